What follows belongs to an exercise in optimizing a design on an open flow for small area; a production flow would make more cautious choices. Where RTL was checked, it was by simulation tests only, not by an equivalence proof against the original. The runs stand in the order in which they began. Some may have run side by side, so a run need not build on the results above it, and the first need not be the original design. The series may have gaps, and a smaller design here may also do less where the tests do not look. No functional check of the RTL was part of runs 8 and 12. Power is estimated from default activity; no workload was simulated.

**flow/design.v**
```verilog
module apbslave(pclk,presetn,paddr,pwrite,psel,penable,pwdata,ss,misodata,receivedata,
tip,prdata,mstr,cpol,cpha,lsbfe,spiswai,sppr,spr,spiintr_req,pready,pslverr,senddata,mosidata,spimode,state,spe);
reg [7:0]spicr1;
reg [7:0]spicr2;
reg [7:0]spisr;
reg [7:0]spibr;
reg [7:0]spidr;
input pclk,presetn,pwrite,psel,penable,ss,receivedata,tip;
input [2:0]paddr;
input [7:0]pwdata;
input [7:0]misodata;
output [7:0]prdata;
output spiintr_req;
output cpol,cpha,mstr,lsbfe,spiswai;
output pready,pslverr;
output reg senddata;
output reg[7:0]mosidata;
output reg [1:0]spimode;
wire temp=senddata;
wire [7:0]dcr1;
wire [7:0]dcr2;
wire [7:0]dbr;
wire [7:0]ddr;
wire dsend;
wire wrenb;
wire rdenb;
wire sptef;
wire spif;
output [2:0]sppr;
output [2:0]spr;
output spe;
wire modfen;
wire modf;
wire spie;
wire sptie;
wire ssoe;
parameter cr2mask=8'b00011011;
parameter brmask=8'b01110111;
wire spc0,bidiroe;
wire modef;
assign lsbfe=spicr1[0];
assign ssoe=spicr1[1];
assign cpha=spicr1[2];
assign cpol=spicr1[3];
assign mstr=spicr1[4];
assign sptie=spicr1[5];
assign spe=spicr1[6];
assign spie=spicr1[7];
assign spc0=spicr2[0];
assign spiswai=spicr2[1];
assign bidiroe=spicr2[3];
assign modfen=spicr2[4];
assign sppr=spibr[6:4];
assign spr=spibr[2:0];
parameter idle=2'b00,
	  setup=2'b01,
          enable=2'b10;
parameter spirun=2'b00,
          spiwait=2'b01,
          spistop=2'b10;
output reg [1:0]state;
reg [1:0]nextstate;
reg [1:0]nextmode;
assign prdata=(rdenb==0)?8'b0:((paddr==3'b000)?spicr1:((paddr==3'b001)?spicr2:((paddr==3'b010)?spibr:((paddr==3'b011)?spisr:spidr))));
assign pready=(state==enable)?1:0;
assign wrenb=((state==enable)&&(pwrite==1'b1))?1:0;
assign rdenb=((state==enable)&&(pwrite==1'b0))?1:0;
assign pslverr=(state==enable)?1:0;
assign sptef=(spidr==8'h00)?1:0;
assign spif=(spidr!=8'h00)?1:0;
assign modef=(~ss)&&mstr&&modfen&&(~ssoe);
assign spiintr_req=(~spie&&(~sptie))?1'b0:(spie&&(~sptie))?(spif||modf):((~spie&&sptie)?sptef:(spif||sptef||modf));
assign dcr2=(wrenb==1'b1)?((paddr==3'b001)?(pwdata&cr2mask):spicr2):spicr2;
assign dcr1=(wrenb==1'b1)?((paddr==3'b000)?pwdata:spicr1):spicr1;
assign dbr=(wrenb==1'b1)?((paddr==3'b010)?(pwdata&brmask):spibr):spibr;
assign ddr=(wrenb==1'b1)?((paddr==3'b101)?(pwdata):spidr):((spidr==pwdata)&(spidr!=misodata)&((spimode==spiwait)|(spimode==spirun)))?8'b0:((receivedata&((spimode==spiwait)|(spimode==spirun)))?misodata:spidr);
assign dsend=(wrenb==1'b1)?(senddata):((spidr==pwdata)&(spidr!=misodata)&((spimode==spiwait)|(spimode==spirun)))?(1'b1):((((spimode==spiwait)|(spimode==spirun))&receivedata)?1'b0:1'b0); 
assign modf=mstr&modfen&(~ss)&(~ssoe);
always@(posedge pclk)
begin
   spisr<=(presetn==0)?8'b00000000:{spif,1'b0,sptef,modf,4'b0};
end
always@(posedge pclk)
begin
  if(~presetn)
        mosidata<=8'b0; 
  else if(((spidr==pwdata)&&(spidr!=misodata))&&((spimode==spirun)||(spimode==spiwait))&&(~wrenb))
        mosidata<=spidr; 
end
always@(posedge pclk)
begin
	if(~presetn) state<=idle; 
	else state<=nextstate; 
end
always@(psel,penable,state)
begin
   nextstate=idle;
   case(state)
       idle:
        begin 
            if(psel&(~penable))
                 nextstate=setup;
        end
       setup:
         begin
             if(psel&penable)
                  nextstate=enable;
             else if((psel)&(~penable))
                   nextstate=setup;
         end
       enable:
          begin
             if(psel&(~penable))
                  nextstate=setup;
             else if((psel)&(penable))
                   nextstate=enable;
          end
    endcase
end
always@(posedge pclk)
begin
	if(~presetn) 
          spimode<=spirun; 
	else 
          spimode<=nextmode;
end
always@(spimode,spe,spiswai)
begin
  nextmode=spirun;
  case(spimode)
   spirun:
   begin 
        if(spe==1'b0) 
           nextmode=spiwait;
   end
   spiwait:
      begin
        if(spiswai==1'b1)
           nextmode=spistop; 
        else if((spe==1'b0)&(spiswai==1'b0))
           nextmode=spiwait;
      end
   spistop:
    begin
     if(spiswai==1'b0) 
         nextmode=spiwait; 
     else if(spiswai)
           nextmode=spistop;
    end
  endcase 
end  
always@(posedge pclk)
begin
  if(~presetn) begin spicr1<=8'h04; end
  else begin spicr1<=dcr1; end
end
always@(posedge pclk)
begin
  if(~presetn) begin spicr2<=8'h00; end
  else begin spicr2<=dcr2; end
end
always@(posedge pclk)
begin
  if(~presetn) begin spibr<=8'h00; end
  else begin spibr<=dbr; end
end
always@(posedge pclk)
begin 
  if(~presetn) begin spidr<=8'b0; end
  else begin spidr<=ddr; end
end
always@(posedge pclk)
begin
  if(~presetn) begin senddata<=1'b0; end
  else begin senddata<=dsend; end
end 
endmodule
module baudgenerator(pclk,presetn,spimode,spiswai,sppr,spr,cpol,cpha,ss,sclk,flaglow,flaghigh,flagslow,flagshigh,baudratedivisor);
input pclk,presetn,spiswai,cpol,cpha,ss;
input [1:0]spimode;
input [2:0]sppr;
input [2:0]spr;
output reg sclk,flaglow,flaghigh,flagslow,flagshigh;
output [11:0]baudratedivisor;
wire temp;
wire temp1;
wire presclk,dflaglow,dflaghigh,dflagslow,dflagshigh;
reg [11:0]count;
wire [11:0]dcount;
wire dsclk;
assign baudratedivisor=(sppr+1)*2**(spr+1);
assign temp=(((spimode==2'b00)|(spimode==2'b01))&(~ss)&(~spiswai));
assign temp1=((~cpha)&(cpol))|((cpha)&(~cpol));
assign presclk=1'b0;
assign dcount=(temp)?((count==(baudratedivisor-2'b01))?12'b0:(count+1'b1)):12'b0;
assign dsclk=(temp)?((count==(baudratedivisor-2'b01))?(~sclk):sclk):presclk;
assign dflaglow=(temp1)?flaglow:(sclk?(1'b0):((count==(baudratedivisor-2'b01))?1'b1:1'b0));
assign dflagslow=(temp1)?flagslow:(~sclk?(1'b0):((count==(baudratedivisor-2'b10))?1'b1:1'b0));
assign dflaghigh=(temp1)?(sclk?((count==(baudratedivisor-2'b01))?1'b1:1'b0):(1'b0)):flaghigh;
assign dflagshigh=(temp1)?(~sclk?((count==(baudratedivisor-2'b10))?1'b1:1'b0):(1'b0)):flagshigh;
always@(posedge pclk)
begin
 if(~presetn) begin count<=12'b0; end
 else begin count<=dcount; end
end
always@(posedge pclk)
begin
 if(~presetn) begin sclk<=presclk; end
 else begin sclk<=dsclk; end
end
always@(posedge pclk)
begin
 if(~presetn) begin flaglow<=1'b0; end
 else begin flaglow<=dflaglow; end
end
always@(posedge pclk)
begin
 if(~presetn) begin flagslow<=1'b0; end
 else begin flagslow<=dflagslow; end
end
always@(posedge pclk)
begin
 if(~presetn) begin flaghigh<=1'b0; end
 else begin flaghigh<=dflaghigh; end
end
always@(posedge pclk)
begin
 if(~presetn) begin flagshigh<=1'b0; end
 else begin flagshigh<=dflagshigh; end
end
endmodule
module shiftregister(pclk,presetn,ss,senddata,lsbfe,cpha,cpol,flaglow,flaghigh,flagslow,flagshigh,mosidata,miso,receivedata,mosi,misodata,count,count1,count2,count3);
input pclk,presetn,ss,senddata,lsbfe,cpha,cpol,flaglow,flaghigh,flagslow,flagshigh;
input [7:0]mosidata;
input miso,receivedata;
output reg mosi;
output [7:0]misodata;
output reg [2:0]count;
output reg [2:0]count1;
output reg [2:0]count2;
output reg [2:0]count3;
reg [7:0]tempreg;
reg [7:0]shift_register;
wire temp,dtemp,tempout;
wire [2:0]tempcount;
wire [2:0]tempcount2;
wire [7:0]dtempshift;
wire dtempmosi;
assign temp=((~cpol)&cpha)|((~cpha)&cpol); 
assign tempout=(tempreg[count2])|(tempreg[count3]);
assign tempcount=({3{~ss}})&(temp?(lsbfe?(flagshigh?((count<=3'd7)?((count+1'b1)&({3{flagshigh}})):(3'd0)):(count)):(flagshigh?((count1>=3'd0)?((count1-1'b1)&({3{flagshigh}})):(3'd7)):(count1))):(lsbfe?(flagslow?((count<=3'd7)?((count+1'b1)&({3{flagslow}})):(3'd0)):(count)):(flagslow?((count1>=3'd0)?((count1-1'b1)&({3{flagslow}})):(3'd7)):(count1))));
assign tempcount2=({3{~ss}})&(temp?(lsbfe?(flaghigh?((count2<=3'd7)?((count2+1'b1)&({3{flaghigh}})):(3'd0)):(count2)):(flaghigh?((count3>=3'd0)?((count3-1'b1)&({3{flaghigh}})):(3'd7)):(count3))):(lsbfe?(flaglow?((count2<=3'd7)?((count2+1'b1)&({3{flaglow}})):(3'd0)):(count2)):(flaglow?((count3>=3'd0)?((count3-1'b1)&({3{flaglow}})):(3'd7)):(count3))));
assign dtemp=(~ss)&(temp?(lsbfe?((count2<=3'd7)?((miso)&(flaghigh)):(tempout)):((count3>=3'd0)?((miso)&(flaghigh)):(tempout))):(lsbfe?((count2<=3'd7)?((miso)&(flaglow)):(tempout)):((count3>=3'd0)?((miso)&(flaglow)):(tempout))));
assign misodata=(receivedata==1'b1)?tempreg:8'h00;
assign dtempshift=(senddata==1'b1)?mosidata:shift_register;
assign dtempmosi=(~ss)?((temp==1'b1)?((lsbfe==1)?((count<=3'd7)?((flagshigh==1)?(shift_register[count]):(mosi)):(mosi)):(mosi)):((count>=3'd0)?((flagshigh==1'b1)?(shift_register[count1]):(mosi)):(mosi))):mosi;
always@(posedge pclk)
begin
  if(~presetn) begin mosi<=1'b0; end
  else begin mosi<=dtempmosi; end
end
always@(posedge pclk)
begin
   if(~presetn)begin shift_register<=8'b0; end
   else begin shift_register<=dtempshift; end
end
always@(posedge pclk)
begin
 if(~presetn)
   begin
     count<=3'b0;
     count1<=3'b0;
   end
  else
    begin
       if(lsbfe) begin count<=tempcount; end
       else begin count1<=tempcount; end
    end
end
always@(posedge pclk)
begin
 if(~presetn)
   begin
     count2<=3'b0;
     count3<=3'b0;
   end
  else
    begin
       if(lsbfe) begin count2<=tempcount2; end
       else begin count3<=tempcount2; end
    end
end
always@(posedge pclk)
begin
 if(~presetn)
   begin
     tempreg<=8'b0;
   end
  else
    begin
       if(lsbfe) begin tempreg[count2]<=dtemp; end
       else begin tempreg[count3]<=dtemp; end
    end
end
endmodule
module sscontrol(pclk,presetn,mstr,spiswai,spimode,senddata,baudratedivisor,target,receivedata,ss,tip,count);
input pclk,presetn,mstr,spiswai,senddata;
input [1:0]spimode;
input [11:0]baudratedivisor;
output reg receivedata;
output reg ss;
output tip;
wire drcv;
wire dss;
output [15:0]target;
wire [15:0]dcnt;
output reg [15:0]count;
assign tip=(~ss);
assign drcv=(mstr&(~spiswai)&((spimode==2'b01)|(spimode==2'b00)))?((senddata==1'b1)?(1'b0):(((count<(target-1'b1))|(count==(target-1'b1)))?((count==(target-1'b1))?(1'b1):(receivedata)):(1'b0))):(1'b0);
assign dss=(mstr&(~spiswai)&((spimode==2'b01)|(spimode==2'b00)))?((senddata==1'b1)?(1'b0):(((count<(target-1'b1))|(count==(target-1'b1)))?(1'b0):(1'b1))):(1'b1);
assign dcnt=(mstr&(~spiswai)&((spimode==2'b01)|(spimode==2'b00)))?((senddata==1'b1)?(16'b0):((count<(target-1'b1))?(count+1'b1):(16'h0000))):(16'h0000);
assign target=baudratedivisor*16;
always@(posedge pclk)
begin
 if(~presetn)
     receivedata<=1'b0;
 else
     receivedata<=drcv;
end
always@(posedge pclk)
begin
 if(~presetn)
     ss<=1'b1;
 else
     ss<=dss;
end
always@(posedge pclk)
begin
 if(~presetn)
     count<=16'hffff;
 else
     count<=dcnt;
end
endmodule
module spi(pclk,presetn,paddr,pwrite,psel,penable,pwdata,miso,sclk,ss,spiintr_req,mosi,prdata,pready,pslverr);
input pclk,presetn,pwrite,psel,penable,miso;
input[2:0]paddr;
input[7:0]pwdata;
output ss,sclk,spiintr_req,mosi,pready,pslverr;
output [7:0]prdata;
wire [1:0]spimode;
wire [1:0]state;
wire spe;
wire [7:0]misodata;
wire [7:0]mosidata;
wire senddata,receivedata;
wire tip;
wire mstr,cpol,cpha,lsbfe,spiswai;
wire [2:0]sppr;
wire [2:0]spr;
wire flaglow,flaghigh,flagslow,flagshigh;
wire [11:0]baudratedivisor;
wire [2:0]count;
wire [2:0]count1;
wire [2:0]count2;
wire [2:0]count3;
wire [15:0]target;
wire [15:0]cnt;
apbslave dut(pclk,presetn,paddr,pwrite,psel,penable,pwdata,ss,misodata,receivedata,tip,prdata,mstr,cpol,cpha,lsbfe,spiswai,sppr,spr,spiintr_req,pready,pslverr,senddata,mosidata,spimode,state,spe);
baudgenerator dut1(pclk,presetn,spimode,spiswai,sppr,spr,cpol,cpha,ss,sclk,flaglow,flaghigh,flagslow,flagshigh,baudratedivisor);
shiftregister dut2(pclk,presetn,ss,senddata,lsbfe,cpha,cpol,flaglow,flaghigh,flagslow,flagshigh,mosidata,miso,receivedata,mosi,misodata,count,count1,count2,count3);
sscontrol dut3(pclk,presetn,mstr,spiswai,spimode,senddata,baudratedivisor,target,receivedata,ss,tip,cnt);
endmodule
```
**flow/run.sh**
```bash
#!/bin/bash
# synth_recipe.tcl (not shown) runs the flow's synth.tcl, then flattens the netlist and writes it again
# the make line also repeats each setting of config.mk as NAME=value (left out here)
make -C /OpenROAD-flow-scripts/flow DESIGN_CONFIG=/design/flow/config.mk WORK_HOME=/design/flow/orfs CLKGATE_MAP_FILE= SYNTH_SCRIPT=/design/flow/synth_recipe.tcl finish
```
**flow/config.mk**
```make
export PLATFORM = sky130hd
export DESIGN_NAME = spi
export DESIGN_NICKNAME = spi
export VERILOG_FILES = /design/flow/design.v
export SDC_FILE = /design/flow/constraint.sdc
export NUM_CORES = 4
export LEC_CHECK = 0
export CAP_MARGIN = 20
export CORE_MARGIN = 2
export CORE_UTILIZATION = 40
export PLACE_DENSITY = 0.6
export SLEW_MARGIN = 20
```
**flow/constraint.sdc**
```tcl
create_clock -name core_clock -period 8.0 [get_ports {pclk}]
set_input_delay 1.6000 -clock core_clock [delete_from_list [all_inputs] [get_ports {pclk}]]
set_output_delay 1.6000 -clock core_clock [all_outputs]
set_load 0.01 [all_outputs]
```
==> results of run 1 <==
-- cell usage after synthesis, types with 7 or more instances --
library cell | n | share of area (%)
dfxtp_1 | 106 | 27
nand2_1 | 85 | 4.0
nor2_1 | 62 | 3.0
inv_1 | 47 | 2.2
clkbuf_1 | 46 | 2.2
mux2i_1 | 44 | 5.6
nor2b_1 | 43 | 3.4
ha_1 | 41 | 6.5
xnor2_1 | 38 | 4.2
o21ai_0 | 34 | 2.2
xor2_1 | 33 | 3.7
nand3_1 | 32 | 2.0
a21oi_1 | 31 | 2.0
and3_1 | 26 | 2.1
nand2b_1 | 24 | 1.9
nor3_1 | 22 | 1.4
fa_1 | 17 | 4.3
a21boi_0 | 12 | 1.1
nor3b_1 | 9 | 0.86
a211oi_1 | 8 | 0.76
a21o_1 | 8 | 0.76
a221o_1 | 8 | 1.0
o31ai_1 | 8 | 0.76
a22oi_1 | 7 | 0.67
and2_1 | 7 | 0.56
nand4_1 | 7 | 0.56
o22ai_1 | 7 | 0.56
-- cells in the final DEF (no fill, tap or decap), types with 7 or more instances in the layout --
cell type        instances
and2_1                   7
a21o_1                   8
nor3_1                  22
o22ai_1                  7
o31ai_1                  8
a211oi_1                 8
clkdlybuf4s50_1         29
ha_1                    41
nor2_1                  62
nor3b_1                  9
nand2_1                 85
o21ai_0                 34
xor2_1                  33
nor2b_1                 43
a21boi_0                12
fa_1                    17
nand2b_1                24
inv_1                   47
a22oi_1                  7
nand3_1                 32
a221o_1                  8
dfxtp_1                106
a21oi_1                 31
nand4_1                  7
and3_1                  26
xnor2_1                 38
clkbuf_16                9
conb_1                   8
mux2i_1                 44
-- stage by stage --
stage / cell area (sq um) / utilization, % / hold WS (ns) / std cells / worst slack, ns
detailed placement: 8340 / 43.0 / 0.469 / 1183 / 1.90
floorplan: 7910 / - / 0.445 / 939 / 2.62
global route: 8650 / 44.6 / 0.505 / 1198 / 1.41
finish: 8650 / 44.6 / 0.477 / 1198 / 1.93
global placement: 8340 / 43.0 / 0.459 / 1183 / 2.06
CTS: 8640 / 44.6 / 0.480 / 1198 / 1.88
-- power by group --
| part | switching (uW) | internal (uW) | total [uW] | leakage, uW |
|---|---|---|---|---|
| combinational | 62.4 | 51.1 | 114 | 0.00231 |
| clock | 204 | 252 | 456 | 0.000145 |
| sequential | 7.22 | 533 | 541 | 0.000861 |
-- path summary, 6_finish.rpt --
kind              slack (ns)  cells after the start                   endpoint
setup / recovery        1.93                     21  dut3.count[15]$_SDFF_PN1_
hold / removal          0.48                      1    dut.state[0]$_SDFF_PN0_
setup reg to reg        1.93                     21  dut3.count[15]$_SDFF_PN1_
hold reg to reg         0.48                      1    dut.state[0]$_SDFF_PN0_
-- area by class of cell --
type | instances | area [sq um] | area share (%)
Clock buffer | 10 | 239 | 2.76
Timing Repair Buffer | 34 | 325 | 3.76
Inverter | 47 | 176 | 2.04
Clock inverter | 5 | 63.8 | 0.738
Multi-Input combinational cell | 731 | 5390 | 62.3
Sequential cell | 106 | 2120 | 24.5
Tap cell | 265 | 332 | 3.83
-- flip-flops by register name, indices dropped and copies added (netlist names), 2 cells and up --
signal               cells
dut2.count1              3
dut.spicr1               8
dut3.count              16
dut.state                2
dut.mosidata             8
dut.spisr                3
dut2.shift_register      8
dut1.count              12
dut2.tempreg             8
dut2.count3              3
dut.spibr                6
dut.spicr2               4
dut2.count               3
dut.spidr                8
dut.spimode              2
dut2.count2              3
-- metal layers --
metal / GRT usage, % / up-vias / wire length, um
met5: 0 / - / 0
met4: 3.53 / 0 / 166
met3: 3.21 / 10 / 431
met2: 30.6 / 57 / 8930
met1: 25.1 / 3000 / 8990
li1: - / 3255 / -
-- logic make-up (layout without fill, tap and decap cells) --
logic type,Yosys count,after routing
mux,53,53
buf+inv,102,96
other cells,2,8
compound gates,171,171
flops,106,106
xor+xnor,75,75
simple gates,366,366
fa+ha+maj,58,58
==> flow_metrics.tcl, run 1 <==
set metrics [dict create \
    outcome "no timing/DRC/antenna violations" \
    grt_pass1_wl_mm 30.5 \
    nNetsFinal 1004 \
    total_power_uw 1110 \
    hpwl_mm 13.8 \
    grt_overflow 0 \
    r2r-start "dut.spibr[4]$_SDFFE_PN0P_" \
    finalHoldViolCount 0 \
    syn_area_per_cell_sq_um 8.45 \
    crit_slowest_cell "fa_1" \
    nFillCells 2000 \
    fin_setup_tns_ns 0 \
    cts_tree "built" \
    cp-startpoint "dut.spibr[4]$_SDFFE_PN0P_" \
    vias 6322 \
    ctsResizeCount 0 \
    worstSetupStartpointType "flip-flop" \
    routed_via_density 5.28 \
    grt_util_all_layers_pct 18.4 \
    synth-adder-area-share_pct 10.8 \
    path_buf_inv 2 \
    worstPathMaxFanout 16 \
    synth-xor-area-share_pct 8.93 \
    max_freq_ghz 0.165 \
    clock_latency_ns 0.35 \
    yosysSeqAreaShare_pct 26.9 \
    synth_compound_area_share_pct 15.7 \
    drive_gt1_share_pct 6.43 \
    row_count 51 \
    layout_worst_path_cycle_share_pct 75.8 \
    async_flop_share_pct 0 \
    cap_violations 0 \
    skew_ns 0.00860 \
    total_leakage_power_uw 0.00332 \
    synth_edf_count 0 \
    die_y_um 144 \
    critical_path_class "reg -> reg" \
    clk_pin_slew_worst_paths_ns 0.07 \
    rsz0062_at_grt "no" \
    cellPowerDensity_nw_per_um2 128 \
    cts_max_path_buffers 2 \
    htreeDepth 3 \
    antenna_found_initial 0 \
    synthFlopType "dfxtp_1" \
    port_buffers 30 \
    syn_to_final_growth_pct 9.69 \
    syn_area_sq_um 7890 \
    die_w_um 144 \
    first_pass_iters 4 \
    peakVddDrop_mv 0.112 \
    crit_top_cell "fa_1" \
    yosys.area_share.simple_pct 24.8 \
    drt_iter0_drc 284 \
    final-setup-viol-count 0 \
    io_pins 31 \
    postRouteAntennaNets 0 \
    slew_viol_final 0 \
    holdCritStartpoint "dut.state[1]$_SDFF_PN0_" \
    wl_mm 18.5 \
    synth_top_family_by_area "simple AND/OR/NAND/NOR gates" \
    cts-root-buf "clkbuf_16" \
    muxShareOfSynthArea_pct 7.73 \
    cp_top_family "adder cells" \
    ys_seq_elements 106 \
    layout_min_cycle_time_ns 6.07 \
    syn_inst 933 \
    arrival_ns 6.33 \
    synthDistinctLibCells 85 \
    hold_path_class "reg -> reg" \
    maxSlewHeadroom_pct 41.0 \
    antennaDiodeCount 0 \
    grt_pass1_vias 5907 \
    hold_buffers 0 \
    required_ns 8.27 \
    gp_congestion 0.845 \
    cp-end-kind "flip-flop" \
    cts_num_sinks 106 \
    coreArea_sq_um 19400 \
    drc 0 \
    start_util_pct 40.7 \
    die_area_sq_um 20900 \
    numCtsBuffers 9 \
    worst_pin_slew_ns 0.881 \
    grt_max_degree 96 \
    post-cts-setup-buffers 0 \
    path_cells "ha_1 > xor2_1 > nand2b_1 > or2_2 > fa_1 > inv_1 > fa_1 > inv_1 > fa_1 > nand2b_1 > a21oi_2 > xnor2_4 > a311o_2 > and2_2 > ha_1 > and4_1 > nand3_1 > o221ai_1 > a21oi_1 > nand3b_1 > o21ai_0" \
    critPathMaxStageDelay_ns 0.56 \
    wl_per_cell_um 15.5 \
    ys_warn_count 4 \
]
==> inputs of run 2 (changes only) <==
==> flow/design.v (replaced) <==
module spi(pclk,presetn,paddr,pwrite,psel,penable,pwdata,miso,sclk,ss,spiintr_req,mosi,prdata,pready,pslverr);
input pclk,presetn,pwrite,psel,penable,miso;
input [2:0]paddr;
input [7:0]pwdata;
output reg ss,sclk,mosi;
output spiintr_req,pready,pslverr;
output [7:0]prdata;
reg st_act;             
reg st_en;              
reg md_wait, md_stop;   
reg [7:0] spicr1;
reg [4:0] spicr2;       
reg [6:0] spibr;        
reg [7:0] spidr;
reg [7:0] mosidata;
reg senddata;
reg jr;                 
reg spif_q, modf_q;     
reg receivedata;
wire lsbfe  = spicr1[0];
wire ssoe   = spicr1[1];
wire cpha   = spicr1[2];
wire cpol   = spicr1[3];
wire mstr   = spicr1[4];
wire sptie  = spicr1[5];
wire spe    = spicr1[6];
wire spie   = spicr1[7];
wire spiswai = spicr2[1];
wire modfen  = spicr2[4];
wire [2:0] sppr = spibr[6:4];
wire [2:0] spr  = spibr[2:0];
wire mode_ok = ~md_stop;
wire wrenb = st_en & pwrite;
wire rdenb = st_en & ~pwrite;
reg  [7:0] tempreg;
wire [7:0] misodata = receivedata ? tempreg : 8'h00;
wire cond = (spidr == pwdata) & (spidr != misodata) & mode_ok;
wire spif = |spidr;
wire modf = mstr & modfen & ~ss & ~ssoe;
reg [7:0] rd;
always @* begin
  case (paddr)
    3'd0: rd = spicr1;
    3'd1: rd = {3'b000, spicr2[4:3], 1'b0, spicr2[1:0]};
    3'd2: rd = {1'b0, spibr[6:4], 1'b0, spibr[2:0]};
    3'd3: rd = {spif_q, 1'b0, ~jr & ~spif_q, modf_q, 4'b0000};
    default: rd = spidr;
  endcase
end
assign prdata = rdenb ? rd : 8'h00;
assign pready = st_en;
assign pslverr = st_en;
assign spiintr_req = (spie & (spif | modf)) | (sptie & ~spif);
always @(posedge pclk) begin
  if (~presetn) begin
    st_act <= 1'b0; st_en <= 1'b0;
    md_wait <= 1'b0; md_stop <= 1'b0;
    spicr1 <= 8'h04; spicr2 <= 5'h00; spibr <= 7'h00; spidr <= 8'h00;
    senddata <= 1'b0; jr <= 1'b1; spif_q <= 1'b0; modf_q <= 1'b0;
  end else begin
    st_act <= psel & (~penable | st_act);
    st_en  <= psel & penable & st_act;
    md_stop <= spiswai & (md_wait | md_stop);
    md_wait <= md_stop ? ~spiswai : (~spe & ~(md_wait & spiswai));
    if (wrenb & paddr == 3'd0) spicr1 <= pwdata;
    if (wrenb & paddr == 3'd1) spicr2 <= {pwdata[4:3], 1'b0, pwdata[1:0]};
    if (wrenb & paddr == 3'd2) spibr <= {pwdata[6:4], 1'b0, pwdata[2:0]};
    if (wrenb) begin
      if (paddr == 3'd5) spidr <= pwdata;
    end else if (cond) spidr <= 8'h00;
    else if (receivedata & mode_ok) spidr <= tempreg;
    if (~wrenb) senddata <= cond;
    jr <= 1'b0;
    spif_q <= spif;
    modf_q <= modf;
  end
end
always @(posedge pclk)
  if (~wrenb & cond) mosidata <= spidr;
wire [9:0] K = ({7'b0, sppr} << spr) | ((10'd1 << spr) - 10'd1);
reg [11:0] bcnt;
reg flaglow, flaghigh, flagslow, flagshigh;
wire beq  = (bcnt[11:1] == {1'b0, K});
wire hit1 = beq & bcnt[0];
wire hit2 = beq & ~bcnt[0];
wire brun = mode_ok & ~ss & ~spiswai;
wire tpol = cpol ^ cpha;
always @(posedge pclk) begin
  if (~presetn) begin
    bcnt <= 12'd0; sclk <= 1'b0;
    flaglow <= 1'b0; flaghigh <= 1'b0; flagslow <= 1'b0; flagshigh <= 1'b0;
  end else begin
    bcnt <= (brun & ~hit1) ? bcnt + 12'd1 : 12'd0;
    sclk <= brun & (sclk ^ hit1);
    if (~tpol) begin
      flaglow  <= ~sclk & hit1;
      flagslow <= sclk & hit2;
    end else begin
      flaghigh  <= sclk & hit1;
      flagshigh <= ~sclk & hit2;
    end
  end
end
reg [14:0] scnt;
wire sen = mstr & ~spiswai & mode_ok;
wire sle = ~jr & (scnt[14:5] <= K);
wire seq = ~jr & (scnt[14:5] == K) & (&scnt[4:0]);
wire slt = sle & ~seq;
always @(posedge pclk) begin
  if (~presetn) begin
    receivedata <= 1'b0; ss <= 1'b1; scnt <= 15'd0;
  end else begin
    receivedata <= sen & ~senddata & (seq | (slt & receivedata));
    ss <= ~sen | (~senddata & ~sle);
    scnt <= (sen & ~senddata & slt) ? scnt + 15'd1 : 15'd0;
  end
end
reg [7:0] shreg;
reg [2:0] c0, c1, c2, c3;
wire fA = tpol ? flagshigh : flagslow;
wire fB = tpol ? flaghigh : flaglow;
wire [2:0] ridx = lsbfe ? c2 : c3;
always @(posedge pclk) begin
  if (~presetn) begin
    mosi <= 1'b0; shreg <= 8'h00; tempreg <= 8'h00;
    c0 <= 3'd0; c1 <= 3'd0; c2 <= 3'd0; c3 <= 3'd0;
  end else begin
    if (senddata) shreg <= mosidata;
    if (lsbfe) begin
      c0 <= ss ? 3'd0 : c0 + {2'b0, fA};
      c2 <= ss ? 3'd0 : c2 + {2'b0, fB};
    end else begin
      c1 <= ss ? 3'd0 : c1 - {2'b0, fA};
      c3 <= ss ? 3'd0 : c3 - {2'b0, fB};
    end
    tempreg[ridx] <= ~ss & miso & fB;
    if (~ss & flagshigh & (~tpol | lsbfe)) mosi <= shreg[tpol ? c0 : c1];
  end
end
endmodule
--- a/flow/config.mk
+++ b/flow/config.mk
@@ -7,2 +7,3 @@
 export LEC_CHECK = 0
+export ABC_AREA = 1
 export CAP_MARGIN = 20
==> flow_metrics.tcl, run 2 <==
set metrics [dict create \
    outcome "no timing/DRC/antenna violations" \
    layout_min_cycle_time_ns 5.42 \
    finalHoldViolCount 0 \
    cp-end-kind "output pin" \
    switchingPower_uw 217 \
    path_cells "clkdlybuf4s50_1 > nor2_1 > nand2_1 > o22ai_1 > a211oi_1 > a211oi_1 > clkdlybuf4s50_1" \
    required_ns 6.40 \
    setup_slack_ns 2.58 \
    worstHoldEndpoint "st_en$_SDFF_PN0_" \
    yosysTopAreaCell "dfxtp_1" \
    htreeDepth 3 \
    wl_per_cell_um 14.6 \
    syn_to_final_growth_pct 12.5 \
    syn_area_sq_um 5580 \
    largest-register "scnt" \
    cts_max_path_buffers 2 \
    vias 4984 \
    postRouteAntennaNets 0 \
    worstSetupStartpointType "input pin" \
    cap_violations 0 \
    syn_area_per_cell_sq_um 7.12 \
    grt_overflow 0 \
    wl_mm 14.5 \
    sw_frac_of_total_pct 21.6 \
    synth_most_common_cell "nand2_1" \
    antennaDiodeCount 0 \
    hpwl_mm 11.0 \
    hold_depth 2 \
    r2r-start "spibr[1]$_SDFFE_PN0P_" \
    crit_slowest_cell "clkdlybuf4s50_1" \
    p_int_uw 787 \
    synthFlopType "dfxtp_1" \
    synthDistinctLibCells 40 \
    maxSlewHeadroom_pct 45.7 \
    grt_pass1_vias 4599 \
    instances_no_fill 987 \
    routed_via_density 5.05 \
    rsz0062_at_grt "no" \
    multi_input_area_sq_um 2870 \
    total_leakage_power_uw 0.00261 \
    ys_seq_elements 105 \
    p_seq_share_pct 53.0 \
    arrival_ns 3.82 \
    cts-root-buf "clkbuf_16" \
    worstPathMaxFanout 11 \
    clk_pin_slew_worst_paths_ns 0.07 \
    whs_ns 0.440 \
    worst_pin_slew_ns 0.814 \
    layout_commonest_cell "nand2_1" \
    critical_path_class "in -> out" \
    top_regs "scnt x15, bcnt x12" \
    port_buffers 30 \
    clkPwrFrac_pct 43.5 \
    ff_latch_area_sq_um 2180 \
    placedCellCount 971 \
    post-cts-setup-buffers 0 \
    holdCritStartpoint "st_act$_SDFF_PN0_" \
    drive_gt1_share_pct 4.96 \
    grt_max_degree 41 \
    drt_iter0_drc 315 \
    critPathMaxStageDelay_ns 0.60 \
    dpl_worst_slack_ns 2.59 \
    row_count 43 \
    io_pins 31 \
    syn_inst 783 \
    coreArea_sq_um 13800 \
    antenna_found_initial 0 \
    grt_util_all_layers_pct 20.4 \
    synth_common_cells "161 x nand2_1, 105 x nor2_1, 100 x inv_1" \
    die_y_um 122 \
    reg2reg_slack_ns 5.23 \
    ys_warn_count 1 \
    start_util_pct 40.5 \
    peakVddDrop_mv 0.106 \
    yosysSeqAreaShare_pct 39.1 \
    largest_register_ffs 15 \
    die_w_um 122 \
    fin_setup_tns_ns 0 \
    die_area_sq_um 14900 \
    numCtsBuffers 9 \
    final-setup-viol-count 0 \
    worstReg2RegEnd "scnt[14]$_SDFF_PN0_" \
    first_pass_iters 5 \
    cellPowerDensity_nw_per_um2 160 \
    ctsResizeCount 0 \
    synth_top_area_share_pct 34.8 \
    r2r_cells 15 \
    synth_area_leaders "dfxtp_1 35%, nand2_1 11%, nor2_1 7.1%, inv_1 6.7%, ha_1 5.8%" \
    cts_num_sinks 105 \
    hold_buffers 0 \
    comb_power_share_pct 3.6 \
    hold_path_class "reg -> reg" \
    gp_congestion 0.854 \
    clock_latency_ns 0.35 \
    final_cell_mix "161 x nand2_1, 105 x nor2_1, 100 x inv_1" \
    layout_worst_path_cycle_share_pct 67.8 \
    skew_ns 0.00859 \
    slew_viol_final 0 \
    cts_tree "built" \
    drc 0 \
    nFillCells 1444 \
    synth_edf_count 8 \
    max_freq_ghz 0.184 \
    grt_pass1_wl_mm 23.5 \
    async_flop_share_pct 0 \
    nNetsFinal 845 \
]
run 2: cell types whose count changed after synthesis, moves of 18 or more:
cell      delta
nand2_1     +76
inv_1       +53
mux2i_1     -44
nor2_1      +43
nor2b_1     -43
clkbuf_1    -34
xnor2_1     -32
and3_1      -24
nand2b_1    -24
a21oi_1     +19
nand3_1     +19
xor2_1      -18
run 2: metal layers:
layer  vias to the layer above  wire length, um  GRT usage [%]
met5                         -                0              0
met4                         0              236           6.82
met3                        17              689           3.23
met2                       122             6210           31.4
met1                      2247             7320           29.0
li1                       2598                -              -
run 2: worst max path at each step:
stage,from,end,slack [ns],depth (start not counted)
6_report,paddr[2],prdata[0],2.58,7
5_1_grt,paddr[2],prdata[0],2.38,7
4_1_cts,paddr[2],prdata[4],2.58,7
3_5_place_dp,paddr[2],prdata[4],2.59,7
3_3_place_gp,paddr[2],prdata[4],2.60,7
2_1_floorplan,paddr[0],prdata[0],3.97,5
run 2: critical path, delay by kind of cell:
kind	cells	cell delay (ns)
AOI/OAI and AO/OA	3	0.55
and+or+nand+nor	2	0.47
buffers and inverters	2	1.19
run 2: power groups by stage:
stage / clock, uW / combinational (uW) / sequential (uW)
2_1_floorplan: 0 / 18.2 / 543
3_5_place_dp: 0 / 35.9 / 544
3_3_place_gp: 0 / 35.9 / 544
6_report: 437 / 35.7 / 532
5_1_grt: 466 / 39.8 / 532
4_1_cts: 447 / 36.1 / 532
run 2: per-stage QoR:
stage | util [%] | area (sq um) | total power, uW
2_1_floorplan | - | 5580 | 561
3_3_place_gp | 43.4 | 5980 | 580
3_5_place_dp | 43.4 | 5980 | 580
4_1_cts | 45.5 | 6270 | 1020
5_1_grt | 45.5 | 6270 | 1040
6_report | 45.5 | 6270 | 1000
run 2: cell families after synthesis:
group	after synthesis	synth area share, %
adders and majority gates	26	5.83
xor gates and xnor gates	22	3.59
buffers and inverters	129	9.45
DFF	105	39.1
and+or+nand+nor	372	28.9
AOI/OAI and AO/OA	129	13.1
run 2: cell type report:
class	count	share of cell area [%]
multi-input combinational	549	45.7
sequential	105	34.8
inverter	106	6.34
timing repair buffer	31	4.91
clock buffer	11	3.71
tap	180	3.59
clock inverter	5	0.918
==> inputs of run 3 (changes only) <==
--- a/flow/design.v
+++ b/flow/design.v
@@ -16,3 +16,2 @@
 reg senddata;
-reg jr;                 
 reg spif_q, modf_q;     
@@ -45,3 +44,3 @@
     3'd2: rd = {1'b0, spibr[6:4], 1'b0, spibr[2:0]};
-    3'd3: rd = {spif_q, 1'b0, ~jr & ~spif_q, modf_q, 4'b0000};
+    3'd3: rd = {spif_q, 1'b0, ~spif_q, modf_q, 4'b0000};
     default: rd = spidr;
@@ -58,3 +57,3 @@
     spicr1 <= 8'h04; spicr2 <= 5'h00; spibr <= 7'h00; spidr <= 8'h00;
-    senddata <= 1'b0; jr <= 1'b1; spif_q <= 1'b0; modf_q <= 1'b0;
+    senddata <= 1'b0;
   end else begin
@@ -72,6 +71,7 @@
     if (~wrenb) senddata <= cond;
-    jr <= 1'b0;
-    spif_q <= spif;
-    modf_q <= modf;
   end
+end
+always @(posedge pclk) begin
+  spif_q <= spif;
+  modf_q <= modf;
 end
@@ -79,3 +79,15 @@
   if (~wrenb & cond) mosidata <= spidr;
-wire [9:0] K = ({7'b0, sppr} << spr) | ((10'd1 << spr) - 10'd1);
+reg [9:0] K;
+always @* begin
+  case (spr)
+    3'd0: K = {7'b0, sppr};
+    3'd1: K = {6'b0, sppr, 1'b1};
+    3'd2: K = {5'b0, sppr, 2'b11};
+    3'd3: K = {4'b0, sppr, 3'b111};
+    3'd4: K = {3'b0, sppr, 4'b1111};
+    3'd5: K = {2'b0, sppr, 5'b11111};
+    3'd6: K = {1'b0, sppr, 6'b111111};
+    default: K = {sppr, 7'b1111111};
+  endcase
+end
 reg [11:0] bcnt;
@@ -105,4 +117,4 @@
 wire sen = mstr & ~spiswai & mode_ok;
-wire sle = ~jr & (scnt[14:5] <= K);
-wire seq = ~jr & (scnt[14:5] == K) & (&scnt[4:0]);
+wire sle = (scnt[14:5] <= K);
+wire seq = (scnt[14:5] == K) & (&scnt[4:0]);
 wire slt = sle & ~seq;
@@ -110,3 +122,3 @@
   if (~presetn) begin
-    receivedata <= 1'b0; ss <= 1'b1; scnt <= 15'd0;
+    receivedata <= 1'b0; ss <= 1'b1;
   end else begin
@@ -114,5 +126,6 @@
     ss <= ~sen | (~senddata & ~sle);
-    scnt <= (sen & ~senddata & slt) ? scnt + 15'd1 : 15'd0;
   end
 end
+always @(posedge pclk)
+  scnt <= (sen & ~senddata & slt) ? scnt + 15'd1 : 15'd0;
 reg [7:0] shreg;
==> flow/flow/run.sh (new file) <==
#!/bin/bash
set -o pipefail
bash standard.sh > standard.log 2>&1
==> flow/standard.sh (new file) <==
#!/bin/bash
# synth_recipe.tcl (not shown) runs the flow's synth.tcl, then flattens the netlist and writes it again
# the make line also repeats each setting of config.mk as NAME=value (left out here)
make -C /OpenROAD-flow-scripts/flow DESIGN_CONFIG=/design/flow/config.mk WORK_HOME=/design/flow/orfs CLKGATE_MAP_FILE= SYNTH_SCRIPT=/design/flow/synth_recipe.tcl "${@:-finish}"
removed: flow/run.sh
==> flow_metrics.tcl, run 3 <==
set metrics [dict create \
    port_buffers 30 \
    layout_commonest_cell "nand2_1" \
    row_count 43 \
    whs_ns 0.441 \
    vias 4999 \
    syn_inst 804 \
    drc 0 \
    clock_latency_ns 0.36 \
    outcome "no timing/DRC/antenna violations" \
    ctsResizeCount 0 \
    synth_edf_count 8 \
    start_util_pct 40.9 \
    drive_gt1_share_pct 4.48 \
    utilization_pct 45.8 \
    synth_top_area_share_pct 33.8 \
    syn_area_sq_um 5680 \
    slew_viol_final 0 \
    hold_path_class "reg -> reg" \
    peakVddDrop_mv 0.103 \
    r2r_cells 13 \
    hold_depth 1 \
    syn_area_per_cell_sq_um 7.07 \
    cts-root-buf "clkbuf_16" \
    grt_util_all_layers_pct 19.3 \
    arrival_ns 3.78 \
    coreArea_sq_um 13900 \
    synthFlopType "dfxtp_1" \
    grt_max_degree 43 \
    place_area_sq_um 6040 \
    die_y_um 123 \
    io_pins 31 \
    synth_common_cells "145 x nand2_1, 115 x nor2_1, 113 x inv_1" \
    hpwl_mm 10.1 \
    postRouteAntennaNets 0 \
    cap_violations 0 \
    final_cell_mix "145 x nand2_1, 115 x nor2_1, 113 x inv_1" \
    synth_area_leaders "dfxtp_1 34%, nand2_1 9.6%, nor2_1 7.6%, inv_1 7.5%, ha_1 5.7%" \
    placedCellCount 990 \
    instances_no_fill 1006 \
    clk_pin_slew_worst_paths_ns 0.07 \
    die_area_sq_um 15200 \
    hold_buffers 0 \
    worst_pin_slew_ns 0.665 \
    ys_warn_count 1 \
    antenna_found_initial 0 \
    layout_min_cycle_time_ns 5.38 \
    total_leakage_power_uw 0.00261 \
    largest_register_ffs 15 \
    fin_setup_tns_ns 0 \
    cts_max_path_buffers 2 \
    stdcell_area_sq_um 6360 \
    cellPowerDensity_nw_per_um2 165 \
    yosysTopAreaCell "dfxtp_1" \
    final-setup-viol-count 0 \
    largest-register "scnt" \
    grt_overflow 0 \
    layout_worst_path_cycle_share_pct 67.2 \
    max_freq_ghz 0.186 \
    yosysSeqAreaShare_pct 38.1 \
    grt_pass1_vias 4617 \
    post-cts-setup-buffers 0 \
    numCtsBuffers 9 \
    synthDistinctLibCells 41 \
    die_w_um 123 \
    maxSlewHeadroom_pct 55.3 \
    async_flop_share_pct 0 \
    cts_tree "built" \
    gp_congestion 0.831 \
    worstSetupStartpointType "input pin" \
    synth_most_common_cell "nand2_1" \
    first_pass_iters 5 \
    ys_seq_elements 104 \
    top_regs "scnt x15, bcnt x12" \
    wl_mm 13.7 \
    rsz0062_at_grt "no" \
    worstPathMaxFanout 11 \
    cp-end-kind "output pin" \
    critical_path_class "in -> out" \
    drt_iter0_drc 342 \
    grt_pass1_wl_mm 22.9 \
    required_ns 6.40 \
    wl_per_cell_um 13.6 \
    skew_ns 0.00609 \
    syn_to_final_growth_pct 12.0 \
    nNetsFinal 864 \
    htreeDepth 3 \
    finalHoldViolCount 0 \
    routed_via_density 4.97 \
    cts_num_sinks 104 \
    antennaDiodeCount 0 \
]
==> run 3: area by class of cell <==
cell class | count | area (sq um)
clock inverter | 7 | 98.8
timing repair buffer | 31 | 308
multi-input combinational | 558 | 2910
tap | 180 | 225
clock buffer | 9 | 225
sequential | 104 | 2160
inverter | 117 | 439
fill | 1436 | 7520
==> run 3: power breakdown <==
| part | switching [uW] | internal (uW) |
|---|---|---|
| Combinational | 21.2 | 13.7 |
| Sequential | 1.89 | 525 |
| Clock | 209 | 277 |
==> run 3: layer usage <==
| layer | GRT usage, % | wire length (um) |
|---|---|---|
| met1 | 26.6 | 6830 |
| met2 | 31.0 | 6120 |
| met3 | 3.87 | 508 |
| met4 | 4.90 | 197 |
| met5 | 0 | 0 |
==> run 3: final timing paths <==
kind                         endpoint  slack [ns]                   start
setup / recovery            prdata[0]        2.62                paddr[2]
hold / removal         modf_q$_DFF_P_        0.44  spicr1[1]$_SDFFE_PN0P_
hold reg to reg        modf_q$_DFF_P_        0.44  spicr1[1]$_SDFFE_PN0P_
setup reg to reg  scnt[11]$_SDFF_PN0_        5.19   spibr[1]$_SDFFE_PN0P_
==> run 3: through the flow <==
step / power [uW] / setup WS, ns
floorplan: 556 / 3.93
global placement: 574 / 2.67
detailed placement: 574 / 2.67
CTS: 1060 / 2.65
global route: 1080 / 2.47
finish: 1050 / 2.62
==> run 3: cells by family (layout without fill, tap and decap cells) <==
logic type,count (synthesis),after routing,synth area share (%)
buffers and inverters,142,164,10.8
xor gates and xnor gates,27,27,4.16
and+or+nand+nor,365,365,27.6
AOI/OAI and AO/OA,140,140,13.7
adders and majority gates,26,26,5.73
DFF,104,104,38.1
==> run 3: worst max-delay path: stages <==
cell and delay [ns]:
clkdlybuf4s50_1 0.61, nor2_1 0.26, nand2_1 0.22, o22ai_1 0.23, a211oi_1 0.07, a211oi_1 0.20
clkdlybuf4s50_1 0.58
==> inputs of run 4 (changes only) <==
==> flow/flow/run.sh (replaced) <==
#!/bin/bash
# Standard synthesis, then a stronger area re-mapping of the combinational logic
# (flip-flops kept as the standard synthesis made them), then the standard layout.
set -euo pipefail
HERE=$(pwd)
R=$HERE/orfs/results/sky130hd/spi/base
LIB=$FLOW_HOME/platforms/sky130hd/lib/sky130_fd_sc_hd__tt_025C_1v80.lib
YOSYS=$(command -v yosys || echo /OpenROAD-flow-scripts/tools/install/yosys/bin/yosys)

bash standard.sh synth > synth.log 2>&1
cp $R/1_2_yosys.v $HERE/std_synth.v

cat > $HERE/reopt.ys <<EOS
read_liberty -ignore_miss_func $LIB
read_verilog $HERE/std_synth.v
hierarchy -top $FLOW_TOP
blackbox sky130_fd_sc_hd__df* sky130_fd_sc_hd__edf* sky130_fd_sc_hd__sdf* sky130_fd_sc_hd__dl*
flatten
opt -purge
abc -liberty $LIB -dont_use sky130_fd_sc_hd__probe_p_8 -dont_use sky130_fd_sc_hd__probec_p_8 -dont_use sky130_fd_sc_hd__lpflow_* -script $HERE/flow/strong.abc
setundef -zero
splitnets
opt_clean -purge
hilomap -singleton -hicell sky130_fd_sc_hd__conb_1 HI -locell sky130_fd_sc_hd__conb_1 LO
insbuf -buf sky130_fd_sc_hd__buf_4 A X
write_verilog -noattr -nohex -nodec $HERE/reopt.v
EOS
cat > $HERE/reopt_check.ys <<EOS
read_liberty -lib $LIB
read_verilog $HERE/reopt.v
hierarchy -top $FLOW_TOP
check -assert
stat -liberty $LIB
EOS
if $YOSYS -l $HERE/reopt.log -q $HERE/reopt.ys > /dev/null 2>&1 && \
   $YOSYS -l $HERE/reopt_check.log -q $HERE/reopt_check.ys > /dev/null 2>&1; then
  cp $HERE/reopt.v $R/1_2_yosys.v
  rm -f $R/1_synth.odb
fi
bash standard.sh > standard.log 2>&1
==> flow/flow/strong.abc (new file) <==
strash
dch
map -a
strash
dch -f
map -a
mfs2
strash
&get -n
&st
&dch
&nf -R 1000
&put
topo
dnsize -c
==> flow_metrics.tcl, run 4 <==
set metrics [dict create \
    outcome "no timing/DRC/antenna violations" \
    dpl_worst_slack_ns 2.29 \
    row_count 39 \
    worstPathMaxFanout 15 \
    grt_pass1_vias 4003 \
    antennaDiodeCount 0 \
    skew_ns 0.00809 \
    arrival_ns 4.16 \
    port_buffers 30 \
    postRouteAntennaNets 0 \
    largest-register "scnt" \
    die_w_um 113 \
    final_cell_mix "96 x dfxtp_1, 67 x nor2_1, 53 x nand2_1" \
    max_freq_ghz 0.174 \
    grt_util_all_layers_pct 19.1 \
    worst_pin_slew_ns 0.908 \
    rsz0062_at_grt "no" \
    layout_worst_path_cycle_share_pct 72.0 \
    setup_slack_ns 2.24 \
    vias 4307 \
    wl_mm 12.0 \
    grt_overflow 0 \
    syn_area_sq_um 4720 \
    layout_min_cycle_time_ns 5.76 \
    path_buf_inv 2 \
    numCtsBuffers 9 \
    cap_violations 0 \
    io_pins 31 \
    ys_warn_count 1 \
    multi_input_area_sq_um 2440 \
    critical_path_class "in -> out" \
    gp_congestion 0.929 \
    start_util_pct 41.1 \
    nNetsFinal 614 \
    path_cells "clkdlybuf4s50_1 > nor3b_1 > a22o_1 > a211oi_1 > a211oi_1 > clkdlybuf4s50_1" \
    cts_tree "built" \
    syn_to_final_growth_pct 16.4 \
    clk_pin_slew_worst_paths_ns 0.07 \
    final-setup-viol-count 0 \
    top_regs "scnt x15, bcnt x12" \
    syn_area_per_cell_sq_um 8.51 \
    cp-end-kind "output pin" \
    total_leakage_power_uw 0.00193 \
    hold_buffers 0 \
    fin_setup_tns_ns 0 \
    reg2reg_slack_ns 4.79 \
    drive_gt1_share_pct 3.16 \
    grt_pass1_wl_mm 19.6 \
    worstReg2RegEnd "scnt[13]$_SDFF_PN0_" \
    cts-root-buf "clkbuf_16" \
    worstHoldEndpoint "st_en$_SDFF_PN0_" \
    hold_depth 2 \
    cellPowerDensity_nw_per_um2 181 \
    wl_per_cell_um 16.1 \
    cts_max_path_buffers 2 \
    syn_inst 554 \
    ctsResizeCount 0 \
    first_pass_iters 5 \
    finalHoldViolCount 0 \
    holdCritStartpoint "st_act$_SDFF_PN0_" \
    layout_commonest_cell "dfxtp_1" \
    die_y_um 113 \
    worstSetupStartpointType "input pin" \
    nFillCells 1123 \
    htreeDepth 3 \
    ff_latch_area_sq_um 2160 \
    required_ns 6.40 \
    coreArea_sq_um 11500 \
    largest_register_ffs 15 \
    slew_viol_final 0 \
    post-cts-setup-buffers 0 \
    grt_max_degree 42 \
    maxSlewHeadroom_pct 39.3 \
    peakVddDrop_mv 0.156 \
    r2r_cells 12 \
    cts_num_sinks 104 \
    hold_path_class "reg -> reg" \
    clock_latency_ns 0.35 \
    crit_slowest_cell "nor3b_1" \
    routed_via_density 5.78 \
    r2r-start "spibr[0]$_SDFFE_PN0P_" \
    drc 0 \
    critPathMaxStageDelay_ns 0.85 \
    hpwl_mm 8.67 \
    die_area_sq_um 12700 \
    drt_iter0_drc 266 \
    antenna_found_initial 0 \
    cp_top_family "buffers and inverters" \
]
==> run 4: per-layer routing <==
layer  up-vias  GRT usage (%)  wire, um
met4         0           8.13       301
met3        25           4.75       695
met2        91           30.1      5610
met5         -              0         0
met1      2047           24.9      5390
li1       2144              -         -
==> run 4: stage by stage <==
step	std cells	utilization, %	hold WS [ns]	instance area, sq um	total power (uW)
final	745	47.9	0.433	5490	991
after global routing	745	47.9	0.455	5490	1030
after detailed placement	729	45.4	0.423	5210	587
after global placement	729	45.4	0.413	5210	586
after floorplan	554	-	0.409	4720	564
after CTS	745	47.9	0.436	5490	1000
==> run 4: power by group <==
part	switching, uW	leakage (uW)	internal [uW]	total, uW
registers	5.49	0.000835	527	533
clock network	200	0.000138	216	416
logic	25.7	0.000961	17.3	43.0
==> run 4: worst max path at each step <==
stage / startpoint / to / slack (ns) / cells past startpoint
after CTS: paddr[2] / prdata[0] / 2.29 / 6
after global routing: paddr[2] / prdata[0] / 2.08 / 6
after detailed placement: paddr[2] / prdata[0] / 2.29 / 6
after floorplan: paddr[2] / prdata[0] / 3.66 / 4
after global placement: paddr[2] / prdata[0] / 2.41 / 6
final: paddr[2] / prdata[0] / 2.24 / 6
==> run 4: worst min-delay path, cell delays in order, from the launching register on <==
cell and delay [ns]:
dfxtp_1 0.30, clkinv_1 0.05, nor3_1 0.04
==> run 4: final cells by class <==
cell class / instances / area share (%)
Multi-Input combinational cell: 421 / 44.5
Sequential cell: 104 / 39.4
Timing Repair Buffer: 33 / 5.88
Clock buffer: 10 / 4.17
Tap cell: 143 / 3.26
Inverter: 28 / 1.91
Clock inverter: 6 / 0.889
==> inputs of run 5 (changes only) <==
--- a/flow/flow/run.sh
+++ b/flow/flow/run.sh
@@ -9,2 +9,3 @@
 
+export BUFFER_PORTS_ARGS="-buffer_cell sky130_fd_sc_hd__buf_1"
 bash standard.sh synth > synth.log 2>&1
==> flow/flow/strong.abc (replaced) <==
strash
&get -n
&deepsyn -T 60
&put
dch -f
map -a
mfs2
strash
dch -f
map -a
mfs2
strash
&get -n
&st
&dch
&nf -p -R 1000
&put
topo
dnsize -c
--- a/flow/config.mk
+++ b/flow/config.mk
@@ -10,4 +10,5 @@
 export CORE_MARGIN = 2
-export CORE_UTILIZATION = 40
-export PLACE_DENSITY = 0.6
+export CORE_UTILIZATION = 60
+export CTS_BUF_LIST = sky130_fd_sc_hd__clkbuf_2 sky130_fd_sc_hd__clkbuf_4 sky130_fd_sc_hd__clkbuf_8
+export PLACE_DENSITY = 0.7
 export SLEW_MARGIN = 20
==> flow_metrics.tcl, run 5 <==
set metrics [dict create \
    layout_min_cycle_time_ns 4.34 \
    critical_path_class "in -> out" \
    grt_max_degree 37 \
    cts_num_sinks 104 \
    drc 0 \
    grt_pass1_vias 3615 \
    fin_setup_tns_ns 0 \
    nFillCells 609 \
    syn_area_per_cell_sq_um 9.06 \
    htreeDepth 3 \
    reg2reg_slack_ns 4.89 \
    critPathMaxStageDelay_ns 0.43 \
    final_cell_mix "96 x dfxtp_1, 53 x nand2_1, 46 x nor2_1" \
    start_util_pct 61.9 \
    rsz0062_at_grt "no" \
    top_regs "scnt x15, bcnt x12" \
    r2r_cells 9 \
    maxSlewHeadroom_pct 28.4 \
    die_y_um 90.5 \
    coreArea_sq_um 7250 \
    syn_area_sq_um 4490 \
    drt_iter0_drc 305 \
    stdcell_area_sq_um 4930 \
    hold_buffers 0 \
    antenna_found_initial 0 \
    layout_commonest_cell "dfxtp_1" \
    syn_to_final_growth_pct 9.80 \
    crit_top_cell "buf_1" \
    ys_warn_count 1 \
    die_area_sq_um 8200 \
    path_buf_inv 2 \
    max_freq_ghz 0.231 \
    required_ns 6.40 \
    skew_ns 0.00814 \
    place_area_sq_um 4740 \
    cp_top_family "simple AND/OR/NAND/NOR gates" \
    row_count 31 \
    crit_slowest_cell "nor4_1" \
    antennaDiodeCount 0 \
    nNetsFinal 555 \
    hold_path_class "reg -> reg" \
    gp_congestion 0.920 \
    syn_inst 496 \
    hpwl_mm 7.70 \
    peakVddDrop_mv 0.134 \
    cp-end-kind "output pin" \
    largest_register_ffs 15 \
    largest-register "scnt" \
    worstReg2RegEnd "bcnt[6]$_SDFF_PN0_" \
    holdCritStartpoint "st_act$_SDFF_PN0_" \
    cts_max_path_buffers 2 \
    r2r-start "spibr[0]$_SDFFE_PN0P_" \
    routed_via_density 6.22 \
    io_pins 31 \
    worstSetupStartpointType "input pin" \
    post-cts-setup-buffers 0 \
    wl_per_cell_um 16.6 \
    worstHoldEndpoint "st_en$_SDFF_PN0_" \
    vias 3982 \
    numCtsBuffers 9 \
    finalHoldViolCount 0 \
    cts_tree "built" \
    cap_violations 0 \
    worst_pin_slew_ns 1.07 \
    outcome "no timing/DRC/antenna violations" \
    final-setup-viol-count 0 \
    grt_util_all_layers_pct 27.0 \
    first_pass_iters 6 \
    postRouteAntennaNets 0 \
    layout_worst_path_cycle_share_pct 54.2 \
    port_buffers 30 \
    clk_pin_slew_worst_paths_ns 0.09 \
    total_leakage_power_uw 0.00166 \
    drive_gt1_share_pct 3.14 \
    ff_latch_area_sq_um 2160 \
    cts-root-buf "clkbuf_8" \
    grt_pass1_wl_mm 17.8 \
    clock_latency_ns 0.36 \
    cellPowerDensity_nw_per_um2 177 \
    wl_mm 10.6 \
    worstPathMaxFanout 8 \
    ctsResizeCount 0 \
    slew_viol_final 0 \
    multi_input_area_sq_um 2230 \
    arrival_ns 2.74 \
    path_cells "buf_1 > nor2_1 > nand2_1 > nor4_1 > a21o_1 > buf_1" \
    hold_depth 2 \
    die_w_um 90.5 \
    grt_overflow 0 \
]
==> run 5: how the worst max path moves through the flow <==
stage	startpoint	slack, ns	cells after the start	endpoint
after floorplan	paddr[0]	4.02	4	prdata[0]
after global routing	paddr[0]	3.56	6	prdata[1]
after CTS	paddr[2]	3.68	6	prdata[4]
after global placement	paddr[0]	3.73	6	prdata[1]
final	paddr[2]	3.66	6	prdata[4]
after detailed placement	paddr[2]	3.68	6	prdata[4]
==> run 5: per-stage QoR <==
stage	util (%)	worst slack (ns)	instances	hold slack (ns)	power (uW)
after global placement	65.3	3.73	626	0.414	560
after global routing	68.0	3.56	640	0.466	901
after detailed placement	65.4	3.68	626	0.430	561
after CTS	68.0	3.68	640	0.444	877
final	68.0	3.66	640	0.443	872
after floorplan	-	4.02	496	0.407	548
==> run 5: power by group <==
part / internal (uW) / switching (uW) / leakage (uW)
logic: 7.45 / 17.5 / 0.000732
registers: 524 / 0.850 / 0.000829
clock network: 161 / 162 / 0.0000998
total: 692 / 180 / 0.00166
==> run 5: routing by layer <==
metal	vias to the layer above	share of wire [%]	track usage, %
li1	1930	-	-
met3	23	6.6	4.92
met1	1876	45	37.7
met4	0	1.8	10.5
met5	-	0	0
met2	153	46	41.6
==> run 5: worst reg2reg max path, delay by kind of cell, from the launching register on <==
kind | cells | cell delay, ns
and+or+nand+nor | 5 | 1.18
DFF | 1 | 0.53
muxes | 1 | 0.40
AOI/OAI and AO/OA | 3 | 0.90
==> run 5: area by class of cell <==
| cell class | count | area share (%) |
|---|---|---|
| clock buffer | 13 | 3.25 |
| clock inverter | 1 | 0.609 |
| inverter | 26 | 1.98 |
| multi-input combinational | 365 | 45.2 |
| sequential | 104 | 43.8 |
| tap | 99 | 2.51 |
| timing repair buffer | 32 | 2.59 |
==> inputs of run 6 (changes only) <==
--- a/flow/flow/run.sh
+++ b/flow/flow/run.sh
@@ -9,2 +9,3 @@
 
+if [[ -f $HERE/flow/cts_args ]]; then export CTS_ARGS="$(cat $HERE/flow/cts_args)"; fi
 export BUFFER_PORTS_ARGS="-buffer_cell sky130_fd_sc_hd__buf_1"
==> flow/flow/cts_args (new file) <==
-sink_clustering_enable -repair_clock_nets -dont_use_dummy_load -buf_list {sky130_fd_sc_hd__clkbuf_8} -root_buf sky130_fd_sc_hd__clkbuf_8 -sink_clustering_size 26
--- a/flow/config.mk
+++ b/flow/config.mk
@@ -11,3 +11,2 @@
 export CORE_UTILIZATION = 60
-export CTS_BUF_LIST = sky130_fd_sc_hd__clkbuf_2 sky130_fd_sc_hd__clkbuf_4 sky130_fd_sc_hd__clkbuf_8
 export PLACE_DENSITY = 0.7
==> flow_metrics.tcl, run 6 <==
set metrics [dict create \
    outcome "no timing/DRC/antenna violations" \
    clk_pin_slew_worst_paths_ns 0.08 \
    hold_depth 2 \
    total_leakage_power_uw 0.00163 \
    drive_gt1_share_pct 2.24 \
    gp_congestion 0.920 \
    final_cell_mix "96 x dfxtp_1, 53 x nand2_1, 46 x nor2_1" \
    worstSetupStartpointType "input pin" \
    hold_path_class "reg -> reg" \
    worstHoldEndpoint "st_en$_SDFF_PN0_" \
    clock_latency_ns 0.36 \
    ys_warn_count 1 \
    cellPowerDensity_nw_per_um2 165 \
    fin_setup_tns_ns 0 \
    arrival_ns 2.75 \
    grt_overflow 0 \
    syn_inst 496 \
    numCtsBuffers 9 \
    routed_via_density 6.20 \
    worst_pin_slew_ns 1.07 \
    hold_buffers 0 \
    vias 3934 \
    die_w_um 90.5 \
    ff_latch_area_sq_um 2160 \
    syn_to_final_growth_pct 8.33 \
    layout_commonest_cell "dfxtp_1" \
    hpwl_mm 7.70 \
    coreArea_sq_um 7250 \
    cts-root-buf "clkbuf_8" \
    port_buffers 30 \
    crit_slowest_cell "nor2_1" \
    critPathMaxStageDelay_ns 0.37 \
    instances_no_fill 635 \
    nFillCells 614 \
    nNetsFinal 555 \
    slew_viol_final 0 \
    cts_tree "built" \
    antenna_found_initial 0 \
    die_area_sq_um 8200 \
    postRouteAntennaNets 0 \
    grt_pass1_vias 3578 \
    peakVddDrop_mv 0.127 \
    placedCellCount 626 \
    holdCritStartpoint "st_act$_SDFF_PN0_" \
    cap_violations 0 \
    max_freq_ghz 0.230 \
    wl_mm 10.5 \
    ctsResizeCount 0 \
    cp-end-kind "output pin" \
    finalHoldViolCount 0 \
    required_ns 6.40 \
    largest-register "scnt" \
    path_buf_inv 2 \
    drt_iter0_drc 295 \
    critical_path_class "in -> out" \
    layout_worst_path_cycle_share_pct 54.4 \
    syn_area_sq_um 4490 \
    largest_register_ffs 15 \
    row_count 31 \
    worstReg2RegEnd "bcnt[10]$_SDFF_PN0_" \
    rsz0062_at_grt "no" \
    reg2reg_slack_ns 4.87 \
    crit_top_cell "buf_1" \
    final-setup-viol-count 0 \
    htreeDepth 3 \
    drc 0 \
    start_util_pct 61.9 \
    r2r_cells 9 \
    skew_ns 0.0139 \
    grt_pass1_wl_mm 17.7 \
    cp_top_family "compound AO/OA/AOI/OAI gates" \
    maxSlewHeadroom_pct 28.2 \
    antennaDiodeCount 0 \
    r2r-start "spibr[0]$_SDFFE_PN0P_" \
    cts_num_sinks 104 \
    layout_min_cycle_time_ns 4.35 \
    die_y_um 90.5 \
    grt_max_degree 37 \
    syn_area_per_cell_sq_um 9.06 \
    first_pass_iters 6 \
    grt_util_all_layers_pct 26.7 \
    wl_per_cell_um 16.5 \
    multi_input_area_sq_um 2230 \
    cts_max_path_buffers 2 \
    io_pins 31 \
    post-cts-setup-buffers 0 \
    top_regs "scnt x15, bcnt x12" \
    path_cells "buf_1 > nor2_1 > a22o_1 > a21oi_1 > o21ai_0 > buf_1" \
    worstPathMaxFanout 9 \
]
==> run 6: routing by layer <==
metal  part of all wire, %  track usage, %  vias up
li1                      -               -     1926
met1                    45            37.5     1830
met2                    46            41.2      159
met3                   7.2            4.76       19
met4                   1.7            10.3        0
met5                     0               0        -
==> run 6: cell type report <==
class                      instances  area share [%]
clock buffer                       9            2.54
inverter                          26            2.01
multi-input combinational        365            45.9
sequential                       104            44.4
tap                               99            2.54
timing repair buffer              32            2.62
==> run 6: where the power goes <==
part | total, uW | switching, uW | leakage [uW] | internal [uW]
clock | 254 | 152 | 0.0000647 | 101
combinational | 25.0 | 17.5 | 0.000732 | 7.45
sequential | 525 | 0.849 | 0.000829 | 524
total | 803 | 171 | 0.00163 | 632
==> run 6: worst max-delay path by stage <==
stage                            to  slack (ns)  cells after the start  startpoint
after floorplan           prdata[0]        4.02                      4    paddr[0]
after global placement    prdata[1]        3.73                      6    paddr[0]
after detailed placement  prdata[4]        3.68                      6    paddr[2]
after CTS                 prdata[4]        3.68                      6    paddr[2]
after global routing      prdata[1]        3.56                      6    paddr[0]
final                     prdata[1]        3.65                      6    paddr[0]
==> run 6: worst min-delay path: stages, from the launching register on <==
cell and delay, ns:
dfxtp_1 0.31, clkinv_1 0.05, nor3b_1 0.04
==> run 6: stage by stage <==
stage	setup WS (ns)	hold slack (ns)	utilization [%]	power, uW	instance area [sq um]
after floorplan	4.02	0.407	-	548	4490
final	3.65	0.441	67.1	803	4870
after detailed placement	3.68	0.430	65.4	561	4740
after global placement	3.73	0.414	65.3	560	4740
after CTS	3.68	0.443	67.1	808	4870
after global routing	3.56	0.465	67.1	832	4870
==> inputs of run 7 (changes only) <==
--- a/flow/design.v
+++ b/flow/design.v
@@ -134,3 +134,7 @@
 wire fB = tpol ? flaghigh : flaglow;
-wire [2:0] ridx = lsbfe ? c2 : c3;
+wire [2:0] cA = lsbfe ? c0 : ~c1;
+wire [2:0] cB = lsbfe ? c2 : ~c3;
+wire [2:0] sumA = cA + {2'b0, fA};
+wire [2:0] sumB = cB + {2'b0, fB};
+wire [2:0] ridx = cB ^ {3{~lsbfe}};
 always @(posedge pclk) begin
@@ -142,7 +146,7 @@
     if (lsbfe) begin
-      c0 <= ss ? 3'd0 : c0 + {2'b0, fA};
-      c2 <= ss ? 3'd0 : c2 + {2'b0, fB};
+      c0 <= ss ? 3'd0 : sumA;
+      c2 <= ss ? 3'd0 : sumB;
     end else begin
-      c1 <= ss ? 3'd0 : c1 - {2'b0, fA};
-      c3 <= ss ? 3'd0 : c3 - {2'b0, fB};
+      c1 <= ss ? 3'd0 : ~sumA;
+      c3 <= ss ? 3'd0 : ~sumB;
     end
==> flow/flow/run.sh (replaced) <==
#!/bin/bash
# Standard synthesis; then the combinational logic is re-mapped for area with a few
# ABC scripts (flip-flops kept exactly as the standard synthesis made them) and the
# smallest result is kept; then the standard layout from that netlist.
set -euo pipefail
HERE=$(pwd)
R=$HERE/orfs/results/sky130hd/spi/base
LIB=$FLOW_HOME/platforms/sky130hd/lib/sky130_fd_sc_hd__tt_025C_1v80.lib
YOSYS=$(command -v yosys || echo /OpenROAD-flow-scripts/tools/install/yosys/bin/yosys)

# clock tree: no dummy loads, clkbuf_8 only; port buffers: smallest buffer
if [[ -f $HERE/flow/cts_args ]]; then export CTS_ARGS="$(cat $HERE/flow/cts_args)"; fi
export BUFFER_PORTS_ARGS="-buffer_cell sky130_fd_sc_hd__buf_1"

bash standard.sh synth > synth.log 2>&1
cp $R/1_2_yosys.v $HERE/std_synth.v

reopt() {
  local n=$1
  cat > $HERE/reopt_$n.ys <<EOS
read_liberty -ignore_miss_func $LIB
read_verilog $HERE/std_synth.v
hierarchy -top $FLOW_TOP
blackbox sky130_fd_sc_hd__df* sky130_fd_sc_hd__edf* sky130_fd_sc_hd__sdf* sky130_fd_sc_hd__dl*
flatten
opt -purge
abc -liberty $LIB -dont_use sky130_fd_sc_hd__probe_p_8 -dont_use sky130_fd_sc_hd__probec_p_8 -dont_use sky130_fd_sc_hd__lpflow_* -script $HERE/flow/abc$n.script
setundef -zero
splitnets
opt_clean -purge
hilomap -singleton -hicell sky130_fd_sc_hd__conb_1 HI -locell sky130_fd_sc_hd__conb_1 LO
insbuf -buf sky130_fd_sc_hd__buf_1 A X
write_verilog -noattr -nohex -nodec $HERE/reopt_$n.v
EOS
  cat > $HERE/reopt_check_$n.ys <<EOS
read_liberty -lib $LIB
read_verilog $HERE/reopt_$n.v
hierarchy -top $FLOW_TOP
check -assert
stat -liberty $LIB
EOS
  $YOSYS -l $HERE/reopt_$n.log -q $HERE/reopt_$n.ys > /dev/null 2>&1 && \
  $YOSYS -l $HERE/reopt_check_$n.log -q $HERE/reopt_check_$n.ys > /dev/null 2>&1
}
for n in 1 2 3 4; do reopt $n & done
wait || true
best=""; besta=""
for n in 1 2 3 4; do
  a=$(grep -s "Chip area" $HERE/reopt_check_$n.log | tail -1 | awk '{print $NF}') || true
  if grep -qs "Found and reported 0 problems" $HERE/reopt_check_$n.log && [[ -n "$a" ]]; then
    if [[ -z "$best" ]] || awk "BEGIN{exit !($a < $besta)}"; then best=$n; besta=$a; fi
  fi
done
echo "reopt areas:" > $HERE/reopt_choice.log
grep -s "Chip area" $HERE/reopt_check_*.log >> $HERE/reopt_choice.log || true
echo "chosen: ${best:-standard}" >> $HERE/reopt_choice.log
if [[ -n "$best" ]]; then
  cp $HERE/reopt_$best.v $R/1_2_yosys.v
  rm -f $R/1_synth.odb
fi
bash standard.sh > standard.log 2>&1
==> flow/flow/abc1.script (new file) <==
strash
&get -n
&deepsyn -J 100 -S 1
&put
dch -f
map -a
mfs2
strash
dch -f
map -a
mfs2
strash
&get -n
&st
&dch
&nf -p -R 1000
&put
topo
dnsize -c
==> flow/flow/abc2.script (new file) <==
strash
&get -n
&deepsyn -J 100 -S 2
&put
dch -f
map -a
mfs2
strash
dch -f
map -a
mfs2
strash
&get -n
&st
&dch
&nf -p -R 1000
&put
topo
dnsize -c
==> flow/flow/abc3.script (new file) <==
strash
&get -n
&deepsyn -J 100 -S 3
&put
dch -f
map -a
mfs2
strash
dch -f
map -a
mfs2
strash
&get -n
&st
&dch
&nf -p -R 1000
&put
topo
dnsize -c
==> flow/flow/abc4.script (new file) <==
strash
dch
map -a
strash
dch -f
map -a
mfs2
strash
&get -n
&st
&dch
&nf -R 1000
&put
topo
dnsize -c
removed: flow/flow/strong.abc
==> flow_metrics.tcl, run 7 <==
set metrics [dict create \
    outcome "no timing/DRC/antenna violations" \
    clk_pin_slew_worst_paths_ns 0.09 \
    finalHoldViolCount 0 \
    r2r_cells 10 \
    crit_end "prdata[1]" \
    antenna_found_initial 0 \
    postRouteAntennaNets 0 \
    fin_setup_tns_ns 0 \
    cts_max_path_buffers 2 \
    grt_util_all_layers_pct 28.6 \
    post-cts-setup-buffers 0 \
    grt_pass1_wl_mm 18.5 \
    drc 0 \
    htreeDepth 3 \
    hpwl_mm 8.30 \
    layout_min_cycle_time_ns 4.37 \
    wl_mm 11.3 \
    cellPowerDensity_nw_per_um2 166 \
    instances_no_fill 639 \
    top_regs "scnt x15, bcnt x12" \
    hold_buffers 0 \
    crit_slowest_cell "nor2b_1" \
    start_util_pct 61.9 \
    vias 3961 \
    layout_worst_path_cycle_share_pct 54.6 \
    die_w_um 90.3 \
    coreArea_sq_um 7210 \
    gp_congestion 1.00 \
    syn_to_final_growth_pct 8.62 \
    final_cell_mix "96 x dfxtp_1, 56 x nor2_1, 38 x nand2_1" \
    reg2reg_slack_ns 4.86 \
    syn_area_sq_um 4470 \
    cts_tree "built" \
    crit_top_cell "buf_1" \
    cp_top_family "buffers and inverters" \
    worstPathMaxFanout 9 \
    path_buf_inv 2 \
    arrival_ns 2.77 \
    placedCellCount 630 \
    layout_commonest_cell "dfxtp_1" \
    routed_via_density 6.20 \
    largest_register_ffs 15 \
    grt_pass1_vias 3670 \
    ctsResizeCount 0 \
    total_leakage_power_uw 0.00161 \
    cts-root-buf "clkbuf_8" \
    maxSlewHeadroom_pct 40.2 \
    slew_viol_final 0 \
    cts_num_sinks 104 \
    syn_area_per_cell_sq_um 8.96 \
    port_buffers 30 \
    whs_ns 0.435 \
    cap_violations 0 \
    antennaDiodeCount 0 \
    wl_per_cell_um 17.6 \
    drive_gt1_share_pct 2.41 \
    worstReg2RegEnd "spidr[5]$_SDFFE_PN0P_" \
    grt_max_degree 23 \
    peakVddDrop_mv 0.122 \
    max_freq_ghz 0.229 \
    r2r-start "spidr[4]$_SDFFE_PN0P_" \
    first_pass_iters 5 \
    io_pins 31 \
    final-setup-viol-count 0 \
    cp.depth 6 \
    largest-register "scnt" \
    syn_inst 499 \
    ys_warn_count 1 \
    skew_ns 0.0211 \
    hold_path_class "reg -> reg" \
    numCtsBuffers 9 \
    grt_overflow 0 \
    cp-startpoint "paddr[1]" \
    rsz0062_at_grt "no" \
    die_y_um 90.3 \
    cp-end-kind "output pin" \
    path_cells "buf_1 > nor2b_1 > a22o_1 > a21oi_1 > o21ai_0 > buf_1" \
    drt_iter0_drc 340 \
    nNetsFinal 559 \
    hold_depth 2 \
    die_area_sq_um 8150 \
    clock_latency_ns 0.36 \
    critPathMaxStageDelay_ns 0.35 \
    row_count 31 \
    worst_pin_slew_ns 0.890 \
    required_ns 6.40 \
    worstSetupStartpointType "input pin" \
    critical_path_class "in -> out" \
]
run 7: cell types whose count changed in the layout (fill, tap and decap cells not counted), sizes merged, moves of 4 or more:
cell | before | now
a2111oi | 4 | 0
o21ai | 37 | 30
xnor2 | 18 | 13
nor2 | 46 | 56
nand3 | 13 | 17
o22ai | 7 | 14
nand2 | 53 | 38
o221ai | 4 | 0
a21oi | 22 | 35
o211ai | 10 | 3
nor3 | 18 | 24
run 7: where the power goes:
group	internal (uW)	leakage [uW]	switching (uW)
clock network	101	0.0000647	156
registers	524	0.000829	0.937
logic	6.98	0.000718	18.4
total	632	0.00161	175
run 7: worst min-delay path by stage:
stage	start	to
final	st_act$_SDFF_PN0_	st_en$_SDFF_PN0_
after floorplan	st_act$_SDFF_PN0_	st_en$_SDFF_PN0_
after global placement	st_act$_SDFF_PN0_	st_en$_SDFF_PN0_
after CTS	st_act$_SDFF_PN0_	st_en$_SDFF_PN0_
after global routing	spicr1[1]$_SDFFE_PN0P_	modf_q$_DFF_P_
after detailed placement	st_act$_SDFF_PN0_	st_en$_SDFF_PN0_
run 7: metal layers:
metal	global-route usage, %	wire length (um)	vias to the layer above
met3	8.43	817	16
met2	44.7	5340	129
li1	-	-	1942
met4	6.92	148	0
met5	0	0	-
met1	39.4	4950	1874
run 7: layout make-up:
| cell class | instances | area, sq um |
|---|---|---|
| fillers | 579 | 2360 |
| multi-input cells | 366 | 2200 |
| flip-flops and latches | 104 | 2160 |
| repair buffers | 33 | 135 |
| clock buffers | 9 | 124 |
| well taps | 99 | 124 |
| inverters | 28 | 105 |
run 7: through the flow:
stage | utilization (%) | power (uW) | area [sq um] | setup slack [ns]
after floorplan | - | 547 | 4470 | 4.03
after global routing | 67.3 | 836 | 4850 | 3.49
final | 67.3 | 808 | 4850 | 3.63
after detailed placement | 65.5 | 561 | 4720 | 3.66
after CTS | 67.2 | 808 | 4850 | 3.66
after global placement | 65.4 | 561 | 4720 | 3.70
run 7: worst reg2reg max path: cells and delay by family, from the launching register on:
kind                   cells  cell delay [ns]
AND/OR/NAND/NOR            5             1.51
buffers and inverters      2             0.31
AO/OA/AOI/OAI              3             0.76
flip-flops                 1             0.50
==> inputs of run 8 (changes only) <==
--- a/flow/design.v
+++ b/flow/design.v
@@ -77,4 +77,12 @@
 end
-always @(posedge pclk)
-  if (~wrenb & cond) mosidata <= spidr;
+wire load = ~wrenb & cond;
+reg loadq, oldbit;
+always @(posedge pclk) begin
+  if (~presetn) begin
+    mosidata <= 8'h00; loadq <= 1'b0;
+  end else begin
+    if (load) mosidata <= spidr;
+    loadq <= load;
+  end
+end
 reg [9:0] K;
@@ -130,3 +138,2 @@
   scnt <= (sen & ~senddata & slt) ? scnt + 15'd1 : 15'd0;
-reg [7:0] shreg;
 reg [2:0] c0, c1, c2, c3;
@@ -141,6 +148,5 @@
   if (~presetn) begin
-    mosi <= 1'b0; shreg <= 8'h00; tempreg <= 8'h00;
+    mosi <= 1'b0; tempreg <= 8'h00;
     c0 <= 3'd0; c1 <= 3'd0; c2 <= 3'd0; c3 <= 3'd0;
   end else begin
-    if (senddata) shreg <= mosidata;
     if (lsbfe) begin
@@ -153,5 +159,8 @@
     tempreg[ridx] <= ~ss & miso & fB;
-    if (~ss & flagshigh & (~tpol | lsbfe)) mosi <= shreg[tpol ? c0 : c1];
+    if (~ss & flagshigh & (~tpol | lsbfe)) mosi <= loadq ? oldbit : mosidata[tpol ? c0 : c1];
   end
 end
+wire [2:0] c0n = lsbfe ? (ss ? 3'd0 : sumA) : c0;
+wire [2:0] c1n = lsbfe ? c1 : (ss ? 3'd0 : ~sumA);
+always @(posedge pclk) oldbit <= mosidata[tpol ? c0n : c1n];
 endmodule
--- a/flow/flow/run.sh
+++ b/flow/flow/run.sh
@@ -46,4 +46,6 @@
 wait || true
+for n in 5 6 7 8; do reopt $n & done
+wait || true
 best=""; besta=""
-for n in 1 2 3 4; do
+for n in 1 2 3 4 5 6 7 8; do
   a=$(grep -s "Chip area" $HERE/reopt_check_$n.log | tail -1 | awk '{print $NF}') || true
==> flow/flow/abc4.script (replaced) <==
strash
&get -n
&deepsyn -J 100 -S 4
&put
dch -f
map -a
mfs2
strash
dch -f
map -a
mfs2
strash
&get -n
&st
&dch
&nf -p -R 1000
&put
topo
dnsize -c
==> flow/flow/abc5.script (new file) <==
strash
&get -n
&deepsyn -J 100 -S 5
&put
dch -f
map -a
mfs2
strash
dch -f
map -a
mfs2
strash
&get -n
&st
&dch
&nf -p -R 1000
&put
topo
dnsize -c
==> flow/flow/abc6.script (new file) <==
strash
&get -n
&deepsyn -J 100 -S 6
&put
dch -f
map -a
mfs2
strash
dch -f
map -a
mfs2
strash
&get -n
&st
&dch
&nf -p -R 1000
&put
topo
dnsize -c
==> flow/flow/abc7.script (new file) <==
strash
dch
map -a
strash
dch -f
map -a
mfs2
strash
&get -n
&st
&dch
&nf -R 1000
&put
topo
dnsize -c
==> flow/flow/abc8.script (new file) <==
strash
&get -n
&deepsyn -J 100 -S 9 -t
&put
dch -f
map -a
mfs2
strash
dch -f
map -a
mfs2
strash
&get -n
&st
&dch
&nf -p -R 1000
&put
topo
dnsize -c
==> flow_metrics.tcl, run 8 <==
set metrics [dict create \
    outcome "no timing/DRC/antenna violations" \
    drc 0 \
    nNetsFinal 573 \
    grt_util_all_layers_pct 28.5 \
    slew_viol_final 0 \
    port_buffers 30 \
    antennaDiodeCount 0 \
    largest-register "scnt" \
    layout_worst_path_cycle_share_pct 55.8 \
    coreArea_sq_um 7210 \
    crit_top_cell "buf_1" \
    nFillCells 643 \
    final-setup-viol-count 0 \
    skew_ns 0.0246 \
    die_area_sq_um 8090 \
    drt_iter0_drc 283 \
    grt_max_degree 35 \
    die_w_um 90.0 \
    path_cells "buf_1 > nor2_1 > a22o_1 > a21oi_1 > o21ai_0 > buf_1" \
    wl_mm 11.2 \
    numCtsBuffers 9 \
    die_y_um 90.0 \
    utilization_pct 66.7 \
    row_count 31 \
    critPathMaxStageDelay_ns 0.38 \
    critical_path_class "in -> out" \
    vias 4053 \
    hold_path_class "reg -> reg" \
    maxSlewHeadroom_pct 44.5 \
    total_leakage_power_uw 0.00165 \
    path_buf_inv 2 \
    layout_min_cycle_time_ns 4.46 \
    cp-end-kind "output pin" \
    syn_area_per_cell_sq_um 8.64 \
    gp_congestion 0.897 \
    top_regs "scnt x15, bcnt x12" \
    grt_overflow 0 \
    grt_pass1_vias 3858 \
    cellPowerDensity_nw_per_um2 159 \
    max_freq_ghz 0.224 \
    ctsResizeCount 0 \
    layout_commonest_cell "dfxtp_1" \
    io_pins 31 \
    worstPathMaxFanout 9 \
    fin_setup_tns_ns 0 \
    drive_gt1_share_pct 2.17 \
    postRouteAntennaNets 0 \
    post-cts-setup-buffers 0 \
    final_cell_mix "98 x dfxtp_1, 54 x nand2_1, 43 x o21ai_0" \
    start_util_pct 61.4 \
    worst_pin_slew_ns 0.809 \
    crit_slowest_cell "nor2_1" \
    required_ns 6.40 \
    htreeDepth 3 \
    grt_pass1_wl_mm 18.8 \
    cts_tree "built" \
    arrival_ns 2.86 \
    clk_pin_slew_worst_paths_ns 0.09 \
    wl_per_cell_um 17.2 \
    syn_to_final_growth_pct 8.55 \
    cts_num_sinks 98 \
    hpwl_mm 8.16 \
    finalHoldViolCount 0 \
    worstSetupStartpointType "input pin" \
    cp_top_family "compound AO/OA/AOI/OAI gates" \
    syn_inst 513 \
    cts-root-buf "clkbuf_8" \
    rsz0062_at_grt "no" \
    ys_warn_count 1 \
    routed_via_density 6.21 \
    first_pass_iters 5 \
    antenna_found_initial 0 \
    clock_latency_ns 0.36 \
    syn_area_sq_um 4430 \
    cts_max_path_buffers 2 \
    hold_buffers 0 \
    largest_register_ffs 15 \
    peakVddDrop_mv 0.0888 \
    cap_violations 0 \
]
## run 8: cell count changes in the layout (fill, tap and decap cells not counted), sizes merged, moves of 6 or more
cell,delta
nand2,+16
nor2,-15
o21ai,+13
a222oi,-9
a22oi,+9
clkinv,-9
edfxtp,-8
nor2b,+6
nor3,-6
xor2,+6
## run 8: layout make-up
cell class              instances  area, sq um  share of cell area, %
clock buffers                   9          124                   2.57
inverters                      19         71.3                   1.48
multi-input cells             395         2400                   49.8
flip-flops and latches         98         1960                   40.8
well taps                      99          124                   2.57
repair buffers                 33          135                   2.81
## run 8: final timing paths
path | from | slack (ns) | cells past startpoint | end
worst max-delay path | paddr[0] | 3.54 | 6 | prdata[0]
worst min-delay path | loadq$_SDFF_PN0_ | 0.45 | 2 | mosi$_SDFFE_PN0P_
worst max register to register | spibr[0]$_SDFFE_PN0P_ | 5.02 | 10 | scnt[12]$_SDFF_PN0_
worst min register to register | loadq$_SDFF_PN0_ | 0.45 | 2 | mosi$_SDFFE_PN0P_
## run 8: report_power, final
part / switching (uW) / internal (uW) / leakage, uW / total (uW)
clock network: 149 / 101 / 0.0000647 / 250
logic: 17.7 / 7.48 / 0.000796 / 25.2
registers: 0.728 / 488 / 0.000790 / 489
total: 168 / 597 / 0.00165 / 765
## run 8: per-layer routing
layer,wire length (um),global-route usage (%),vias to the layer above
li1,-,-,1993
met1,5370,40.6,1883
met2,4900,44.3,155
met3,710,3.52,22
met4,249,11.7,0
met5,0,0,-
## run 8: worst register-to-register path, delay by kind of cell (launching register included)
family | cells | cell delay, ns
flops | 1 | 0.55
compound gates | 6 | 1.17
mux | 1 | 0.15
simple gates | 3 | 1.02
## run 8: per-stage QoR
stage / instance area, sq um / setup WS, ns / power [uW] / hold slack [ns] / cells
after global routing: 4810 / 3.45 / 788 / 0.477 / 653
after CTS: 4810 / 3.55 / 768 / 0.451 / 653
after floorplan: 4430 / 4.02 / 512 / 0.417 / 513
after detailed placement: 4690 / 3.55 / 525 / 0.442 / 644
after global placement: 4690 / 3.58 / 524 / 0.426 / 644
final: 4810 / 3.54 / 765 / 0.447 / 653
==> inputs of run 9 (changes only) <==
--- a/flow/design.v
+++ b/flow/design.v
@@ -13,4 +13,5 @@
 reg [6:0] spibr;        
-reg [7:0] spidr;
-reg [7:0] mosidata;
+reg [7:0] dr_q;          
+reg dr_zero;             
+wire [7:0] spidr = dr_zero ? 8'h00 : dr_q;
 reg senddata;
@@ -56,3 +57,3 @@
     md_wait <= 1'b0; md_stop <= 1'b0;
-    spicr1 <= 8'h04; spicr2 <= 5'h00; spibr <= 7'h00; spidr <= 8'h00;
+    spicr1 <= 8'h04; spicr2 <= 5'h00; spibr <= 7'h00; dr_q <= 8'h00; dr_zero <= 1'b0;
     senddata <= 1'b0;
@@ -67,5 +68,5 @@
     if (wrenb) begin
-      if (paddr == 3'd5) spidr <= pwdata;
-    end else if (cond) spidr <= 8'h00;
-    else if (receivedata & mode_ok) spidr <= tempreg;
+      if (paddr == 3'd5) begin dr_q <= pwdata; dr_zero <= 1'b0; end
+    end else if (cond) begin dr_q <= spidr; dr_zero <= 1'b1; end
+    else if (receivedata & mode_ok) begin dr_q <= tempreg; dr_zero <= 1'b0; end
     if (~wrenb) senddata <= cond;
@@ -77,12 +78,5 @@
 end
-wire load = ~wrenb & cond;
-reg loadq, oldbit;
-always @(posedge pclk) begin
-  if (~presetn) begin
-    mosidata <= 8'h00; loadq <= 1'b0;
-  end else begin
-    if (load) mosidata <= spidr;
-    loadq <= load;
-  end
-end
+reg loadq;    
+always @(posedge pclk)
+  loadq <= presetn & ~wrenb & cond;
 reg [9:0] K;
@@ -138,2 +132,3 @@
   scnt <= (sen & ~senddata & slt) ? scnt + 15'd1 : 15'd0;
+reg [7:0] shreg;
 reg [2:0] c0, c1, c2, c3;
@@ -148,5 +143,6 @@
   if (~presetn) begin
-    mosi <= 1'b0; tempreg <= 8'h00;
+    mosi <= 1'b0; shreg <= 8'h00; tempreg <= 8'h00;
     c0 <= 3'd0; c1 <= 3'd0; c2 <= 3'd0; c3 <= 3'd0;
   end else begin
+    if (loadq) shreg <= dr_q;
     if (lsbfe) begin
@@ -159,8 +155,5 @@
     tempreg[ridx] <= ~ss & miso & fB;
-    if (~ss & flagshigh & (~tpol | lsbfe)) mosi <= loadq ? oldbit : mosidata[tpol ? c0 : c1];
+    if (~ss & flagshigh & (~tpol | lsbfe)) mosi <= shreg[tpol ? c0 : c1];
   end
 end
-wire [2:0] c0n = lsbfe ? (ss ? 3'd0 : sumA) : c0;
-wire [2:0] c1n = lsbfe ? c1 : (ss ? 3'd0 : ~sumA);
-always @(posedge pclk) oldbit <= mosidata[tpol ? c0n : c1n];
 endmodule
==> flow_metrics.tcl, run 9 <==
set metrics [dict create \
    cts-root-buf "clkbuf_8" \
    grt_use_met2_pct 44.0 \
    holdCritStartpoint "st_act$_SDFF_PN0_" \
    numCtsBuffers 9 \
    grt_overflow 0 \
    syn_inst 488 \
    worstSetupStartpointType "input pin" \
    slew_viol_final 0 \
    syn_area_sq_um 4330 \
    cp-startpoint "pwrite" \
    final-setup-viol-count 0 \
    grt_max_degree 31 \
    nFillCells 593 \
    path_cells "buf_1 > nor2b_1 > nand2_1 > nor3_1 > a222oi_1 > nand2_1 > buf_1" \
    cap_violations 0 \
    whs_ns 0.431 \
    p_seq_share_pct 64.7 \
    hpwl_mm 7.67 \
    ctsResizeCount 0 \
    drt_iter0_drc 277 \
    row_count 30 \
    top_regs "scnt x15, bcnt x12" \
    largest-register "scnt" \
    p_int_uw 596 \
    finalHoldViolCount 0 \
    layout_commonest_cell "dfxtp_1" \
    worstPathMaxFanout 6 \
    worst_pin_slew_ns 0.765 \
    antennaDiodeCount 0 \
    clkPwrFrac_pct 32.4 \
    coreArea_sq_um 6870 \
    comb_power_share_pct 2.9 \
    htreeDepth 3 \
    globalRouteMet3Util_pct 7.11 \
    critical_path_class "in -> out" \
    ys_warn_count 1 \
    sw_frac_of_total_pct 21.2 \
    drc 0 \
    cellPowerDensity_nw_per_um2 160 \
    layout_min_cycle_time_ns 4.56 \
    switchingPower_uw 161 \
    routed_via_density 6.38 \
    multi_input_area_sq_um 2300 \
    die_y_um 88.9 \
    total_leakage_power_uw 0.00161 \
    nNetsFinal 549 \
    postRouteAntennaNets 0 \
    wl_mm 10.5 \
    fin_setup_tns_ns 0 \
    ff_latch_area_sq_um 1960 \
    port_buffers 30 \
    final_cell_mix "98 x dfxtp_1, 45 x nor2_1, 34 x nand2_1, 34 x a21oi_1, 32 x o21ai_0" \
    clk_pin_slew_worst_paths_ns 0.07 \
    post-cts-setup-buffers 0 \
    io_pins 31 \
    required_ns 6.40 \
    grt_busiest_layer "met2" \
    cp-end-kind "output pin" \
    wl_per_cell_um 16.8 \
    crit_slowest_cell "nor3_1" \
    clock_latency_ns 0.36 \
    arrival_ns 2.96 \
    cts_num_sinks 98 \
    gp_congestion 0.910 \
    grt_pass1_wl_mm 17.1 \
    hold_path_class "reg -> reg" \
    layout_worst_path_cycle_share_pct 57.0 \
    largest_register_ffs 15 \
    first_pass_iters 5 \
    skew_ns 0.0250 \
    die_w_um 88.9 \
    cts_tree "built" \
    die_area_sq_um 7900 \
    antenna_found_initial 0 \
    outcome "no timing/DRC/antenna violations" \
    syn_to_final_growth_pct 9.00 \
    maxSlewHeadroom_pct 47.5 \
    critPathMaxStageDelay_ns 0.52 \
    drive_gt1_share_pct 2.64 \
    cts_max_path_buffers 2 \
    start_util_pct 63.0 \
    grt_util_all_layers_pct 27.9 \
    peakVddDrop_mv 0.0836 \
    use_met1_pct 38.1 \
    grt_pass1_vias 3476 \
    rsz0062_at_grt "no" \
    r2r-start "spibr[0]$_SDFFE_PN0P_" \
    max_freq_ghz 0.219 \
    syn_area_per_cell_sq_um 8.86 \
    vias 3996 \
    hold_buffers 0 \
]
run 9: path summary, 6_finish.rpt:
kind                        end  cells after the start  slack, ns
max                   prdata[4]                      7       3.44
min            st_en$_SDFF_PN0_                      2       0.43
min reg2reg    st_en$_SDFF_PN0_                      2       0.43
max reg2reg  bcnt[1]$_SDFF_PN0_                     10       4.76
run 9: layout make-up:
class | instances | share of cell area [%]
multi-input combinational | 371 | 48.8
sequential | 98 | 41.6
timing repair buffer | 34 | 3.03
clock buffer | 9 | 2.63
tap | 96 | 2.55
inverter | 18 | 1.43
run 9: power by group through the flow:
| stage | logic (uW) | clock network [uW] | registers (uW) |
|---|---|---|---|
| after floorplan | 8.97 | 0 | 500 |
| after global placement | 20.5 | 0 | 501 |
| final | 21.8 | 245 | 489 |
| after CTS | 21.1 | 252 | 489 |
| after detailed placement | 20.9 | 0 | 501 |
| after global routing | 23.5 | 271 | 489 |
run 9: routing by layer:
layer	part of all wire [%]	vias up	wire length, um
li1	-	1918	-
met1	45	1887	4760
met2	45	170	4750
met3	7.7	21	809
met4	1.8	0	184
met5	0	-	0
run 9: per-stage QoR:
stage	cells	total power, uW	cell area (sq um)	util (%)	setup WS [ns]
detailed placement	617	522	4580	66.7	3.11
global route	626	784	4710	68.6	3.21
global placement	617	521	4580	66.7	3.19
CTS	626	762	4710	68.5	3.10
floorplan	488	509	4330	-	3.68
finish	626	756	4710	68.6	3.44
run 9: worst max-delay path: cells and delay by family:
family,cells,cell delay [ns]
buf+inv,2,0.26
compound gates,1,0.18
simple gates,4,0.92
==> inputs of run 10 (changes only) <==
--- a/flow/design.v
+++ b/flow/design.v
@@ -117,6 +117,9 @@
 end
-reg [14:0] scnt;
+reg [9:0] shi;
+reg [4:0] slo;
+wire slo_end = (slo == 5'b10000);
+wire slo_fb = slo[4] ^ slo[2] ^ (slo[3:0] == 4'b0000);
 wire sen = mstr & ~spiswai & mode_ok;
-wire sle = (scnt[14:5] <= K);
-wire seq = (scnt[14:5] == K) & (&scnt[4:0]);
+wire sle = (shi <= K);
+wire seq = (shi == K) & slo_end;
 wire slt = sle & ~seq;
@@ -130,4 +133,7 @@
 end
-always @(posedge pclk)
-  scnt <= (sen & ~senddata & slt) ? scnt + 15'd1 : 15'd0;
+wire srun = sen & ~senddata & slt;
+always @(posedge pclk) begin
+  slo <= srun ? {slo[3:0], slo_fb} : 5'd0;
+  shi <= srun ? shi + {9'd0, slo_end} : 10'd0;
+end
 reg [7:0] shreg;
==> flow_metrics.tcl, run 10 <==
set metrics [dict create \
    outcome "no timing/DRC/antenna violations" \
    cts_num_sinks 98 \
    cp-end-kind "output pin" \
    comb_power_share_pct 6.2 \
    syn_inst 493 \
    clk_pin_slew_worst_paths_ns 0.09 \
    row_count 30 \
    sw_frac_of_total_pct 23.7 \
    drive_gt1_share_pct 2.63 \
    postRouteAntennaNets 0 \
    grt_max_degree 23 \
    die_y_um 88.6 \
    ys_warn_count 1 \
    clock_latency_ns 0.37 \
    nNetsFinal 552 \
    layout_commonest_cell "dfxtp_1" \
    finalHoldViolCount 0 \
    reg2reg_slack_ns 4.64 \
    antennaDiodeCount 0 \
    start_util_pct 62.5 \
    rsz0062_at_grt "no" \
    maxSlewHeadroom_pct 51.2 \
    drc 0 \
    grt_pass1_wl_mm 17.1 \
    drt_iter0_drc 313 \
    top_regs "bcnt x12, shi x10" \
    arrival_ns 2.95 \
    p_int_uw 612 \
    hpwl_mm 7.64 \
    vias 3940 \
    cap_violations 0 \
    grt_pass1_vias 3570 \
    layout_min_cycle_time_ns 4.55 \
    peakVddDrop_mv 0.0994 \
    die_w_um 88.6 \
    wl_mm 10.5 \
    skew_ns 0.0364 \
    die_area_sq_um 7850 \
    cts_tree "built" \
    io_pins 31 \
    numCtsBuffers 9 \
    slew_viol_final 0 \
    syn_area_sq_um 4290 \
    post-cts-setup-buffers 0 \
    cellPowerDensity_nw_per_um2 171 \
    r2r-start "spibr[0]$_SDFFE_PN0P_" \
    fin_setup_tns_ns 0 \
    r2r_cells 14 \
    final-setup-viol-count 0 \
    final_cell_mix "98 x dfxtp_1, 58 x nor2_1, 44 x nand2_1" \
    syn_to_final_growth_pct 8.89 \
    wl_per_cell_um 16.8 \
    hold_depth 2 \
    critical_path_class "in -> out" \
    switchingPower_uw 190 \
    worstSetupStartpointType "input pin" \
    worstReg2RegEnd "shi[8]$_SDFF_PN0_" \
    largest_register_ffs 12 \
    htreeDepth 3 \
    grt_overflow 0 \
    gp_congestion 0.902 \
    clkPwrFrac_pct 31.3 \
    holdCritStartpoint "st_act$_SDFF_PN0_" \
    first_pass_iters 7 \
    routed_via_density 6.26 \
    coreArea_sq_um 6870 \
    worst_pin_slew_ns 0.726 \
    worstPathMaxFanout 8 \
    worstHoldEndpoint "st_en$_SDFF_PN0_" \
    total_leakage_power_uw 0.00166 \
    ctsResizeCount 0 \
    required_ns 6.40 \
    hold_path_class "reg -> reg" \
    cts_max_path_buffers 2 \
    cts-root-buf "clkbuf_8" \
    largest-register "bcnt" \
    hold_buffers 0 \
    utilization_pct 68.0 \
    antenna_found_initial 0 \
    max_freq_ghz 0.220 \
    syn_area_per_cell_sq_um 8.71 \
    nFillCells 596 \
    layout_worst_path_cycle_share_pct 56.9 \
    grt_util_all_layers_pct 28.1 \
    port_buffers 30 \
    p_seq_share_pct 62.5 \
]
## run 10: worst max-delay path, cell delays in order
cell	delay, ns
buf_1	0.08
nand2b_1	0.21
nor4_2	0.57
a22oi_1	0.19
o21ai_0	0.13
buf_1	0.17
## run 10: how the worst max path moves through the flow
| stage | slack, ns | startpoint | endpoint |
|---|---|---|---|
| after global placement | 3.17 | pwrite | prdata[7] |
| after floorplan | 3.64 | pwrite | prdata[7] |
| final | 3.45 | pwrite | prdata[7] |
| after detailed placement | 3.07 | pwrite | prdata[7] |
| after global routing | 3.30 | pwrite | prdata[7] |
| after CTS | 3.06 | pwrite | prdata[7] |
## run 10: cell type report
class	count	area, sq um	share of cell area [%]
Timing Repair Buffer	32	128	2.73
Tap cell	96	120	2.57
Multi-Input combinational cell	367	2240	47.9
Inverter	27	101	2.17
Sequential cell	98	1960	42.0
Clock buffer	9	124	2.65
## run 10: power by group through the flow
stage	clock [uW]	combinational (uW)	sequential [uW]
6_report	251	49.3	501
3_3_place_gp	0	45.6	512
4_1_cts	253	47.6	501
5_1_grt	271	54.0	502
3_5_place_dp	0	47.2	512
2_1_floorplan	0	29.6	510
## run 10: routing by layer
metal,share of wire [%],global-route usage (%),up-vias
li1,-,-,1891
met1,46,38.6,1866
met2,44,44.5,155
met3,6.9,4.29,28
met4,3.0,11.7,0
met5,0,0,-
## run 10: through the flow
| step | instance area (sq um) | total power, uW | cells | setup WS [ns] | hold WS [ns] |
|---|---|---|---|---|---|
| after detailed placement | 4540 | 559 | 620 | 3.07 | 0.430 |
| after floorplan | 4290 | 539 | 493 | 3.64 | 0.414 |
| after CTS | 4660 | 801 | 629 | 3.06 | 0.443 |
| final | 4670 | 801 | 629 | 3.45 | 0.440 |
| after global routing | 4670 | 826 | 629 | 3.30 | 0.474 |
| after global placement | 4540 | 557 | 620 | 3.17 | 0.423 |
==> inputs of run 11 (changes only) <==
--- a/flow/config.mk
+++ b/flow/config.mk
@@ -8,3 +8,3 @@
 export ABC_AREA = 1
-export CAP_MARGIN = 20
+export CAP_MARGIN = 0
 export CORE_MARGIN = 2
@@ -12,2 +12,2 @@
 export PLACE_DENSITY = 0.7
-export SLEW_MARGIN = 20
+export SLEW_MARGIN = 0
==> flow_metrics.tcl, run 11 <==
set metrics [dict create \
    cts_num_sinks 98 \
    routed_via_density 6.27 \
    wl_mm 10.5 \
    ctsResizeCount 0 \
    vias 3946 \
    layout_worst_path_cycle_share_pct 62.6 \
    crit_slowest_cell "nor4_1" \
    die_y_um 88.6 \
    drc 0 \
    globalRouteMet3Util_pct 4.29 \
    cts-root-buf "clkbuf_8" \
    total_leakage_power_uw 0.00166 \
    postRouteAntennaNets 0 \
    grt_pass1_wl_mm 17.1 \
    grt_overflow 0 \
    finalHoldViolCount 0 \
    fin_setup_tns_ns 0 \
    hold_buffers 0 \
    cp.depth 6 \
    io_pins 31 \
    largest_register_ffs 12 \
    path_buf_inv 2 \
    clk_pin_slew_worst_paths_ns 0.09 \
    rsz0062_at_grt "no" \
    r2r_cells 14 \
    post-cts-setup-buffers 0 \
    total_power_uw 802 \
    arrival_ns 3.41 \
    largest-register "bcnt" \
    antenna_found_initial 0 \
    ff_latch_area_sq_um 1960 \
    hold_depth 2 \
    clock_latency_ns 0.38 \
    layout_min_cycle_time_ns 5.01 \
    multi_input_area_sq_um 2220 \
    syn_to_final_growth_pct 8.57 \
    cap_violations 0 \
    critPathMaxStageDelay_ns 0.97 \
    critical_path_class "in -> out" \
    first_pass_iters 8 \
    max_freq_ghz 0.200 \
    peakVddDrop_mv 0.100 \
    grt_busiest_layer "met2" \
    nFillCells 598 \
    start_util_pct 62.5 \
    grt_max_degree 23 \
    worstSetupStartpointType "input pin" \
    syn_area_sq_um 4290 \
    final_cell_mix "98 x dfxtp_1, 58 x nor2_1, 44 x nand2_1" \
    cts_max_path_buffers 2 \
    cp-end-kind "output pin" \
    skew_ns 0.0357 \
    gp_congestion 0.902 \
    layout_commonest_cell "dfxtp_1" \
    syn_inst 493 \
    htreeDepth 3 \
    grt_util_all_layers_pct 28.1 \
    worstPathMaxFanout 8 \
    ys_warn_count 1 \
    slew_viol_final 0 \
    antennaDiodeCount 0 \
    drt_iter0_drc 337 \
    final-setup-viol-count 0 \
    placedCellCount 620 \
    die_area_sq_um 7850 \
    cts_tree "built" \
    hpwl_mm 7.64 \
    top_regs "bcnt x12, shi x10" \
    coreArea_sq_um 6870 \
    crit_top_cell "buf_1" \
    cellPowerDensity_nw_per_um2 172 \
    numCtsBuffers 9 \
    grt_use_met2_pct 44.5 \
    drive_gt1_share_pct 2.25 \
    cp_top_family "simple AND/OR/NAND/NOR gates" \
    grt_pass1_vias 3570 \
    wl_per_cell_um 16.7 \
    nNetsFinal 552 \
    utilization_pct 67.8 \
    instances_no_fill 629 \
    die_w_um 88.6 \
    outcome "no timing/DRC/antenna violations" \
    required_ns 6.40 \
    path_cells "buf_1 > nand2b_1 > nor4_1 > a22oi_1 > o21ai_0 > buf_1" \
    port_buffers 30 \
    syn_area_per_cell_sq_um 8.71 \
    use_met1_pct 38.6 \
    row_count 30 \
    worst_pin_slew_ns 1.25 \
    maxSlewHeadroom_pct 15.8 \
    hold_path_class "reg -> reg" \
]
==> run 11: cell types whose count changed in the layout (fill, tap and decap cells not counted) <==
| cell | before | now |
|---|---|---|
| nor4_2 | 1 | 0 |
| xor2_1 | 8 | 9 |
| xor2_2 | 1 | 0 |
| nor4_1 | 4 | 5 |
==> run 11: worst paths after layout <==
path	from	to	slack, ns
worst max-delay path	pwrite	prdata[7]	2.99
worst min-delay path	st_act$_SDFF_PN0_	st_en$_SDFF_PN0_	0.44
worst max register to register	spibr[0]$_SDFFE_PN0P_	shi[8]$_SDFF_PN0_	4.64
worst min register to register	st_act$_SDFF_PN0_	st_en$_SDFF_PN0_	0.44
==> run 11: worst reg2reg max path, delay by kind of cell, from the launching register on <==
family | cells | cell delay, ns
AOI/OAI and AO/OA | 6 | 1.21
and+or+nand+nor | 7 | 1.33
DFF | 1 | 0.50
muxes | 1 | 0.23
==> run 11: area by class of cell <==
cell class | count | share of cell area [%]
multi-input combinational | 367 | 47.7
clock buffer | 9 | 2.66
tap | 96 | 2.58
inverter | 27 | 2.18
sequential | 98 | 42.1
timing repair buffer | 32 | 2.74
==> run 11: metrics by stage <==
step	hold slack (ns)	worst slack, ns	instance area [sq um]
detailed placement	0.430	3.07	4540
floorplan	0.414	3.64	4290
global route	0.474	2.86	4660
global placement	0.423	3.17	4540
finish	0.440	2.99	4660
CTS	0.443	3.06	4660
==> run 11: power breakdown <==
group          internal [uW]  switching [uW]  total, uW
registers                494            7.04        501
logic                   16.5            32.4       48.9
clock network            101             151        252
total                    612             190        802
==> run 11: per-layer routing <==
layer	vias to the layer above	routed length, um
li1	1898	-
met1	1881	4910
met2	148	4700
met3	19	656
met4	0	251
met5	-	0
==> inputs of run 12 (changes only) <==
--- a/flow/design.v
+++ b/flow/design.v
@@ -78,5 +78,2 @@
 end
-reg loadq;    
-always @(posedge pclk)
-  loadq <= presetn & ~wrenb & cond;
 reg [9:0] K;
@@ -152,3 +149,3 @@
   end else begin
-    if (loadq) shreg <= dr_q;
+    if (senddata & dr_zero) shreg <= dr_q;
     if (lsbfe) begin
--- a/flow/flow/run.sh
+++ b/flow/flow/run.sh
@@ -48,4 +48,6 @@
 wait || true
+for n in 9 10 11 12; do reopt $n & done
+wait || true
 best=""; besta=""
-for n in 1 2 3 4 5 6 7 8; do
+for n in $(seq 1 12); do
   a=$(grep -s "Chip area" $HERE/reopt_check_$n.log | tail -1 | awk '{print $NF}') || true
==> flow/flow/abc10.script (new file) <==
strash
&get -n
&deepsyn -J 100 -S 2
&put
dch -f
map -a
mfs2
strash
dch -f
map -a
mfs2
strash
&get -n
&st
&dch
&nf -p -R 1000
&put
mfs2
strash
&get -n
&st
&dch
&nf -p -R 1000
&put
topo
dnsize -c
==> flow/flow/abc11.script (new file) <==
strash
&get -n
&deepsyn -J 100 -S 3
&put
dch -f
map -a
mfs2
strash
dch -f
map -a
mfs2
strash
&get -n
&st
&dch
&nf -p -R 1000
&put
mfs2
strash
&get -n
&st
&dch
&nf -p -R 1000
&put
topo
dnsize -c
==> flow/flow/abc12.script (new file) <==
strash
&get -n
&deepsyn -J 100 -S 4
&put
dch -f
map -a
mfs2
strash
dch -f
map -a
mfs2
strash
&get -n
&st
&dch
&nf -p -R 1000
&put
mfs2
strash
&get -n
&st
&dch
&nf -p -R 1000
&put
topo
dnsize -c
==> flow/flow/abc9.script (new file) <==
strash
&get -n
&deepsyn -J 100 -S 1
&put
dch -f
map -a
mfs2
strash
dch -f
map -a
mfs2
strash
&get -n
&st
&dch
&nf -p -R 1000
&put
mfs2
strash
&get -n
&st
&dch
&nf -p -R 1000
&put
topo
dnsize -c
--- a/flow/config.mk
+++ b/flow/config.mk
@@ -8,3 +8,3 @@
 export ABC_AREA = 1
-export CAP_MARGIN = 0
+export CAP_MARGIN = 20
 export CORE_MARGIN = 2
@@ -12,2 +12,2 @@
 export PLACE_DENSITY = 0.7
-export SLEW_MARGIN = 0
+export SLEW_MARGIN = 20
==> flow_metrics.tcl, run 12 <==
set metrics [dict create \
    outcome "no timing/DRC/antenna violations" \
    syn_area_per_cell_sq_um 8.89 \
    drc 0 \
    worst_pin_slew_ns 1.08 \
    first_pass_iters 7 \
    finalHoldViolCount 0 \
    start_util_pct 62.4 \
    grt_max_degree 31 \
    worstSetupStartpointType "input pin" \
    critical_path_class "in -> out" \
    gp_congestion 0.926 \
    die_w_um 88.5 \
    grt_pass1_vias 3387 \
    cts_tree "built" \
    final-setup-viol-count 0 \
    coreArea_sq_um 6870 \
    routed_via_density 6.28 \
    wl_per_cell_um 16.6 \
    io_pins 31 \
    syn_to_final_growth_pct 8.82 \
    fin_setup_tns_ns 0 \
    drt_iter0_drc 327 \
    top_regs "bcnt x12, shi x10" \
    place_area_sq_um 4530 \
    max_freq_ghz 0.211 \
    grt_util_all_layers_pct 27.2 \
    cp-end-kind "output pin" \
    peakVddDrop_mv 0.0881 \
    hpwl_mm 7.61 \
    grt_pass1_wl_mm 16.6 \
    layout_min_cycle_time_ns 4.73 \
    worstPathMaxFanout 7 \
    numCtsBuffers 9 \
    layout_worst_path_cycle_share_pct 59.1 \
    ctsResizeCount 0 \
    rsz0062_at_grt "no" \
    largest-register "bcnt" \
    drive_gt1_share_pct 2.68 \
    htreeDepth 3 \
    syn_area_sq_um 4290 \
    postRouteAntennaNets 0 \
    cts-root-buf "clkbuf_8" \
    maxSlewHeadroom_pct 27.7 \
    hold_buffers 0 \
    vias 3879 \
    stdcell_area_sq_um 4660 \
    ys_warn_count 1 \
    clk_pin_slew_worst_paths_ns 0.09 \
    layout_commonest_cell "dfxtp_1" \
    post-cts-setup-buffers 0 \
    largest_register_ffs 12 \
    arrival_ns 3.13 \
    clock_latency_ns 0.35 \
    antenna_found_initial 0 \
    total_power_uw 754 \
    hold_path_class "reg -> reg" \
    dpl_worst_slack_ns 3.18 \
    skew_ns 0.0244 \
    wl_mm 10.3 \
    syn_inst 482 \
    cts_num_sinks 97 \
    final_cell_mix "97 x dfxtp_1, 47 x nand2_1, 45 x nor2_1" \
    antennaDiodeCount 0 \
    grt_overflow 0 \
    cap_violations 0 \
    cellPowerDensity_nw_per_um2 162 \
    die_y_um 88.5 \
    die_area_sq_um 7830 \
    slew_viol_final 0 \
    cts_max_path_buffers 2 \
    setup_slack_ns 3.27 \
    required_ns 6.40 \
    port_buffers 30 \
    nNetsFinal 541 \
    row_count 30 \
    total_leakage_power_uw 0.00165 \
]
## run 12: final cells by class
class / count / area [sq um]
clock buffers: 9 / 124
fillers: 601 / 2210
inverters: 22 / 82.6
multi-input cells: 362 / 2270
flip-flops and latches: 97 / 1940
well taps: 96 / 120
repair buffers: 32 / 128
## run 12: metal layers
layer	vias up	routed length, um	track usage [%]
li1	1886	-	-
met1	1799	4810	41.4
met2	174	4440	39.9
met3	20	823	3.45
met4	0	195	9.23
met5	-	0	0
## run 12: worst paths after layout
kind,start,end,slack (ns),cells past startpoint
hold / removal,st_act$_SDFF_PN0_,st_act$_SDFF_PN0_,0.44,2
setup / recovery,paddr[0],prdata[0],3.27,6
hold reg to reg,st_act$_SDFF_PN0_,st_act$_SDFF_PN0_,0.44,2
setup reg to reg,spibr[0]$_SDFFE_PN0P_,shi[2]$_SDFF_PN0_,4.92,11
## run 12: worst max-delay path, stage by stage
cell and delay [ns]:
buf_1 0.23, nand2b_1 0.16, nor3_1 0.62, a222oi_1 0.24, nand2_1 0.10, buf_1 0.18
## run 12: metrics by stage
step	hold WS (ns)	std cells	utilization, %
6_report	0.441	618	67.9
5_1_grt	0.480	618	67.9
4_1_cts	0.444	618	67.7
3_5_place_dp	0.424	609	65.9
3_3_place_gp	0.425	609	65.9
2_1_floorplan	0.414	482	-
## run 12: power by group
part | leakage [uW] | switching [uW] | internal, uW
Combinational | 0.000802 | 15.2 | 6.38
Clock | 0.0000647 | 147 | 101
Sequential | 0.000782 | 0.670 | 483
Total | 0.00165 | 163 | 591
==> inputs of run 13 (changes only) <==
--- a/flow/design.v
+++ b/flow/design.v
@@ -78,2 +78,5 @@
 end
+reg loadq;    
+always @(posedge pclk)
+  loadq <= presetn & ~wrenb & cond;
 reg [9:0] K;
@@ -149,3 +152,3 @@
   end else begin
-    if (senddata & dr_zero) shreg <= dr_q;
+    if (loadq) shreg <= dr_q;
     if (lsbfe) begin
--- a/flow/config.mk
+++ b/flow/config.mk
@@ -8,3 +8,3 @@
 export ABC_AREA = 1
-export CAP_MARGIN = 20
+export CAP_MARGIN = 0
 export CORE_MARGIN = 2
@@ -12,2 +12,2 @@
 export PLACE_DENSITY = 0.7
-export SLEW_MARGIN = 20
+export SLEW_MARGIN = 0
==> flow_metrics.tcl, run 13 <==
set metrics [dict create \
    htreeDepth 3 \
    grt_max_degree 23 \
    layout_min_cycle_time_ns 5.01 \
    comb_power_share_pct 6.1 \
    p_seq_share_pct 62.5 \
    die_w_um 88.6 \
    max_freq_ghz 0.200 \
    drc 0 \
    placedCellCount 620 \
    drt_iter0_drc 337 \
    antennaDiodeCount 0 \
    slew_viol_final 0 \
    port_buffers 30 \
    switchingPower_uw 190 \
    path_cells "buf_1 > nand2b_1 > nor4_1 > a22oi_1 > o21ai_0 > buf_1" \
    grt_overflow 0 \
    total_power_uw 802 \
    routed_via_density 6.27 \
    arrival_ns 3.41 \
    top_regs "bcnt x12, shi x10" \
    drive_gt1_share_pct 2.25 \
    outcome "no timing/DRC/antenna violations" \
    hpwl_mm 7.64 \
    die_y_um 88.6 \
    grt_util_all_layers_pct 28.1 \
    clock_latency_ns 0.38 \
    coreArea_sq_um 6870 \
    ctsResizeCount 0 \
    largest_register_ffs 12 \
    nNetsFinal 552 \
    largest-register "bcnt" \
    numCtsBuffers 9 \
    total_leakage_power_uw 0.00166 \
    gp_congestion 0.902 \
    hold_path_class "reg -> reg" \
    cp-end-kind "output pin" \
    sw_frac_of_total_pct 23.7 \
    finalHoldViolCount 0 \
    critPathMaxStageDelay_ns 0.97 \
    clkPwrFrac_pct 31.4 \
    worstSetupStartpointType "input pin" \
    final_cell_mix "98 x dfxtp_1, 58 x nor2_1, 44 x nand2_1" \
    cts_num_sinks 98 \
    cellPowerDensity_nw_per_um2 172 \
    layout_commonest_cell "dfxtp_1" \
    syn_to_final_growth_pct 8.57 \
    postRouteAntennaNets 0 \
    hold_buffers 0 \
    crit_slowest_cell "nor4_1" \
    cts-root-buf "clkbuf_8" \
    antenna_found_initial 0 \
    final-setup-viol-count 0 \
    rsz0062_at_grt "no" \
    post-cts-setup-buffers 0 \
    syn_area_sq_um 4290 \
    ys_warn_count 1 \
    row_count 30 \
    syn_area_per_cell_sq_um 8.71 \
    critical_path_class "in -> out" \
    path_buf_inv 2 \
    cts_tree "built" \
    fin_setup_tns_ns 0 \
    wl_per_cell_um 16.7 \
    cp_top_family "simple AND/OR/NAND/NOR gates" \
    syn_inst 493 \
    die_area_sq_um 7850 \
    worstPathMaxFanout 8 \
    clk_pin_slew_worst_paths_ns 0.09 \
    maxSlewHeadroom_pct 15.8 \
    vias 3946 \
    first_pass_iters 8 \
    utilization_pct 67.8 \
    cts_max_path_buffers 2 \
    required_ns 6.40 \
    reg2reg_slack_ns 4.64 \
    peakVddDrop_mv 0.100 \
    skew_ns 0.0357 \
    p_int_uw 612 \
    grt_pass1_wl_mm 17.1 \
    wl_mm 10.5 \
    layout_worst_path_cycle_share_pct 62.6 \
    start_util_pct 62.5 \
    cap_violations 0 \
    crit_top_cell "buf_1" \
    whs_ns 0.440 \
    grt_pass1_vias 3570 \
    worst_pin_slew_ns 1.25 \
    instances_no_fill 629 \
    nFillCells 598 \
    io_pins 31 \
]
[run 13: cell type report]
type,count,area (sq um),share of cell area [%]
Sequential cell,98,1960,42.1
Clock buffer,9,124,2.66
Timing Repair Buffer,32,128,2.74
Inverter,27,101,2.18
Multi-Input combinational cell,367,2220,47.7
Tap cell,96,120,2.58
[run 13: path summary, 6_finish.rpt]
| check | end | from | cells after the start |
|---|---|---|---|
| max | prdata[7] | pwrite | 6 |
| min | st_en$_SDFF_PN0_ | st_act$_SDFF_PN0_ | 2 |
| max reg2reg | shi[8]$_SDFF_PN0_ | spibr[0]$_SDFFE_PN0P_ | 14 |
| min reg2reg | st_en$_SDFF_PN0_ | st_act$_SDFF_PN0_ | 2 |
[run 13: through the flow]
| step | cell area [sq um] | setup slack [ns] |
|---|---|---|
| 2_1_floorplan | 4290 | 3.64 |
| 3_3_place_gp | 4540 | 3.17 |
| 3_5_place_dp | 4540 | 3.07 |
| 4_1_cts | 4660 | 3.06 |
| 5_1_grt | 4660 | 2.86 |
| 6_report | 4660 | 2.99 |
[run 13: power groups by stage]
stage	clock network [uW]	registers, uW	logic, uW
3_5_place_dp	0	512	47.2
5_1_grt	271	502	53.8
6_report	252	501	48.9
4_1_cts	253	501	47.6
2_1_floorplan	0	510	29.6
3_3_place_gp	0	512	45.6
[run 13: metal layers]
| layer | global-route usage, % | wire length (um) |
|---|---|---|
| met1 | 38.6 | 4910 |
| met2 | 44.5 | 4700 |
| met3 | 4.29 | 656 |
| met4 | 11.7 | 251 |
| met5 | 0 | 0 |
[run 13: tightest hold or removal path: stages (launching register included)]
cell and delay, ns:
dfxtp_1 0.33, nand2_1 0.05, nor2_1 0.03
==> inputs of run 14 (changes only) <==
--- a/flow/design.v
+++ b/flow/design.v
@@ -78,5 +78,2 @@
 end
-reg loadq;    
-always @(posedge pclk)
-  loadq <= presetn & ~wrenb & cond;
 reg [9:0] K;
@@ -139,7 +136,7 @@
 reg [7:0] shreg;
-reg [2:0] c0, c1, c2, c3;
+reg [2:0] c0, c1n, c2, c3n;    
 wire fA = tpol ? flagshigh : flagslow;
 wire fB = tpol ? flaghigh : flaglow;
-wire [2:0] cA = lsbfe ? c0 : ~c1;
-wire [2:0] cB = lsbfe ? c2 : ~c3;
+wire [2:0] cA = lsbfe ? c0 : c1n;
+wire [2:0] cB = lsbfe ? c2 : c3n;
 wire [2:0] sumA = cA + {2'b0, fA};
@@ -150,5 +147,5 @@
     mosi <= 1'b0; shreg <= 8'h00; tempreg <= 8'h00;
-    c0 <= 3'd0; c1 <= 3'd0; c2 <= 3'd0; c3 <= 3'd0;
+    c0 <= 3'd0; c1n <= 3'd7; c2 <= 3'd0; c3n <= 3'd7;
   end else begin
-    if (loadq) shreg <= dr_q;
+    if (senddata & dr_zero) shreg <= dr_q;
     if (lsbfe) begin
@@ -157,7 +154,7 @@
     end else begin
-      c1 <= ss ? 3'd0 : ~sumA;
-      c3 <= ss ? 3'd0 : ~sumB;
+      c1n <= ss ? 3'd7 : sumA;
+      c3n <= ss ? 3'd7 : sumB;
     end
     tempreg[ridx] <= ~ss & miso & fB;
-    if (~ss & flagshigh & (~tpol | lsbfe)) mosi <= shreg[tpol ? c0 : c1];
+    if (~ss & flagshigh & (~tpol | lsbfe)) mosi <= shreg[tpol ? c0 : ~c1n];
   end
==> flow_metrics.tcl, run 14 <==
set metrics [dict create \
    antennaDiodeCount 0 \
    maxSlewHeadroom_pct 29.6 \
    ctsResizeCount 0 \
    final-setup-viol-count 0 \
    wl_per_cell_um 16.0 \
    io_pins 31 \
    wl_mm 10.2 \
    die_area_sq_um 7810 \
    syn_to_final_growth_pct 8.79 \
    dpl_worst_slack_ns 3.35 \
    ys_warn_count 1 \
    place_area_sq_um 4520 \
    reg2reg_slack_ns 4.83 \
    total_power_uw 755 \
    start_util_pct 62.5 \
    postRouteAntennaNets 0 \
    nNetsFinal 564 \
    skew_ns 0.0266 \
    multi_input_area_sq_um 2270 \
    coreArea_sq_um 6830 \
    globalRouteMet3Util_pct 6.16 \
    hpwl_mm 7.51 \
    drc 0 \
    fin_setup_tns_ns 0 \
    largest_register_ffs 12 \
    cp-end-kind "output pin" \
    numCtsBuffers 9 \
    htreeDepth 3 \
    grt_pass1_wl_mm 16.7 \
    syn_inst 504 \
    grt_use_met2_pct 40.8 \
    layout_worst_path_cycle_share_pct 58.7 \
    cts-root-buf "clkbuf_8" \
    largest-register "bcnt" \
    ff_latch_area_sq_um 1940 \
    cap_violations 0 \
    arrival_ns 3.10 \
    routed_via_density 6.19 \
    antenna_found_initial 0 \
    outcome "no timing/DRC/antenna violations" \
    grt_busiest_layer "met2" \
    gp_congestion 1.00 \
    stdcell_area_sq_um 4650 \
    grt_pass1_vias 3461 \
    cellPowerDensity_nw_per_um2 162 \
    worst_pin_slew_ns 1.05 \
    top_regs "bcnt x12, shi x10" \
    syn_area_sq_um 4270 \
    max_freq_ghz 0.213 \
    die_y_um 88.4 \
    syn_area_per_cell_sq_um 8.48 \
    clock_latency_ns 0.36 \
    final_cell_mix "97 x dfxtp_1, 62 x nand2_1, 56 x nor2_1" \
    first_pass_iters 5 \
    hold_path_class "reg -> reg" \
    cts_max_path_buffers 2 \
    utilization_pct 68.0 \
    layout_min_cycle_time_ns 4.70 \
    port_buffers 30 \
    drt_iter0_drc 240 \
    cts_tree "built" \
    finalHoldViolCount 0 \
    setup_slack_ns 3.30 \
    drive_gt1_share_pct 2.20 \
    critical_path_class "in -> out" \
    post-cts-setup-buffers 0 \
    peakVddDrop_mv 0.113 \
    vias 3965 \
    clk_pin_slew_worst_paths_ns 0.09 \
    cts_num_sinks 97 \
    nFillCells 592 \
    rsz0062_at_grt "no" \
    worstPathMaxFanout 7 \
    die_w_um 88.4 \
    row_count 30 \
    layout_commonest_cell "dfxtp_1" \
    hold_buffers 0 \
    grt_overflow 0 \
    grt_max_degree 23 \
    worstSetupStartpointType "input pin" \
    grt_util_all_layers_pct 27.4 \
    required_ns 6.40 \
    use_met1_pct 40.1 \
    total_leakage_power_uw 0.00163 \
    slew_viol_final 0 \
]
[run 14: stage by stage]
| step | hold WS [ns] | std cells |
|---|---|---|
| global route | 0.469 | 641 |
| finish | 0.438 | 641 |
| global placement | 0.420 | 632 |
| CTS | 0.438 | 641 |
| floorplan | 0.407 | 504 |
| detailed placement | 0.418 | 632 |
[run 14: final timing paths]
check                            start                    to  cells after the start
setup / recovery              paddr[2]             prdata[6]                      7
hold reg to reg      st_act$_SDFF_PN0_      st_en$_SDFF_PN0_                      2
setup reg to reg  dr_zero$_SDFFE_PN0P_  dr_q[4]$_SDFFE_PN0P_                     10
hold / removal       st_act$_SDFF_PN0_      st_en$_SDFF_PN0_                      2
[run 14: cell type report]
| cell class | instances | share of cell area, % |
|---|---|---|
| Clock buffer | 9 | 2.67 |
| Inverter | 15 | 1.21 |
| Multi-Input combinational cell | 391 | 48.8 |
| Sequential cell | 97 | 41.8 |
| Tap cell | 96 | 2.58 |
| Timing Repair Buffer | 33 | 2.91 |
[run 14: where the power goes]
| group | switching, uW | leakage [uW] | internal (uW) | total, uW |
|---|---|---|---|---|
| clock network | 144 | 0.0000647 | 101 | 245 |
| logic | 17.0 | 0.000783 | 7.49 | 24.5 |
| registers | 1.03 | 0.000782 | 484 | 485 |
| total | 162 | 0.00163 | 593 | 755 |
[run 14: per-layer routing]
metal	part of all wire, %	vias to the layer above
met2	43	174
met3	7.2	24
met5	0	-
met4	1.6	0
li1	-	1934
met1	48	1833
[run 14: critical path, cell delays in order]
cell     delay [ns]
buf_1          0.16
nor2_1         0.17
nand2_1        0.12
nor3_1         0.58
a22oi_1        0.14
o21ai_0        0.15
buf_1          0.18
==> inputs of run 15 (changes only) <==
--- a/flow/flow/run.sh
+++ b/flow/flow/run.sh
@@ -50,4 +50,6 @@
 wait || true
+for n in 13 14 15 16; do reopt $n & done
+wait || true
 best=""; besta=""
-for n in $(seq 1 12); do
+for n in $(seq 1 16); do
   a=$(grep -s "Chip area" $HERE/reopt_check_$n.log | tail -1 | awk '{print $NF}') || true
==> flow/flow/abc13.script (new file) <==
strash
&get -n
&deepsyn -J 100 -S 7
&put
dch -f
map -a
mfs2
strash
dch -f
map -a
mfs2
strash
&get -n
&st
&dch
&nf -p -R 1000
&put
topo
dnsize -c
==> flow/flow/abc14.script (new file) <==
strash
&get -n
&deepsyn -J 100 -S 8
&put
dch -f
map -a
mfs2
strash
dch -f
map -a
mfs2
strash
&get -n
&st
&dch
&nf -p -R 1000
&put
topo
dnsize -c
==> flow/flow/abc15.script (new file) <==
strash
&get -n
&deepsyn -J 100 -S 5
&put
dch -f
map -a
mfs2
strash
dch -f
map -a
mfs2
strash
&get -n
&st
&dch
&nf -p -R 1000
&put
mfs2
strash
&get -n
&st
&dch
&nf -p -R 1000
&put
topo
dnsize -c
==> flow/flow/abc16.script (new file) <==
strash
&get -n
&deepsyn -J 100 -S 6
&put
dch -f
map -a
mfs2
strash
dch -f
map -a
mfs2
strash
&get -n
&st
&dch
&nf -p -R 1000
&put
mfs2
strash
&get -n
&st
&dch
&nf -p -R 1000
&put
topo
dnsize -c
==> flow_metrics.tcl, run 15 <==
set metrics [dict create \
    outcome "no timing/DRC/antenna violations" \
    syn_area_per_cell_sq_um 8.48 \
    syn_to_final_growth_pct 8.79 \
    drt_iter0_drc 240 \
    utilization_pct 68.0 \
    routed_via_density 6.19 \
    wl_mm 10.2 \
    dpl_worst_slack_ns 3.35 \
    start_util_pct 62.5 \
    htreeDepth 3 \
    clock_latency_ns 0.36 \
    antennaDiodeCount 0 \
    cts_tree "built" \
    slew_viol_final 0 \
    cp_top_family "simple AND/OR/NAND/NOR gates" \
    grt_max_degree 23 \
    ctsResizeCount 0 \
    total_leakage_power_uw 0.00163 \
    skew_ns 0.0266 \
    layout_min_cycle_time_ns 4.70 \
    grt_pass1_wl_mm 16.7 \
    wl_met2_mm 4.41 \
    final-setup-viol-count 0 \
    instances_no_fill 641 \
    grt_pass1_vias 3461 \
    clk_pin_slew_worst_paths_ns 0.09 \
    hpwl_mm 7.51 \
    setup_slack_ns 3.30 \
    die_w_um 88.4 \
    rsz0062_at_grt "no" \
    finalHoldViolCount 0 \
    fin_setup_tns_ns 0 \
    crit_slowest_cell "nor3_1" \
    coreArea_sq_um 6830 \
    numCtsBuffers 9 \
    first_pass_iters 5 \
    grt_util_all_layers_pct 27.4 \
    stdcell_area_sq_um 4650 \
    worstSetupStartpointType "input pin" \
    wl_met3_um 739 \
    cts_max_path_buffers 2 \
    die_y_um 88.4 \
    worstPathMaxFanout 7 \
    largest-register "bcnt" \
    nFillCells 592 \
    postRouteAntennaNets 0 \
    top_regs "bcnt x12, shi x10" \
    path_buf_inv 2 \
    largest_register_ffs 12 \
    maxSlewHeadroom_pct 29.6 \
    grt_overflow 0 \
    required_ns 6.40 \
    cts_num_sinks 97 \
    layout_worst_path_cycle_share_pct 58.7 \
    io_pins 31 \
    ys_warn_count 1 \
    port_buffers 30 \
    antenna_found_initial 0 \
    vias 3965 \
    path_cells "buf_1 > nor2_1 > nand2_1 > nor3_1 > a22oi_1 > o21ai_0 > buf_1" \
    hold_buffers 0 \
    crit_top_cell "buf_1" \
    hold_path_class "reg -> reg" \
    nNetsFinal 564 \
    gp_congestion 1.00 \
    cap_violations 0 \
    row_count 30 \
    critPathMaxStageDelay_ns 0.58 \
    layout_commonest_cell "dfxtp_1" \
    critical_path_class "in -> out" \
    arrival_ns 3.10 \
    max_freq_ghz 0.213 \
    cp-end-kind "output pin" \
    final_cell_mix "97 x dfxtp_1, 62 x nand2_1, 56 x nor2_1" \
    placedCellCount 632 \
    drive_gt1_share_pct 2.20 \
    die_area_sq_um 7810 \
    drc 0 \
    wl_per_cell_um 16.0 \
    worst_pin_slew_ns 1.05 \
    met1_length_mm 4.91 \
    place_area_sq_um 4520 \
    syn_inst 504 \
    post-cts-setup-buffers 0 \
    routed.top_layer "met4" \
    cts-root-buf "clkbuf_8" \
    cellPowerDensity_nw_per_um2 162 \
    peakVddDrop_mv 0.113 \
    syn_area_sq_um 4270 \
]
run 15: tightest hold or removal path, stage by stage, from the launching register on:
cell and delay, ns:
dfxtp_1 0.31, clkinv_1 0.05, nor3b_1 0.04
run 15: worst paths after layout:
kind	startpoint	end	slack (ns)	depth (start not counted)
min reg2reg	st_act$_SDFF_PN0_	st_en$_SDFF_PN0_	0.44	2
max reg2reg	dr_zero$_SDFFE_PN0P_	dr_q[4]$_SDFFE_PN0P_	4.83	10
min	st_act$_SDFF_PN0_	st_en$_SDFF_PN0_	0.44	2
max	paddr[2]	prdata[6]	3.30	7
run 15: metrics by stage:
step / hold slack [ns] / total power (uW)
global placement: 0.420 / 520
finish: 0.438 / 755
detailed placement: 0.418 / 520
CTS: 0.438 / 758
global route: 0.469 / 781
floorplan: 0.407 / 508
run 15: final cells by class:
type / instances / area (sq um) / share of cell area (%)
multi-input cells: 391 / 2270 / 48.8
flip-flops and latches: 97 / 1940 / 41.8
repair buffers: 33 / 135 / 2.91
clock buffers: 9 / 124 / 2.67
well taps: 96 / 120 / 2.58
inverters: 15 / 56.3 / 1.21
run 15: report_power, final:
| part | internal [uW] | switching, uW |
|---|---|---|
| Sequential | 484 | 1.03 |
| Combinational | 7.49 | 17.0 |
| Clock | 101 | 144 |
run 15: metal layers:
metal	vias to the layer above	GRT usage [%]
li1	1934	-
met1	1833	40.1
met2	174	40.8
met3	24	6.16
met4	0	7.85
met5	-	0
==> inputs of run 16 (changes only) <==
--- a/flow/flow/run.sh
+++ b/flow/flow/run.sh
@@ -50,6 +50,4 @@
 wait || true
-for n in 13 14 15 16; do reopt $n & done
-wait || true
 best=""; besta=""
-for n in $(seq 1 16); do
+for n in $(seq 1 12); do
   a=$(grep -s "Chip area" $HERE/reopt_check_$n.log | tail -1 | awk '{print $NF}') || true
--- a/flow/config.mk
+++ b/flow/config.mk
@@ -10,4 +10,4 @@
 export CORE_MARGIN = 2
-export CORE_UTILIZATION = 60
-export PLACE_DENSITY = 0.7
+export CORE_UTILIZATION = 75
+export PLACE_DENSITY = 0.85
 export SLEW_MARGIN = 0
removed: flow/flow/abc13.script
removed: flow/flow/abc14.script
removed: flow/flow/abc15.script
removed: flow/flow/abc16.script
==> flow_metrics.tcl, run 16 <==
set metrics [dict create \
    drc 0 \
    total_leakage_power_uw 0.00163 \
    worstReg2RegEnd "bcnt[4]$_SDFF_PN0_" \
    reg2reg_slack_ns 4.80 \
    slew_viol_final 0 \
    syn_to_final_growth_pct 8.08 \
    ctsResizeCount 0 \
    cp-end-kind "output pin" \
    r2r_cells 11 \
    path_cells "buf_1 > nor2_1 > nand2_1 > nor3_1 > a221o_1 > buf_1" \
    wl_per_cell_um 17.1 \
    required_ns 6.40 \
    syn_area_sq_um 4270 \
    place_area_sq_um 4490 \
    hold_buffers 0 \
    vias 4099 \
    numCtsBuffers 9 \
    rsz0062_at_grt "no" \
    io_pins 31 \
    drive_gt1_share_pct 2.20 \
    port_buffers 30 \
    cts_max_path_buffers 2 \
    post-cts-setup-buffers 0 \
    crit_top_cell "buf_1" \
    nNetsFinal 564 \
    grt_pass1_wl_mm 17.1 \
    syn_inst 504 \
    grt_max_degree 23 \
    peakVddDrop_mv 0.134 \
    first_pass_iters 5 \
    critPathMaxStageDelay_ns 0.57 \
    max_freq_ghz 0.214 \
    cp.depth 6 \
    gp_congestion 1.02 \
    antenna_found_initial 0 \
    critical_path_class "in -> out" \
    cellPowerDensity_nw_per_um2 164 \
    syn_area_per_cell_sq_um 8.48 \
    crit_end "prdata[5]" \
    largest-register "bcnt" \
    cp_top_family "simple AND/OR/NAND/NOR gates" \
    top_regs "bcnt x12, shi x10" \
    cap_violations 0 \
    die_w_um 79.5 \
    r2r-start "spibr[0]$_SDFFE_PN0P_" \
    layout_worst_path_cycle_share_pct 58.3 \
    routed_via_density 6.64 \
    grt_overflow 0 \
    fin_setup_tns_ns 0 \
    nFillCells 362 \
    coreArea_sq_um 5510 \
    layout_min_cycle_time_ns 4.66 \
    layout_commonest_cell "dfxtp_1" \
    hpwl_mm 7.55 \
    worstSetupStartpointType "input pin" \
    htreeDepth 3 \
    drt_iter0_drc 448 \
    path_buf_inv 2 \
    die_area_sq_um 6320 \
    whs_ns 0.431 \
    clk_pin_slew_worst_paths_ns 0.08 \
    grt_pass1_vias 3713 \
    finalHoldViolCount 0 \
    clock_latency_ns 0.36 \
    grt_util_all_layers_pct 34.7 \
    postRouteAntennaNets 0 \
    crit_slowest_cell "nor3_1" \
    worstPathMaxFanout 7 \
    final-setup-viol-count 0 \
    hold_path_class "reg -> reg" \
    setup_slack_ns 3.34 \
    arrival_ns 3.06 \
    stdcell_area_sq_um 4620 \
    cp-startpoint "paddr[2]" \
    cts-root-buf "clkbuf_8" \
    cts_num_sinks 97 \
    outcome "no timing/DRC/antenna violations" \
    largest_register_ffs 12 \
    maxSlewHeadroom_pct 31.4 \
    worst_pin_slew_ns 1.03 \
    antennaDiodeCount 0 \
    final_cell_mix "97 x dfxtp_1, 62 x nand2_1, 56 x nor2_1" \
    start_util_pct 77.6 \
    die_y_um 79.5 \
    skew_ns 0.0253 \
    utilization_pct 83.8 \
    wl_mm 10.6 \
    cts_tree "built" \
    ys_warn_count 1 \
    dpl_worst_slack_ns 3.41 \
    row_count 27 \
]
-- run 16: per-layer routing --
metal | up-vias | wire length (um) | global-route usage (%)
met5 | - | 0 | 0
li1 | 1926 | - | -
met3 | 42 | 1200 | 9.39
met2 | 300 | 4780 | 54.6
met1 | 1831 | 4230 | 44.6
met4 | 0 | 357 | 15.3
-- run 16: where the power goes --
part	switching, uW	internal [uW]	total [uW]
Combinational	16.8	7.49	24.3
Sequential	1.13	484	485
Clock	145	101	246
-- run 16: worst register-to-register path, stage by stage, from the launching register on --
cell and delay, ns:
dfxtp_1 0.52, mux2_1 0.41, o22ai_1 0.34, o21ai_0 0.13
a21oi_1 0.13, o2111ai_1 0.12, a21oi_1 0.14, o211ai_1 0.10
a211oi_1 0.26, and2_0 0.29, or2_0 0.53, nor3_1 0.10
-- run 16: through the flow --
stage,std cells,total power [uW]
4_1_cts,617,753
3_3_place_gp,608,519
3_5_place_dp,608,520
5_1_grt,617,775
6_report,617,756
2_1_floorplan,504,508
-- run 16: area by class of cell --
cell class              instances  area, sq um  share of cell area (%)
multi-input cells             391         2270                    49.2
flip-flops and latches         97         1940                    42.1
repair buffers                 33          135                    2.93
clock buffers                   9          124                    2.68
well taps                      72         90.1                    1.95
inverters                      15         56.3                    1.22
-- run 16: worst min-delay path by stage --
stage / from / to / slack, ns / cells past startpoint
floorplan: st_act$_SDFF_PN0_ / st_en$_SDFF_PN0_ / 0.41 / 2
global placement: st_act$_SDFF_PN0_ / st_en$_SDFF_PN0_ / 0.42 / 2
detailed placement: st_act$_SDFF_PN0_ / st_en$_SDFF_PN0_ / 0.42 / 2
CTS: st_act$_SDFF_PN0_ / st_en$_SDFF_PN0_ / 0.44 / 2
global route: st_act$_SDFF_PN0_ / st_en$_SDFF_PN0_ / 0.46 / 2
finish: st_act$_SDFF_PN0_ / st_en$_SDFF_PN0_ / 0.43 / 2

## afterwards: timing with drivers on the ports
The flow's constraints put no driver on any port. The routed layouts listed below were extracted and timed again, unchanged, in two steps.
Step 1 (the two cells are an assumption about what drives the block):
set clk [get_ports {pclk}]
set_driving_cell -lib_cell sky130_fd_sc_hd__clkbuf_16 $clk
set_driving_cell -lib_cell sky130_fd_sc_hd__buf_2 [delete_from_list [all_inputs] $clk]
Step 2 moves the port delays by t, midway between the first and last clock arrival at a register: inputs arrive t later, outputs are due t later. That takes back most of the time a late clock gives input paths.
a / b / c = ideal ports / drivers / drivers and shift; a / b = the first two.
run	t (ns)	setup slack, ns	latest minus earliest clock arrival (ns)	slew at the worst register clock pin (ns)	worst slew at a driven data input, ns
run 1	0.397	1.932 / 1.932 / 1.932	0.009 / 0.008	0.07 / 0.07	0.06
run 2	0.390	2.580 / 2.557 / 2.557	0.009 / 0.009	0.07 / 0.07	0.04
run 3	0.395	2.623 / 2.601 / 2.601	0.007 / 0.007	0.07 / 0.07	0.03
run 4	0.388	2.239 / 2.216 / 2.216	0.009 / 0.009	0.07 / 0.07	0.04
run 5	0.385	3.664 / 3.645 / 3.645	0.008 / 0.009	0.09 / 0.09	0.03
run 6	0.381	3.651 / 3.631 / 3.631	0.014 / 0.014	0.09 / 0.09	0.03
run 7	0.382	3.633 / 3.607 / 3.607	0.022 / 0.022	0.09 / 0.09	0.03
run 8	0.379	3.539 / 3.520 / 3.520	0.025 / 0.025	0.09 / 0.09	0.04
run 9	0.385	3.441 / 3.417 / 3.417	0.025 / 0.026	0.10 / 0.10	0.03
run 10	0.390	3.446 / 3.425 / 3.425	0.037 / 0.036	0.11 / 0.11	0.03
run 11	0.390	2.993 / 2.972 / 2.972	0.036 / 0.036	0.11 / 0.11	0.03
run 12	0.372	3.268 / 3.246 / 3.246	0.024 / 0.024	0.09 / 0.09	0.03
run 13	0.390	2.993 / 2.972 / 2.972	0.036 / 0.036	0.11 / 0.11	0.03
run 14	0.377	3.301 / 3.281 / 3.281	0.031 / 0.031	0.10 / 0.10	0.03
run 15	0.377	3.301 / 3.281 / 3.281	0.031 / 0.031	0.10 / 0.10	0.03
run 16	0.377	3.336 / 3.315 / 3.315	0.026 / 0.026	0.09 / 0.09	0.03
After both steps every run listed still meets setup and hold. The setup slack of run 7, which loses most, moves by -0.026 ns with the drivers and by -0.026 ns with both steps.
